Source: an optimization exercise on an open RTL-to-GDS flow (aim: a short achievable clock period and few clock cycles per item). Production flows keep margins and buffers that such runs may drop. In this exercise RTL edits were held to simulation tests only and were not proved equivalent to the original. Runs are listed by start time; runs that overlapped did not see each other's results, and the first one shown may already differ from the original design. Not every run is shown, and edits may drop behaviour that the tests do not exercise.

### flow/constraint.sdc
create_clock -name core_clock -period 10.0 [get_ports {Clk}]
set_input_delay 2.0000 -clock core_clock [delete_from_list [all_inputs] [get_ports {Clk}]]
set_output_delay 2.0000 -clock core_clock [all_outputs]
set_load 0.01 [all_outputs]
### flow/run.sh
#!/bin/bash
# synth_recipe.tcl (not shown) runs the flow's synth.tcl, then flattens the netlist and writes it again
# the make line also repeats each setting of config.mk as NAME=value (left out here)
make -C /OpenROAD-flow-scripts/flow DESIGN_CONFIG=/design/flow/config.mk WORK_HOME=/design/flow/orfs CLKGATE_MAP_FILE= SYNTH_SCRIPT=/design/flow/synth_recipe.tcl finish
### flow/design.v
`timescale 1ns / 1ps
module MUX2X32(A0,A1,S,Y);
    input[31:0]A0,A1;
    input S;
    output[31:0]Y;
    function[31:0]select;
        input[31:0]A0,A1;
        input S;
        case(S)
        1'b0:select=A0;
        1'b1:select=A1;
        endcase
    endfunction
    assign Y=select(A0,A1,S);
endmodule
`timescale 1ns / 1ps
module MUX2X5(A0,A1,S,Y);
input[4:0]A0,A1;
input S;
output[4:0]Y;
function[4:0]select;
    input[4:0]A0,A1;
    input S;
    case(S)
    1'b0:select=A0;
    1'b1:select=A1;
    endcase
endfunction
assign Y=select(A0,A1,S);
endmodule
`timescale 1ns / 1ps
module MUX4X32(A0,A1,A2,A3,S,Y);
    input [31:0]A0,A1,A2,A3;
    input [1:0]S;
    output [31:0]Y;
    function [31:0]select;
        input [31:0]A0,A1,A2,A3;
        input [1:0]S;
        case(S)
            2'b00:select=A0;
            2'b01:select=A1;
            2'b10:select=A2;
            2'b11:select=A3;
        endcase
    endfunction
    assign Y=select(A0,A1,A2,A3,S);
endmodule
`timescale 1ns / 1ps
module CLA_32(X,Y,Cin,S);
    input[31:0]X,Y;
    input Cin;
    output[31:0]S;
    assign S = X + Y + Cin;
endmodule
`timescale 1ns / 1ps
module ADDSUB_32(X,Y,Sub,S);
    input[31:0]X,Y;
    input Sub;
    output[31:0]S;
    CLA_32 adder0(X,Y^{32{Sub}},Sub,S);
endmodule
`timescale 1ns / 1ps
module ALU(X,Y,Aluc,R,Z);
    input[31:0]X,Y;
    input[1:0]Aluc;
    output[31:0]R;
    output Z;
    wire [31:0]d_as,d_and,d_or,d_and_or;
    ADDSUB_32 as32(X,Y,Aluc[0],d_as);
    assign d_and = X&Y;
    assign d_or = X|Y;
    MUX2X32 select1(d_and,d_or,Aluc[0],d_and_or);
    MUX2X32 select2(d_as,d_and_or,Aluc[1],R);
    assign Z=~|R;
endmodule
`timescale 1ns / 1ps
module dffe32(d,Clk,Clrn,e,q);
    input [31:0]d;
    input Clk,Clrn,e;
    output reg [31:0]q;
    always @(posedge Clk or negedge Clrn)    
        if(Clrn == 0)begin
            q <= 0 ;
        end else begin
        if(e)
             q<=d;
        end
endmodule
`timescale 1ns / 1ps
module REGFILE_1(rna,rnb,d,wn,we,clk,Clrn,qa,qb);
    input [4:0]rna,rnb,wn;
    input [31:0]d;
    input we,clk,Clrn;
    output [31:0]qa,qb;
    reg [31:0]register [1:31];
    integer i;
    assign qa=(rna==0)?0:((we&&(wn==rna))?d:register[rna]);
    assign qb=(rnb==0)?0:((we&&(wn==rnb))?d:register[rnb]);
    always @(posedge clk or negedge Clrn) begin        
        if(Clrn == 0) begin
            for(i=1;i<32;i=i+1)
                register[i]<=32'h0;
        end else if ((wn!=0)&&we)
            register[wn]<=d;
        end
endmodule
`timescale 1ns / 1ps
module pipe_CONUNIT(Op,M_Op,Func,M_Z,Regrt,Se,Wreg,Aluqb,Aluc,Wmem,Pcsrc,Reg2reg,E_Rd,M_Rd,E_Wreg,M_Wreg,Rs,Rt,FwdA,FwdB,E_Reg2reg,stall,br_taken);
    input [5:0]Op,Func,M_Op;
    input M_Z;
    input E_Wreg,M_Wreg,E_Reg2reg;
    input [4:0]E_Rd,M_Rd,Rs,Rt;
    output Regrt,Se,Wreg,Aluqb,Wmem,Reg2reg,stall,br_taken;
    output [1:0]Pcsrc,Aluc;
    output reg [1:0]FwdA,FwdB;
    wire R_type=~|Op;
    wire I_add=R_type&Func[5]&~Func[4]&~Func[3]&~Func[2]&~Func[1]&~Func[0];
    wire I_sub=R_type&Func[5]&~Func[4]&~Func[3]&~Func[2]&Func[1]&~Func[0];
    wire I_and=R_type&Func[5]&~Func[4]&~Func[3]&Func[2]&~Func[1]&~Func[0];
    wire I_or=R_type&Func[5]&~Func[4]&~Func[3]&Func[2]&~Func[1]&Func[0];
    wire I_addi=~Op[5]&~Op[4]&Op[3]&~Op[2]&~Op[1]&~Op[0];
    wire I_andi=~Op[5]&~Op[4]&Op[3]&Op[2]&~Op[1]&~Op[0];
    wire I_ori=~Op[5]&~Op[4]&Op[3]&Op[2]&~Op[1]&Op[0];
    wire I_lw=Op[5]&~Op[4]&~Op[3]&~Op[2]&Op[1]&Op[0];
    wire I_sw=Op[5]&~Op[4]&Op[3]&~Op[2]&Op[1]&Op[0];
    wire I_beq=~Op[5]&~Op[4]&~Op[3]&Op[2]&~Op[1]&~Op[0];
    wire I_bne=~Op[5]&~Op[4]&~Op[3]&Op[2]&~Op[1]&Op[0];
    wire M_beq=~M_Op[5]&~M_Op[4]&~M_Op[3]&M_Op[2]&~M_Op[1]&~M_Op[0];
    wire M_bne=~M_Op[5]&~M_Op[4]&~M_Op[3]&M_Op[2]&~M_Op[1]&M_Op[0];
    wire I_J=~Op[5]&~Op[4]&~Op[3]&~Op[2]&Op[1]&~Op[0];
    wire E_Inst = I_add|I_sub|I_and|I_or|I_sw|I_beq|I_bne;
    assign Regrt = I_addi|I_andi|I_ori|I_lw|I_sw|I_beq|I_bne|I_J;
    assign Se = I_addi|I_lw|I_sw|I_beq|I_bne;
    assign Wreg = I_add|I_sub|I_and|I_or|I_addi|I_andi|I_ori|I_lw;
    assign Aluqb = I_add|I_sub|I_and|I_or|I_beq|I_bne|I_J;
    assign Aluc[1] = I_and|I_or|I_andi|I_ori;
    assign Aluc[0] = I_sub|I_or|I_ori|I_beq|I_bne;
    assign Wmem = I_sw;
    assign br_taken = (M_beq&M_Z)|(M_bne&~M_Z);
    assign Pcsrc[1] = br_taken|I_J;
    assign Pcsrc[0] = I_J&~br_taken;
    assign Reg2reg = I_add|I_sub|I_and|I_or|I_addi|I_andi|I_ori|I_sw|I_beq|I_bne|I_J;
    always@(E_Rd,M_Rd,E_Wreg,M_Wreg,Rs,Rt)begin
        FwdA=2'b00; 
        if((Rs==E_Rd)&(E_Rd!=0)&(E_Wreg==1))begin
            FwdA=2'b10; 
        end else begin
            if((Rs==M_Rd)&(M_Rd!=0)&(M_Wreg==1))begin
                FwdA=2'b01; 
            end
        end
        end
    always@(E_Rd,M_Rd,E_Wreg,M_Wreg,Rs,Rt)begin
        FwdB=2'b00; 
        if((Rt==E_Rd)&(E_Rd!=0)&(E_Wreg==1))begin
                   FwdB=2'b10; 
        end else begin
            if((Rt==M_Rd)&(M_Rd!=0)&(M_Wreg==1))begin
                FwdB=2'b01; 
            end
        end
    end
    assign stall=((Rs==E_Rd)|(Rt==E_Rd))&(E_Reg2reg==0)&(E_Rd!=0)&(E_Wreg==1);
endmodule
`timescale 1ns / 1ps
module pipepc(d,e,Clk,Clrn,q);
    input [31:0]d;
    input Clk,Clrn,e;
    output reg [31:0]q;
    always @(posedge Clk or negedge Clrn)    
        if(Clrn == 0)begin
              q <= 0 ;
        end else begin
        if(e)
             q<=d;
        end
endmodule
`timescale 1ns / 1ps
module pipeif(Pcsrc,Addr,M_bpc,jpc,npc,pc4);
    input [1:0]Pcsrc;
    input [31:0]Addr,M_bpc,jpc;
    output [31:0]npc,pc4;
    MUX4X32 nextpc(pc4,32'h0,M_bpc,jpc,Pcsrc,npc);    
    assign pc4=Addr+4;       
endmodule
`timescale 1ns / 1ps
module pipe_irid_reg(pc4,Inst,we_irid,flush,Clk,Clrn,D_pc4,D_Inst);
    input [31:0]pc4,Inst;
    input we_irid,flush,Clk,Clrn;
    output [31:0]D_pc4,D_Inst;
    dffe32 ifid_pc4(pc4,Clk,Clrn,we_irid,D_pc4);
    dffe32 ifid_Inst(flush ? 32'h0 : Inst,Clk,Clrn,we_irid | flush,D_Inst);
endmodule
`timescale 1ns / 1ps
module pipeid(Clk,Clrn,D_pc4,D_Inst,E_Rd,M_Rd,M_Op,M_Z,E_Wreg,M_Wreg,E_Reg2reg,W_Wreg,Wreg,Aluqb,Wmem,Reg2reg,we_irid,we_pc,flush_irid,bubble_e,bubble_m,Aluc,Pcsrc,FwdA,FwdB,jpc,immediate,W_Din,W_Rd,I_Rd,Op,qa,qb);
    input Clk,Clrn;
    input [31:0]D_pc4,D_Inst,W_Din;
    input [4:0]E_Rd,M_Rd,W_Rd;
    input [5:0]M_Op;
    input M_Z,E_Wreg,M_Wreg,E_Reg2reg,W_Wreg;
    output Wreg,Aluqb,Wmem,Reg2reg;
    output we_irid,we_pc,flush_irid,bubble_e,bubble_m;
    output [1:0]Aluc,Pcsrc;
    output [4:0]I_Rd;
    output [1:0]FwdA,FwdB;
    output [31:0]jpc,immediate;
    output [5:0]Op;
    output [31:0]qa,qb;
    wire [5:0]Func;
    wire [4:0]rs,rt,rd;
    wire Regrt,stall,Se,br_taken;
    wire e =Se&D_Inst[15];                          
    assign immediate ={{16{e}},D_Inst[15:0]};
    assign Op=D_Inst[31:26];
    assign Func=D_Inst[5:0];
    assign rs=D_Inst[25:21];
    assign rt=D_Inst[20:16];
    assign rd=D_Inst[15:11];
    assign we_irid=~stall;
    assign we_pc=~stall|br_taken;
    assign flush_irid=br_taken|(Pcsrc[0]&~stall);
    assign bubble_e=stall|br_taken;
    assign bubble_m=br_taken;
    pipe_CONUNIT CONUNIT(Op,M_Op,Func,M_Z,Regrt,Se,Wreg,Aluqb,Aluc,Wmem,Pcsrc,Reg2reg,E_Rd,M_Rd,E_Wreg,M_Wreg,rs,rt,FwdA,FwdB,E_Reg2reg,stall,br_taken);
    REGFILE_1 i0(rs,rt,W_Din,W_Rd,W_Wreg,Clk,Clrn,qa,qb);
    MUX2X5 reg_wr(rd,rt,Regrt,I_Rd);
    assign jpc={D_pc4[31:28],D_Inst[25:0],2'b00};
endmodule
`timescale 1ns / 1ps
module pipe_idexe_reg(Clk,Clrn,bubble,Wreg,Reg2reg,Wmem,Aluqb,Aluc,FwdA,FwdB,Op,I_Rd,D_pc4,qa,qb,immediate,E_Wreg,E_Reg2reg,E_Wmem,E_Aluqb,E_Op,E_Aluc,E_Rd,E_pc4,E_qa,E_qb,E_immediate,E_FwdA,E_FwdB);
    input Clk,Clrn,bubble;
    input Wreg,Reg2reg,Wmem,Aluqb;
    input [1:0]Aluc,FwdA,FwdB;
    input [5:0]Op;
    input [4:0]I_Rd;
    input [31:0]D_pc4,qa,qb,immediate;
    output reg E_Wreg,E_Reg2reg,E_Wmem,E_Aluqb;
    output reg [5:0]E_Op;
    output reg [1:0]E_Aluc;
    output reg [4:0]E_Rd;
    output reg [31:0]E_pc4,E_qa,E_qb,E_immediate;
    output reg [1:0]E_FwdA,E_FwdB;
    always@ (posedge Clk or negedge Clrn)
        if(Clrn==0)begin
            E_Wreg<=0;     E_Reg2reg<=0;
            E_Wmem<=0;     E_Aluqb  <=0;
            E_Op  <=0;     E_Aluc   <=0;
            E_Rd  <=0;     E_pc4    <=0;
            E_qa  <=0;     E_qb     <=0;
            E_FwdA<=0;     E_FwdB   <=0;
            E_immediate<=0;
        end else begin
            E_Wreg<=Wreg&~bubble;  E_Reg2reg<=Reg2reg;
            E_Wmem<=Wmem&~bubble;  E_Aluqb<=Aluqb;
            E_Op<=bubble?6'b0:Op;  E_Aluc<=Aluc;
            E_Rd<=I_Rd;         E_pc4<=D_pc4;
            E_qa<=qa;           E_qb<=qb;
            E_FwdA<=FwdA;       E_FwdB<=FwdB;
            E_immediate<=immediate;
        end
endmodule
`timescale 1ns / 1ps
module pipeexe(E_Aluqb,E_Aluc,E_pc4,E_qa,E_qb,E_immediate,W_Din,M_ALUR,E_FwdA,E_FwdB,E_bpc,E_ALUR,E_FwdB_out,E_Z);
    input E_Aluqb;
    input [1:0]E_Aluc;
    input [31:0]E_pc4,E_qa,E_qb,E_immediate,W_Din,M_ALUR;
    input [1:0]E_FwdA,E_FwdB;
    output [31:0]E_bpc,E_ALUR,E_FwdB_out;
    output E_Z;
    wire [31:0]E_beqbne_imm;
    wire [31:0]ALU_X1,ALU_Y1;
    wire [31:0]A3=32'h0;
    assign E_beqbne_imm=E_immediate<<2; 
    CLA_32 pc4_imm(E_pc4,E_beqbne_imm,1'b0,E_bpc); 
    MUX4X32 ALU_X(E_qa,W_Din,M_ALUR,A3,E_FwdA,ALU_X1);
    MUX4X32 ALU_Y(E_qb,W_Din,M_ALUR,A3,E_FwdB,E_FwdB_out);
    MUX2X32 alu_b(E_immediate,E_FwdB_out,E_Aluqb,ALU_Y1);
    ALU ii0(ALU_X1,ALU_Y1,E_Aluc,E_ALUR,E_Z);
endmodule
`timescale 1ns / 1ps
module pipe_exemem_reg(Clk,Clrn,bubble,E_Wreg,E_Reg2reg,E_Wmem,E_Z,E_Op,E_bpc,E_ALUR,E_FwdB_out,E_Rd,M_Wreg,M_Reg2reg,M_Wmem,M_Z,M_Op,M_bpc,M_ALUR,M_FwdB_out,M_Rd);
    input Clk,Clrn,bubble;
    input E_Wreg,E_Reg2reg,E_Wmem,E_Z;
    input [5:0]E_Op;
    input [31:0]E_bpc,E_ALUR,E_FwdB_out;
    input [4:0]E_Rd;
    output reg M_Wreg,M_Reg2reg,M_Wmem,M_Z;
    output reg [5:0]M_Op;
    output reg [31:0]M_bpc,M_ALUR,M_FwdB_out;
    output reg [4:0]M_Rd;
    always@ (posedge Clk or negedge Clrn)
        if(Clrn==0)begin
            M_Wreg<=0;          M_Reg2reg<=0;
            M_Wmem<=0;          M_Z<=0;
            M_Op<=0;            M_bpc<=0;
            M_ALUR<=0;          M_FwdB_out<=0;
            M_Rd<=0;
        end else begin
            M_Wreg<=E_Wreg&~bubble;  M_Reg2reg<=E_Reg2reg;
            M_Wmem<=E_Wmem&~bubble;  M_Z<=E_Z;
            M_Op<=bubble?6'b0:E_Op;  M_bpc<=E_bpc;
            M_ALUR<=E_ALUR;          M_FwdB_out<=E_FwdB_out;
            M_Rd<=E_Rd;
        end
endmodule
`timescale 1ns / 1ps
module pipe_memwb_reg(Clk,Clrn,M_Wreg,M_Reg2reg,M_ALUR,M_Dout,M_Rd,W_Wreg,W_Reg2reg,W_ALUR,W_Dout,W_Rd);
    input Clk,Clrn;
    input M_Wreg,M_Reg2reg;
    input [31:0]M_ALUR,M_Dout;
    input [4:0]M_Rd;
    output reg W_Wreg,W_Reg2reg;
    output reg [31:0]W_ALUR,W_Dout;
    output reg [4:0]W_Rd;
    always@ (posedge Clk or negedge Clrn)
        if(Clrn==0)begin
            W_Wreg<=0;          W_Reg2reg<=0;
            W_ALUR<=0;          W_Dout<=0;
            W_Rd<=0;
        end else begin
            W_Wreg<=M_Wreg;     W_Reg2reg<=M_Reg2reg;
            W_ALUR<=M_ALUR;     W_Dout<=M_Dout;
            W_Rd<=M_Rd;
        end
endmodule
`timescale 1ns / 1ps
module pipewb(W_Reg2reg,W_ALUR,W_Dout,W_Din);
    input W_Reg2reg;
    input [31:0]W_ALUR,W_Dout;
    output [31:0]W_Din;
    MUX2X32 i0(W_Dout,W_ALUR,W_Reg2reg,W_Din);      
endmodule
`timescale 1ns / 1ps
module pipelinedcpu(Clk,Clrn,Addr,Inst,D_Addr,D_Wdata,D_We,D_Rdata);
    input Clk,Clrn;
    output [31:0]Addr;
    input [31:0]Inst;
    output [31:0]D_Addr,D_Wdata;
    output D_We;
    input [31:0]D_Rdata;
    wire [31:0]M_FwdB_out,M_Dout,W_Din;
    wire [31:0]E_ALUR,M_ALUR,W_ALUR;
    wire [1:0]FwdA,FwdB,E_FwdA,E_FwdB;
    wire [31:0]npc,M_bpc,jpc,pc4,D_pc4,D_Inst,immediate,qa,qb,E_pc4,E_qa,E_qb,E_immediate,E_bpc,E_FwdB_out,W_Dout;
    wire we_irid,we_pc,flush_irid,bubble_e,bubble_m,M_Z,E_Wreg,M_Wreg,E_Reg2reg,W_Wreg,Wreg,Aluqb,Wmem,Reg2reg,E_Wmem,E_Aluqb,E_Z,M_Reg2reg,M_Wmem,W_Reg2reg;
    wire [1:0]Pcsrc,Aluc,E_Aluc;
    wire [4:0]E_Rd,M_Rd,W_Rd,I_Rd;
    wire [5:0]M_Op,Op,E_Op;
    pipepc i0(npc,we_pc,Clk,Clrn,Addr);
    pipeif i1(Pcsrc,Addr,M_bpc,jpc,npc,pc4);
    pipe_irid_reg i2(pc4,Inst,we_irid,flush_irid,Clk,Clrn,D_pc4,D_Inst);
    pipeid i3(Clk,Clrn,D_pc4,D_Inst,E_Rd,M_Rd,M_Op,M_Z,E_Wreg,M_Wreg,E_Reg2reg,W_Wreg,Wreg,Aluqb,Wmem,Reg2reg,we_irid,we_pc,flush_irid,bubble_e,bubble_m,Aluc,Pcsrc,FwdA,FwdB,jpc,immediate,W_Din,W_Rd,I_Rd,Op,qa,qb);
    pipe_idexe_reg i4(Clk,Clrn,bubble_e,Wreg,Reg2reg,Wmem,Aluqb,Aluc,FwdA,FwdB,Op,I_Rd,D_pc4,qa,qb,immediate,E_Wreg,E_Reg2reg,E_Wmem,E_Aluqb,E_Op,E_Aluc,E_Rd,E_pc4,E_qa,E_qb,E_immediate,E_FwdA,E_FwdB);
    pipeexe i5(E_Aluqb,E_Aluc,E_pc4,E_qa,E_qb,E_immediate,W_Din,M_ALUR,E_FwdA,E_FwdB,E_bpc,E_ALUR,E_FwdB_out,E_Z);
    pipe_exemem_reg i6(Clk,Clrn,bubble_m,E_Wreg,E_Reg2reg,E_Wmem,E_Z,E_Op,E_bpc,E_ALUR,E_FwdB_out,E_Rd,M_Wreg,M_Reg2reg,M_Wmem,M_Z,M_Op,M_bpc,M_ALUR,M_FwdB_out,M_Rd);
    assign D_Addr  = M_ALUR;
    assign D_Wdata = M_FwdB_out;
    assign D_We    = M_Wmem;
    assign M_Dout  = D_Rdata;
    pipe_memwb_reg i8(Clk,Clrn,M_Wreg,M_Reg2reg,M_ALUR,M_Dout,M_Rd,W_Wreg,W_Reg2reg,W_ALUR,W_Dout,W_Rd);
    pipewb i9(W_Reg2reg,W_ALUR,W_Dout,W_Din);
endmodule
### flow/config.mk
export PLATFORM = sky130hd
export DESIGN_NAME = pipelinedcpu
export DESIGN_NICKNAME = pipelinedcpu
export VERILOG_FILES = /design/flow/design.v
export SDC_FILE = /design/flow/constraint.sdc
export NUM_CORES = 4
export LEC_CHECK = 0
export CAP_MARGIN = 20
export CORE_MARGIN = 2
export CORE_UTILIZATION = 40
export SLEW_MARGIN = 20
==> run_results.csv, run 1 <==
group,metric,value,unit
grt,antenna_found_initial,16,
cells_and_area,fin_nets,6948,
hold_path,hold_start,"i4.E_pc4[0]",
cells_and_area,layout.cells.non_filler,9142,
grt,grt_first_pass_wirelength,442,mm
setup_path,cp-start-kind,"register",
floorplan,dieArea,169000,um^2
detailed_routing,drt_iter0_drc,11547,
setup_path,crit_path_cell_trace,"mux2i_4, a211oi_1, or2_2, ha_1, nor2b_1, o211ai_1, a21oi_1, or4b_1, o211a_2, nand4b_1, or4_1, or4b_1, or4_1, or4_1, nor4_2",
logic_synthesis,yosys.area.top_type_share,0.530,
place,dpl.cell_count,8841,
sta,final.min_clock_period,6.99,ns
logic_synthesis,synth_edf_count,0,
status,outcome,"finished clean",
setup_path,cp-end-kind,"register",
logic_synthesis,synth_fa_ha_area_frac,0.0160,
floorplan,start_util,0.402,
grt,grtUsageTotal,0.364,
setup_path,crit_buf_inv,0,
setup_path,reg2reg_to,"i6.M_Z",
setup_path,required,10.70,ns
setup_path,critical_path.top_delay_family,"simple AND/OR/NAND/NOR gates",
sta,max_freq,143,MHz
clocking,numCtsBuffers,150,
hold_path,hold_class,"register to register",
hold_path,holdPathEnd,"i6.M_bpc[0]",
floorplan,chipWidth,411,um
job,cap_violations,0,
setup_path,worstPathArrival,7.70,ns
detailed_routing,ant_nets,0,
logic_synthesis,synth_xor_area_frac,0.0172,
grt,grt_overflow,0,
logic_synthesis,synth_compound_area_frac,0.257,
detailed_routing,vias,62898,
logic_synthesis,synth_cells,6968,
clocking,clk_pin_slew,0.06,ns
logic_synthesis,synth.distinct_cells,80,
clocking,cts_tree,"built",
place,place_area,70700,um^2
clocking,cts_repair_resize_count,0,
grt,grt_pass1_vias,58805,
hold_path,hold_depth,0,
logic_synthesis,synth.most_common_cell,"dfrtp_1",
logic_synthesis,ys_seq_elements,1404,
floorplan,num_io_pins,163,
cells_and_area,fin_area,76500,um^2
detailed_routing,wl_per_cell,34.4,um
logic_synthesis,yosys_warnings,11,
setup_path,cpMostUsedCell,"or4_1",
clocking,cts.sinks,1404,
cells_and_area,synthToLayoutAreaGrowth,15.3,%
cells_and_area,fillers,15446,
logic_synthesis,synth_top_family_by_area,"compound AO/OA/AOI/OAI gates",
sta,slew_headroom,0.133,
logic_synthesis,synth_flop_cell,"dfrtp_1",
sta,tightestPinTransition,1.30,ns
place,gp_congestion,0.948,
clocking,htreeDepth,4,
cells_and_area,drive_gt1_frac,0.0879,
clocking,cts_setup_buffers,0,
logic_synthesis,synth_top_cell_by_area,"dfrtp_1",
logic_synthesis,synth_common_cells,"dfrtp_1, nor2_1, a21oi_1",
place,place.port_buffers,162,
floorplan,die_h,411,um
floorplan,core_area,165000,um^2
sta,clock_skew,0.0340,ns
detailed_routing,route.detailed.drc,0,
clocking,clk_path_buf_depth,3,
detailed_routing,wl,314,mm
logic_synthesis,synthMuxAreaShare,0.00777,
logic_synthesis,netlist_area,66300,um^2
setup_path,reg2reg_slack,3.01,ns
setup_path,crit_slowest_cell,"mux2i_4",
setup_path,path_max_fanout,36,
detailed_routing,viasPerCell,6.88,
sta,finalSetupTns,0,ns
clocking,hold_buffers,0,
logic_synthesis,syn_area_per_cell,9.52,um^2
sta,finalHoldViolations,0,
detailed_routing,drtPass1Iterations,14,
sta,report.final.slew_viol_count,0,
logic_synthesis,yosys.area_share.simple,0.132,
setup_path,path_class,"register to register",
cells_and_area,multi_input_area,29600,um^2
sta,rsz0062_at_grt,"no",
logic_synthesis,synth-seq-area-share,0.530,
sta,setup_viol,0,
setup_path,r2r-start,"i8.W_Reg2reg",
setup_path,critPathMaxStageDelay,0.96,ns
cells_and_area,seq_area,35100,um^2
sta,finalCritPeriodShare,0.699,
place,dpl.hpwl,177,mm
clocking,clkLatencyLatePin,0.81,ns
clocking,cts_root_buf,"clkbuf_16",
setup_path,r2r_cells,15,
grt,grt_max_degree,160,
floorplan,rows,149,
logic_synthesis,synth_area_leaders,"dfrtp_1, a21oi_1, nor2_1",
logic_synthesis,synth-async-reset-ratio,1.00,
-- cells by family after synthesis --
group                      Yosys count
AOI/OAI and AO/OA                 2628
and+or+nand+nor                   1974
DFF                               1404
buffers and inverters              698
xor gates and xnor gates           130
adders and majority gates           89
muxes                               45
-- per-stage QoR --
step	utilization	setup WS, ns	hold WS [ns]
after floorplan	-	4.14	0.331
after detailed placement	0.429	2.76	0.342
after global routing	0.464	2.65	0.368
after CTS	0.461	2.72	0.356
final	0.464	3.01	0.354
after global placement	0.429	2.82	0.333
-- area by class of cell --
| class | count | share of cell area |
|---|---|---|
| timing repair buffer | 343 | 0.0450 |
| inverter | 55 | 0.00270 |
| sequential | 1404 | 0.460 |
| antenna | 14 | 0.000458 |
| multi-input combinational | 4866 | 0.387 |
| clock inverter | 62 | 0.0119 |
| clock buffer | 209 | 0.0575 |
| tap | 2189 | 0.0358 |
-- state kept, by name, indices dropped and copies added (netlist names), 5 cells and up --
register and flops:
i3.i0.register 992, i0.q 32, i2.ifid_Inst.q 32, i2.ifid_pc4.q 32
i4.E_pc4 32, i4.E_qa 32, i4.E_qb 32, i6.M_ALUR 32
i6.M_FwdB_out 32, i6.M_bpc 32, i8.W_ALUR 32, i8.W_Dout 32
i4.E_immediate 17, i4.E_Op 6, i6.M_Op 6, i4.E_Rd 5
i6.M_Rd 5, i8.W_Rd 5
-- layer usage --
metal / track usage / part of all wire
met1: 0.484 / 0.37
met3: 0.155 / 0.16
met5: 0.00509 / 0.00062
met4: 0.203 / 0.075
met2: 0.493 / 0.39
-- how the worst max path moves through the flow --
stage | startpoint | endpoint | slack, ns | cells past startpoint
2_1_floorplan | i4.E_FwdB[0] | i6.M_Z | 4.14 | 21
3_3_place_gp | i8.W_Reg2reg | i6.M_Z | 2.82 | 17
3_5_place_dp | i8.W_Reg2reg | i6.M_Z | 2.76 | 17
4_1_cts | i8.W_Reg2reg | i6.M_Z | 2.72 | 17
5_1_grt | i8.W_Reg2reg | i6.M_Z | 2.65 | 18
6_report | i8.W_Reg2reg | i6.M_Z | 3.01 | 15
-- worst reg2reg max path, stage by stage, from the launching register on --
cell	delay [ns]
dfrtp_4	0.79
mux2i_4	1.00
a211oi_1	0.25
or2_2	0.34
ha_1	0.34
nor2b_1	0.18
o211ai_1	0.48
a21oi_1	0.27
or4b_1	0.52
o211a_2	0.17
nand4b_1	0.23
or4_1	0.56
or4b_1	0.50
or4_1	0.48
or4_1	0.56
nor4_2	0.23
-- layout by cell type, fill, tap and decap left out, types with 64 or more instances in the layout --
cell type,Yosys,routed
a222oi_1,64,64
a21oi_1,836,836
nand4_1,142,142
dfrtp_1,1404,1399
nor2_4,0,73
clkdlybuf4s50_1,0,161
xnor2_1,83,83
o21ai_0,567,567
a22o_1,242,242
a22oi_1,425,425
buf_4,3,152
clkbuf_16,0,156
nand2_1,566,555
nand3_1,87,86
nor2_1,885,810
a221oi_1,272,272
Testbench counts, summed over its fixed seeds: cycles 39,346, instrs 28,142.
Power of run 1 is not shown: the default activity estimate is doubtful for this run.
==> run 2, diff against run 1 <==
==> flow/design.v (replaced) <==
`timescale 1ns / 1ps
module pipelinedcpu(Clk,Clrn,Addr,Inst,D_Addr,D_Wdata,D_We,D_Rdata);
    input Clk,Clrn;
    output [31:0]Addr;
    input [31:0]Inst;
    output [31:0]D_Addr,D_Wdata;
    output D_We;
    input [31:0]D_Rdata;
    reg  [9:0] pc;                       
    assign Addr = {20'b0, pc, 2'b00};
    reg  [15:0] btb_v;
    reg  [5:0]  btb_tag [0:15];
    reg  [9:0]  btb_tgt [0:15];
    wire [3:0]  bidx    = pc[3:0];
    wire        btb_hit = btb_v[bidx] & (btb_tag[bidx] == pc[9:4]);
    wire [9:0]  pc1     = pc + 10'd1;
    wire [9:0]  f_next  = btb_hit ? btb_tgt[bidx] : pc1;
    reg  [31:0] ir;
    reg         d_valid, d_bp;
    reg  [9:0]  d_pc;
    wire [5:0]  op = ir[31:26];
    wire [5:0]  fn = ir[5:0];
    wire [4:0]  rs = ir[25:21];
    wire [4:0]  rt = ir[20:16];
    wire [4:0]  rd = ir[15:11];
    wire r_type = (op == 6'b000000);
    wire i_add  = r_type & (fn == 6'b100000);
    wire i_sub  = r_type & (fn == 6'b100010);
    wire i_and  = r_type & (fn == 6'b100100);
    wire i_or   = r_type & (fn == 6'b100101);
    wire i_addi = (op == 6'b001000);
    wire i_andi = (op == 6'b001100);
    wire i_ori  = (op == 6'b001101);
    wire i_lw   = (op == 6'b100011);
    wire i_sw   = (op == 6'b101011);
    wire i_beq  = (op == 6'b000100);
    wire i_bne  = (op == 6'b000101);
    wire i_j    = (op == 6'b000010);
    wire i_alur = i_add | i_sub | i_and | i_or;
    wire i_br   = i_beq | i_bne;
    wire use_rs = i_alur | i_addi | i_andi | i_ori | i_lw | i_sw | i_br;
    wire use_rt = i_alur | i_sw | i_br;
    wire use_imm = i_addi | i_andi | i_ori | i_lw | i_sw;
    wire [4:0] dst = i_alur ? rd : rt;
    wire d_wr  = (i_alur | i_addi | i_andi | i_ori | i_lw) & (dst != 5'd0);
    wire se    = i_addi | i_lw | i_sw;
    wire [31:0] imm = {{16{se & ir[15]}}, ir[15:0]};
    reg         e_wr, e_load;
    reg  [4:0]  e_dst;
    reg         m_wr, m_load;
    reg  [4:0]  m_dst;
    reg  [31:0] m_res;
    wire stall = e_load & ((use_rs & (rs == e_dst)) | (use_rt & (rt == e_dst)));
    reg  [31:0] rf [1:31];
    wire [31:0] m_val = m_load ? D_Rdata : m_res;
    wire [31:0] rf_a  = (rs == 5'd0) ? 32'd0 : rf[rs];
    wire [31:0] rf_b  = (rt == 5'd0) ? 32'd0 : rf[rt];
    wire [31:0] qa    = (m_wr & (m_dst == rs)) ? m_val : rf_a;
    wire [31:0] qb    = (m_wr & (m_dst == rt)) ? m_val : rf_b;
    wire fa  = e_wr & (e_dst == rs);
    wire frt = e_wr & (e_dst == rt);
    wire [9:0] d_pc1  = d_pc + 10'd1;
    wire [9:0] d_btgt = d_pc1 + ir[9:0];
    wire       d_zoff = (ir[15:0] == 16'd0);
    wire       d_pt   = i_br & ~d_zoff & (d_bp | ir[15]);
    wire [9:0] d_expect = i_j ? ir[9:0] : (d_pt ? d_btgt : d_pc1);
    wire       id_redirect = d_valid & (d_expect != pc);
    reg         e_bp, e_store, e_beq, e_bne, e_pt, e_sub, e_logic, e_or, e_fa, e_fb, e_frt;
    reg  [31:0] e_a, e_b, e_rt;
    reg  [9:0]  e_pc, e_pc1, e_btgt;
    wire [31:0] alu_a = e_fa  ? m_res : e_a;
    wire [31:0] alu_b = e_fb  ? m_res : e_b;
    wire [31:0] sd    = e_frt ? m_res : e_rt;
    wire [31:0] sum   = alu_a + (alu_b ^ {32{e_sub}}) + {31'd0, e_sub};
    wire [31:0] lgc   = e_or ? (alu_a | alu_b) : (alu_a & alu_b);
    wire [31:0] res   = e_logic ? lgc : sum;
    wire eq_rr = (e_a == e_rt);
    wire eq_ma = (m_res == e_rt);
    wire eq_mb = (e_a == m_res);
    wire eq    = e_fa ? (e_frt ? 1'b1 : eq_ma) : (e_frt ? eq_mb : eq_rr);
    wire taken = (e_beq & eq) | (e_bne & ~eq);
    wire e_br  = e_beq | e_bne;              
    wire ex_mis = e_br & (taken ^ e_pt);
    wire [9:0] e_fix = taken ? e_btgt : e_pc1;
    reg         m_store;
    reg  [31:0] m_sd;
    assign D_Addr  = m_res;
    assign D_Wdata = m_sd;
    assign D_We    = m_store;
    integer i;
    always @(posedge Clk or negedge Clrn) begin
        if (Clrn == 0) begin
            pc <= 0;
            btb_v <= 0;
            ir <= 0; d_valid <= 0; d_bp <= 0; d_pc <= 0;
            e_wr <= 0; e_load <= 0; e_dst <= 0; e_store <= 0; e_beq <= 0; e_bne <= 0;
            e_pt <= 0; e_bp <= 0; e_sub <= 0; e_logic <= 0; e_or <= 0; e_fa <= 0; e_fb <= 0; e_frt <= 0;
            e_a <= 0; e_b <= 0; e_rt <= 0; e_pc <= 0; e_pc1 <= 0; e_btgt <= 0;
            m_wr <= 0; m_load <= 0; m_dst <= 0; m_res <= 0; m_store <= 0; m_sd <= 0;
            for (i = 1; i < 32; i = i + 1) rf[i] <= 32'd0;
        end else begin
            if (ex_mis)           pc <= e_fix;
            else if (id_redirect) pc <= d_expect;
            else if (!stall)      pc <= f_next;
            if (ex_mis | (id_redirect & ~stall)) begin
                ir <= 0; d_valid <= 0; d_bp <= 0;
            end else if (!stall) begin
                ir <= Inst; d_valid <= 1; d_bp <= btb_hit; d_pc <= pc;
            end
            if (ex_mis | stall) begin
                e_wr <= 0; e_load <= 0; e_store <= 0; e_beq <= 0; e_bne <= 0; e_pt <= 0; e_bp <= 0;
            end else begin
                e_wr <= d_wr; e_load <= i_lw; e_store <= i_sw;
                e_beq <= i_beq & ~d_zoff; e_bne <= i_bne & ~d_zoff; e_pt <= d_pt;
                e_bp <= d_bp;
            end
            e_dst <= dst;
            e_sub <= i_sub; e_logic <= i_and | i_or | i_andi | i_ori; e_or <= i_or | i_ori;
            e_fa <= fa; e_fb <= frt & ~use_imm; e_frt <= frt;
            e_a <= qa; e_b <= use_imm ? imm : qb; e_rt <= qb;
            e_pc <= d_pc; e_pc1 <= d_pc1; e_btgt <= d_btgt;
            m_wr <= e_wr; m_load <= e_load; m_store <= e_store; m_dst <= e_dst;
            m_res <= res; m_sd <= sd;
            if (m_wr) rf[m_dst] <= m_val;
            if (btb_wr) btb_v[btb_widx] <= 1'b1;
            else if (e_br & ~taken & e_bp) btb_v[e_pc[3:0]] <= 1'b0;
        end
    end
    wire       btb_wr_br = e_br & taken;
    wire       btb_wr    = btb_wr_br | (d_valid & i_j & ~d_bp);
    wire [3:0] btb_widx  = btb_wr_br ? e_pc[3:0] : d_pc[3:0];
    always @(posedge Clk) begin
        if (btb_wr) begin
            btb_tag[btb_widx] <= btb_wr_br ? e_pc[9:4] : d_pc[9:4];
            btb_tgt[btb_widx] <= btb_wr_br ? e_btgt : ir[9:0];
        end
    end
endmodule
==> run 2 against run 1 <==
Net effect:
- cell area grew 8.8%
- still clean on timing, DRC and antenna
- core utilization decreased by 0.43 points
- largest cell class unchanged
- clock-buffer cell count grew 15
- highest routed layer unchanged
==> run_results.csv, run 2 <==
group,metric,value,unit
logic_synthesis,synth_edf_count,256,
clocking,cts_tree,"built",
floorplan,dieArea,186000,um^2
clocking,htreeDepth,4,
clocking,cts_setup_buffers,0,
clocking,numCtsBuffers,160,
setup_path,cp-end-kind,"register",
setup_path,worstPathArrival,6.91,ns
sta,slew_headroom,0.0870,
logic_synthesis,synth-async-reset-ratio,0.833,
floorplan,start_util,0.403,
logic_synthesis,yosys.area.top_type_share,0.439,
sta,report.final.slew_viol_count,0,
sta,final.min_clock_period,6.49,ns
logic_synthesis,synth_area_leaders,"dfrtp_1, edfxtp_1, a21oi_1",
cells_and_area,largest_register,"rf",
clocking,cts_repair_resize_count,0,
setup_path,required,10.42,ns
cells_and_area,drive_gt1_frac,0.120,
grt,grt_max_degree,150,
logic_synthesis,ys_seq_elements,1534,
cells_and_area,fin_nets,7076,
clocking,cts.sinks,1534,
setup_path,reg2reg_slack,3.51,ns
grt,grt_pass1_vias,60900,
hold_path,hold_class,"register to register",
logic_synthesis,synth_top_cell_by_area,"dfrtp_1",
clocking,clk_path_buf_depth,3,
grt,grtUsageTotal,0.343,
floorplan,die_h,431,um
sta,finalSetupTns,0,ns
grt,antenna_found_initial,15,
clocking,cts_root_buf,"clkbuf_16",
sta,max_freq,154,MHz
detailed_routing,wl_per_cell,34.5,um
clocking,hold_buffers,0,
sta,finalHoldViolations,0,
logic_synthesis,synth-seq-area-share,0.544,
detailed_routing,drtPass1Iterations,14,
place,gp_congestion,0.963,
detailed_routing,ant_nets,0,
logic_synthesis,yosys_warnings,2,
place,place.port_buffers,140,
clocking,clkLatencyLatePin,0.84,ns
logic_synthesis,synth_cells,7080,
logic_synthesis,synth_common_cells,"dfrtp_1, nor2_1, a21oi_1",
job,cap_violations,0,
cells_and_area,fin_area,83200,um^2
cells_and_area,largest_reg_flops,992,
setup_path,path_class,"register to register",
logic_synthesis,synth.distinct_cells,89,
place,dpl.hpwl,187,mm
floorplan,rows,156,
clocking,clk_pin_slew,0.06,ns
detailed_routing,viasPerCell,6.78,
setup_path,path_max_fanout,48,
cells_and_area,synthToLayoutAreaGrowth,14.1,%
place,place_area,77400,um^2
logic_synthesis,syn_area_per_cell,10.3,um^2
sta,clock_skew,0.0519,ns
status,outcome,"finished clean",
logic_synthesis,netlist_area,72900,um^2
floorplan,core_area,181000,um^2
cells_and_area,final_common_cell,"dfrtp_1",
sta,finalCritPeriodShare,0.649,
detailed_routing,wl,327,mm
cells_and_area,top_regs,"rf (992), btb_tgt (160), btb_tag (96)",
sta,whs,0.364,ns
sta,tightestPinTransition,1.36,ns
sta,rsz0062_at_grt,"no",
setup_path,cp-start-kind,"register",
floorplan,num_io_pins,163,
cells_and_area,layout_common_cells,"dfrtp_1, a21oi_1, nor2_1",
detailed_routing,vias,64274,
sta,setup_viol,0,
grt,grt_overflow,0,
grt,grt_first_pass_wirelength,458,mm
logic_synthesis,synth.most_common_cell,"dfrtp_1",
detailed_routing,drt_iter0_drc,12457,
logic_synthesis,synth_flop_cell,"dfrtp_1",
floorplan,chipWidth,431,um
detailed_routing,route.detailed.drc,0,
==> run 2: cell count changes in the layout (fill, tap and decap cells not counted), sizes merged, moves of 44 or more <==
cell | before | now
a211oi | 55 | 11
a21oi | 836 | 756
a221oi | 272 | 168
a22o | 242 | 196
a22oi | 425 | 504
dfrtp | 1404 | 1278
edfxtp | 0 | 256
mux2 | 7 | 125
mux2i | 38 | 101
mux4 | 0 | 75
nand3 | 87 | 155
nor2 | 885 | 761
o21ai | 569 | 499
==> run 2: stage by stage <==
step | setup WS, ns | utilization | cells
after floorplan | 5.13 | - | 7101
after detailed placement | 3.74 | 0.428 | 9155
after global routing | 3.22 | 0.460 | 9463
after global placement | 3.76 | 0.427 | 9152
final | 3.51 | 0.460 | 9476
after CTS | 3.72 | 0.458 | 9449
==> run 2: cells by family (layout without fill, tap and decap cells) <==
kind of cell,count (synthesis),count (layout),share of synthesized area
flops,1534,1534,0.544
buf+inv,680,670,0.0371
xor+xnor,184,184,0.0222
fa+ha+maj,66,66,0.0110
compound gates,2373,2373,0.212
simple gates,1941,1941,0.118
other cells,1,37,0.0000514
mux,301,301,0.0563
==> run 2: worst max-delay path, stage by stage, from the launching register on <==
cell and delay (ns):
dfrtp_1 0.32, buf_4 0.46, mux2_2 0.44, xor2_1 0.15
nor4_1 0.71, nand4_1 0.22, nor3_2 0.61, nor2_1 0.22
mux2i_4 0.19, buf_4 0.51, mux2i_1 0.54, ha_1 0.52
nand2_1 0.29, nor2_2 0.78
==> run 2: area by class of cell <==
cell class	count	area [um^2]
antenna	15	37.5
clock buffer	224	4590
clock inverter	70	866
fill	16680	97800
inverter	32	120
multi-input combinational	4887	31700
sequential	1534	39700
tap	2370	2970
timing repair buffer	344	3230
==> run 2: per-layer routing <==
metal	part of all wire	vias up	track usage
met2	0.41	5175	0.476
li1	-	25958	-
met5	0.0011	-	0.00911
met4	0.083	16	0.228
met1	0.37	31559	0.442
met3	0.14	1566	0.132
==> run 2: worst paths after layout <==
kind	startpoint	to	cells after the start
setup reg to reg	e_frt	btb_tag[4][1]	13
min in group asynchronous	Clrn	rf[16][5]	1
max in group asynchronous	Clrn	e_b[26]	3
setup / recovery	e_frt	btb_tag[4][1]	13
hold reg to reg	e_store	m_store	0
hold / removal	e_store	m_store	0
Testbench counts for the RTL of run 2, summed over its fixed seeds: cycles 31,716, instrs 28,142.
Power of run 2 is not shown: the default activity estimate is doubtful for this run.
==> run 3, diff against run 2 <==
==> flow/design.v (replaced) <==
`timescale 1ns / 1ps
module pipelinedcpu(Clk,Clrn,Addr,Inst,D_Addr,D_Wdata,D_We,D_Rdata);
    input Clk,Clrn;
    output [31:0]Addr;
    input [31:0]Inst;
    output [31:0]D_Addr,D_Wdata;
    output D_We;
    input [31:0]D_Rdata;
    reg  [9:0] pc;                       
    assign Addr = {20'b0, pc, 2'b00};
    wire [9:0] pc1 = pc + 10'd1;
    reg  [63:0] bh_v, bh_t;
    wire [5:0]  f_op   = Inst[31:26];
    wire        f_j    = (f_op == 6'b000010);
    wire        f_br   = (f_op[5:1] == 5'b00010);
    wire        f_zoff = (Inst[15:0] == 16'd0);
    wire [9:0]  f_btgt = pc1 + Inst[9:0];
    wire        f_pt   = f_br & ~f_zoff & (bh_v[pc[5:0]] ? bh_t[pc[5:0]] : Inst[15]);
    wire [9:0]  f_next = f_j ? Inst[9:0] : (f_pt ? f_btgt : pc1);
    reg         m_wr, m_load;
    reg  [4:0]  m_dst;
    reg  [31:0] m_res;
    wire [31:0] m_val = m_load ? D_Rdata : m_res;
    reg  [31:0] rf [1:31];
    reg  [31:0] ir;
    reg         d_valid, d_pt;
    reg  [9:0]  d_pc1, d_btgt;
    reg  [9:0]  d_alt;                       
    reg  [5:0]  d_pc;
    reg  [31:1] d_sa, d_sb;                  
    wire [5:0]  op = ir[31:26];
    wire [5:0]  fn = ir[5:0];
    wire [4:0]  rs = ir[25:21];
    wire [4:0]  rt = ir[20:16];
    wire [4:0]  rd = ir[15:11];
    wire r_type = (op == 6'b000000);
    wire i_add  = r_type & (fn == 6'b100000);
    wire i_sub  = r_type & (fn == 6'b100010);
    wire i_and  = r_type & (fn == 6'b100100);
    wire i_or   = r_type & (fn == 6'b100101);
    wire i_addi = (op == 6'b001000);
    wire i_andi = (op == 6'b001100);
    wire i_ori  = (op == 6'b001101);
    wire i_lw   = (op == 6'b100011);
    wire i_sw   = (op == 6'b101011);
    wire i_beq  = (op == 6'b000100);
    wire i_bne  = (op == 6'b000101);
    wire i_alur = i_add | i_sub | i_and | i_or;
    wire i_lgc  = i_and | i_or | i_andi | i_ori;
    wire use_rs = i_alur | i_addi | i_andi | i_ori | i_lw | i_sw | i_beq | i_bne;
    wire use_rt = i_alur | i_sw | i_beq | i_bne;
    wire use_imm = i_addi | i_andi | i_ori | i_lw | i_sw;
    wire [4:0] dst = i_alur ? rd : rt;
    wire d_wr  = (i_alur | i_addi | i_andi | i_ori | i_lw) & (dst != 5'd0);
    wire se    = i_addi | i_lw | i_sw;
    wire [31:0] imm = {{16{se & ir[15]}}, ir[15:0]};
    wire d_zoff = (ir[15:0] == 16'd0);
    wire d_beq  = d_valid & i_beq & ~d_zoff;    
    wire d_bne  = d_valid & i_bne & ~d_zoff;
    reg         e_wr, e_load, e_lgc, e_zok;     
    reg  [4:0]  e_dst;
    wire        e_zero;                      
    wire stall = d_valid & e_load & ((use_rs & (rs == e_dst)) | (use_rt & (rt == e_dst)));
    reg  [31:0] rf_a, rf_b;
    integer k;
    always @(*) begin
        rf_a = 32'd0; rf_b = 32'd0;
        for (k = 1; k < 32; k = k + 1) begin
            rf_a = rf_a | ({32{d_sa[k]}} & rf[k]);
            rf_b = rf_b | ({32{d_sb[k]}} & rf[k]);
        end
    end
    wire m_a = m_wr & (m_dst == rs);
    wire m_b = m_wr & (m_dst == rt);
    wire [31:0] qa = m_a ? m_val : rf_a;
    wire [31:0] qb = m_b ? m_val : rf_b;
    wire fa  = e_wr & (e_dst == rs);
    wire frt = e_wr & (e_dst == rt);
    wire fb  = frt & ~use_imm;
    wire id_eq  = (rs == rt) | e_zero;
    wire id_ok  = (rs == rt) | (e_zok & ((fa & (rt == 5'd0)) | (frt & (rs == 5'd0))));
    wire id_mis = (d_beq | d_bne) & id_ok & ~stall & (id_eq ^ d_pt ^ i_bne);
    reg         e_store, e_beq, e_bne, e_pt, e_inv, e_sub, e_or, e_fa, e_fb, e_frt;
    reg  [9:0]  e_alt;
    reg         s_rr, s_mr, s_rma, s_rms, s_mm, s_0;        
    reg  [31:0] e_a, e_b, e_bx, e_rt;
    reg  [5:0]  e_pc;
    wire [31:0] sum_rr  = e_a + e_bx + {31'd0, e_sub};
    wire [31:0] sum_mr  = m_res + e_bx + {31'd0, e_sub};
    wire [31:0] sum_rma = e_a + m_res;
    wire [31:0] sum_rms = e_a - m_res;
    wire [31:0] alu_a = e_fa ? m_res : e_a;
    wire [31:0] lgc_b = e_fb ? m_res : e_b;
    wire [31:0] lgc   = e_or ? (alu_a | lgc_b) : (alu_a & lgc_b);
    wire [31:0] res   = ({32{s_rr}}  & sum_rr)  | ({32{s_mr}}  & sum_mr)
                      | ({32{s_rma}} & sum_rma) | ({32{s_rms}} & sum_rms)
                      | ({32{s_mm}}  & {m_res[30:0], 1'b0}) | ({32{e_lgc}} & lgc);
    wire [31:0] addr  = e_fa ? sum_mr : sum_rr;   
    wire [31:0] sd    = e_frt ? m_res : e_rt;
    function zsum;
        input [31:0] a, b;
        input c;
        zsum = ((a ^ b) == {a[30:0] | b[30:0], c});
    endfunction
    assign e_zero = e_fa ? zsum(m_res, e_bx, e_sub) : zsum(e_a, e_bx, e_sub);
    wire eq_rr = (e_a == e_rt);
    wire eq_ma = (m_res == e_rt);
    wire eq_mb = (e_a == m_res);
    wire eq    = e_fa ? (e_frt ? 1'b1 : eq_ma) : (e_frt ? eq_mb : eq_rr);
    wire taken = (e_beq & eq) | (e_bne & ~eq);
    wire e_br  = e_beq | e_bne;
    wire ex_mis = e_br & (eq ^ e_inv);         
    reg         m_store;
    reg  [31:0] m_addr, m_sd;
    assign D_Addr  = m_addr;
    assign D_Wdata = m_sd;
    assign D_We    = m_store;
    reg        u_we, u_t;
    reg  [5:0] u_idx;
    integer i;
    always @(posedge Clk or negedge Clrn) begin
        if (Clrn == 0) begin
            pc <= 0;
            bh_v <= 0; bh_t <= 0; u_we <= 0; u_t <= 0; u_idx <= 0;
            d_valid <= 0; d_pt <= 0;
            e_wr <= 0; e_load <= 0; e_lgc <= 0; e_dst <= 0; e_store <= 0; e_beq <= 0; e_bne <= 0;
            e_pt <= 0; e_inv <= 0; e_zok <= 0; e_sub <= 0; e_or <= 0; e_fa <= 0; e_fb <= 0; e_frt <= 0;
            s_rr <= 0; s_mr <= 0; s_rma <= 0; s_rms <= 0; s_mm <= 0; s_0 <= 0;
            m_wr <= 0; m_load <= 0; m_dst <= 0; m_store <= 0;
            for (i = 1; i < 32; i = i + 1) rf[i] <= 32'd0;
        end else begin
            if (ex_mis)      pc <= e_alt;
            else if (id_mis) pc <= d_alt;
            else if (!stall) pc <= f_next;
            if (ex_mis | id_mis) d_valid <= 0;
            else if (!stall) d_valid <= 1;
            if (!stall) d_pt <= f_pt;
            if (ex_mis | stall) begin
                e_wr <= 0; e_load <= 0; e_store <= 0; e_beq <= 0; e_bne <= 0; e_pt <= 0; e_inv <= 0;
            end else begin
                e_wr <= d_valid & d_wr; e_load <= d_valid & i_lw; e_store <= d_valid & i_sw;
                e_beq <= d_beq; e_bne <= d_bne;
                e_pt <= d_pt ^ id_mis;
                e_inv <= d_pt ^ id_mis ^ i_bne;
            end
            e_dst <= dst;
            e_sub <= i_sub; e_or <= i_or | i_ori;
            e_fa <= fa; e_fb <= fb; e_frt <= frt;
            e_lgc <= i_lgc;
            e_zok <= d_wr & ~i_lw & ~i_lgc & ~fb;
            s_rr  <= ~i_lgc & ~fa & ~fb;
            s_mr  <= ~i_lgc &  fa & ~fb;
            s_rma <= ~i_lgc & ~fa &  fb & ~i_sub;
            s_rms <= ~i_lgc & ~fa &  fb &  i_sub;
            s_mm  <= ~i_lgc &  fa &  fb & ~i_sub;
            s_0   <= ~i_lgc &  fa &  fb &  i_sub;    
            m_wr <= e_wr; m_load <= e_load; m_store <= e_store; m_dst <= e_dst;
            if (m_wr) rf[m_dst] <= m_val;
            u_we <= e_br; u_t <= taken; u_idx <= e_pc;
            if (u_we) begin
                bh_v[u_idx] <= 1'b1;
                bh_t[u_idx] <= u_t;
            end
        end
    end
    always @(posedge Clk) begin
        if (!stall) begin
            ir <= Inst; d_pc <= pc[5:0]; d_pc1 <= pc1; d_btgt <= f_btgt;
            d_alt <= f_pt ? pc1 : f_btgt;
        end
        if (!stall) begin
            for (k = 1; k < 32; k = k + 1) begin
                d_sa[k] <= (Inst[25:21] == k);
                d_sb[k] <= (Inst[20:16] == k);
            end
        end
        e_a <= qa; e_b <= use_imm ? imm : qb; e_bx <= (use_imm ? imm : qb) ^ {32{i_sub}}; e_rt <= qb;
        e_pc <= d_pc;
        e_alt <= (d_pt ^ id_mis) ? d_pc1 : d_btgt;
        m_res <= res; m_addr <= addr; m_sd <= sd;
    end
endmodule
==> flow/flow/run.sh (new file) <==
#!/bin/bash
set -euo pipefail
MARGIN=$(cat flow/margin.txt)
bash standard.sh SETUP_SLACK_MARGIN=$MARGIN finish > flow_make.log 2>&1
==> flow/flow/margin.txt (new file) <==
7
==> flow/standard.sh (new file) <==
#!/bin/bash
# synth_recipe.tcl (not shown) runs the flow's synth.tcl, then flattens the netlist and writes it again
# the make line also repeats each setting of config.mk as NAME=value (left out here)
make -C /OpenROAD-flow-scripts/flow DESIGN_CONFIG=/design/flow/config.mk WORK_HOME=/design/flow/orfs CLKGATE_MAP_FILE= SYNTH_SCRIPT=/design/flow/synth_recipe.tcl "${@:-finish}"
--- a/flow/config.mk
+++ b/flow/config.mk
@@ -7,2 +7,3 @@
 export LEC_CHECK = 0
+export ABC_CLOCK_PERIOD_IN_PS = 2500
 export CAP_MARGIN = 20
removed: flow/run.sh
==> run 3 against run 2 <==
Net effect:
- synthesized cell count is 13% higher
- cell area rose by 12%
- clock-buffer cell count up 7
- via count rose by 16%
- sequential cell count up 7
- first-iteration DRC count rose by 3.8%
- still clean
- routed wire length increased by 18%
- cell count grew 14%
==> run_results.csv, run 3 <==
group,metric,value,unit
status,outcome,"finished clean",
logic_synthesis,synth_area_leaders,"dfrtp_1, dfxtp_1, edfxtp_1",
setup_path,path_max_fanout,5,
grt,grt_first_pass_wirelength,528,mm
place,dpl.hpwl,217,mm
detailed_routing,drt_iter0_drc,12929,
floorplan,rows,161,
setup_path,crit_path_cell_trace,"buf_6, buf_6, buf_6, fa_2, buf_6, buf_6, a211oi_4, o211ai_1, a21bo_2, a31oi_2, buf_4, o21ai_4, nand2_4, o31ai_2, a21oi_2, xnor2_1, mux2i_2",
detailed_routing,wl_per_cell,35.7,um
cells_and_area,seq_area,38300,um^2
cells_and_area,top_regs,"rf (992), bh_t (64), bh_v (64)",
cells_and_area,fillers,17627,
sta,setup_viol,0,
grt,grt_overflow,0,
setup_path,path_class,"register to register",
logic_synthesis,synth_top_cell_by_area,"dfrtp_1",
cells_and_area,drive_gt1_frac,0.190,
clocking,htreeDepth,4,
setup_path,critPathMaxStageDelay,0.42,ns
clocking,clk_pin_slew,0.06,ns
floorplan,die_h,443,um
logic_synthesis,synth_edf_count,130,
detailed_routing,drtPass1Iterations,12,
setup_path,cpMostUsedCell,"buf_6",
sta,slew_headroom,0.127,
grt,grt_pass1_vias,70052,
setup_path,critical_path.top_delay_family,"compound AO/OA/AOI/OAI gates",
sta,finalHoldViolations,0,
cells_and_area,final_common_cell,"dfrtp_1",
logic_synthesis,synth_common_cells,"dfrtp_1, nor2_1, a21oi_1",
sta,final.min_clock_period,3.57,ns
sta,tightestPinTransition,1.31,ns
grt,grt_max_degree,138,
detailed_routing,viasPerCell,6.93,
place,gp_congestion,1.03,
setup_path,cp-end-kind,"register",
clocking,clkLatencyLatePin,0.83,ns
logic_synthesis,synth_cells,8002,
place,dpl.cell_count,10210,
sta,report.final.slew_viol_count,0,
cells_and_area,layout.cells.non_filler,10777,
sta,clock_skew,0.0382,ns
grt,antenna_found_initial,13,
setup_path,crit_slowest_cell,"dfrtp_1",
cells_and_area,largest_register,"rf",
sta,max_freq,280,MHz
logic_synthesis,yosys_warnings,2,
clocking,hold_buffers,0,
clocking,numCtsBuffers,166,
logic_synthesis,synth-seq-area-share,0.492,
clocking,cts.sinks,1541,
floorplan,chipWidth,443,um
logic_synthesis,netlist_area,77200,um^2
clocking,cts_root_buf,"clkbuf_16",
job,cap_violations,0,
setup_path,worstPathArrival,4.25,ns
floorplan,num_io_pins,163,
detailed_routing,wl,385,mm
grt,grtUsageTotal,0.375,
logic_synthesis,synth.distinct_cells,94,
cells_and_area,fin_area,93600,um^2
logic_synthesis,synth-async-reset-ratio,0.760,
cells_and_area,synthToLayoutAreaGrowth,21.1,%
detailed_routing,ant_nets,0,
clocking,cts_tree,"built",
setup_path,crit_buf_inv,6,
floorplan,start_util,0.402,
logic_synthesis,synth.most_common_cell,"dfrtp_1",
logic_synthesis,yosys.area.top_type_share,0.379,
logic_synthesis,synth_flop_cell,"dfrtp_1",
cells_and_area,layout_common_cells,"dfrtp_1, nor2_1, a21oi_1",
place,place.port_buffers,140,
cells_and_area,multi_input_area,40000,um^2
cells_and_area,largest_reg_flops,992,
place,place_area,81700,um^2
logic_synthesis,syn_area_per_cell,9.65,um^2
detailed_routing,vias,74713,
detailed_routing,route.detailed.drc,0,
logic_synthesis,ys_seq_elements,1541,
setup_path,cp-start-kind,"register",
cells_and_area,finalCoreUtilization,0.487,
hold_path,hold_class,"register to register",
floorplan,core_area,192000,um^2
setup_path,required,10.68,ns
sta,finalCritPeriodShare,0.357,
sta,finalSetupTns,0,ns
cells_and_area,fin_nets,8374,
clocking,clk_path_buf_depth,3,
floorplan,dieArea,197000,um^2
sta,rsz0062_at_grt,"yes",
-- run 3: cell count changes after synthesis, moves of 107 or more --
| cell | previous run | this run |
|---|---|---|
| ha_1 | 49 | 198 |
| edfxtp_1 | 256 | 130 |
| o21ai_0 | 497 | 618 |
| a221oi_1 | 168 | 286 |
| xnor2_1 | 98 | 222 |
| inv_1 | 31 | 178 |
| dfrtp_1 | 1278 | 1171 |
| dfxtp_1 | 0 | 240 |
-- run 3: final timing paths --
kind	from	to	slack, ns	depth (start not counted)
worst max-delay path	e_sub	m_addr[31]	6.43	17
worst min-delay path	e_pc[5]	u_idx[5]	0.33	0
worst max register to register	e_sub	m_addr[31]	6.43	17
worst min register to register	e_pc[5]	u_idx[5]	0.33	0
max in group asynchronous	Clrn	rf[4][19]	7.18	3
min in group asynchronous	Clrn	rf[12][14]	1.18	1
-- run 3: what timing repair did --
item	4_1_cts	5_1_grt
setup buffers	138	76
pin swaps	129	123
gates cloned	23	8
gates resized for setup	947	310
endpoints found under the setup margin	1480	1312
-- run 3: cell type report --
cell class                      instances  share of cell area
Multi-Input combinational cell       5627               0.427
Antenna cell                           16            0.000428
Timing Repair Buffer                  586              0.0632
Clock buffer                          231              0.0500
Tap cell                             2526              0.0338
Clock inverter                         69             0.00889
Sequential cell                      1541               0.409
Inverter                              181             0.00752
-- run 3: logic make-up after synthesis --
logic type,synth area share
mux,0.0413
compound gates,0.241
buf+inv,0.0441
flops,0.492
other cells,0.0000485
xor+xnor,0.0317
simple gates,0.116
fa+ha+maj,0.0340
-- run 3: per-layer routing --
metal	GRT usage	vias to the layer above	wire, um
li1	-	29680	-
met1	0.483	36406	140000
met2	0.506	6672	151000
met3	0.157	1937	59600
met4	0.253	18	34500
met5	0.00488	-	211
-- run 3: stage by stage --
stage	hold slack, ns	setup slack [ns]
4_1_cts	0.329	6.46
5_1_grt	0.334	6.37
3_3_place_gp	0.320	5.11
3_5_place_dp	0.321	5.16
2_1_floorplan	0.316	5.57
6_report	0.328	6.43
Testbench counts for the RTL of run 3, summed over its fixed seeds: cycles 30,408, instrs 28,142.
Power of run 3 is not shown: the default activity estimate is doubtful for this run.
==> run 4, diff against run 3 <==
--- a/flow/design.v
+++ b/flow/design.v
@@ -9,2 +9,3 @@
     reg  [9:0] pc;                       
+    reg        run;
     assign Addr = {20'b0, pc, 2'b00};
@@ -62,3 +63,4 @@
     wire        e_zero;                      
-    wire stall = d_valid & e_load & ((use_rs & (rs == e_dst)) | (use_rt & (rt == e_dst)));
+    wire stall = d_valid & ((e_load & ((use_rs & (rs == e_dst)) | (use_rt & (rt == e_dst))))
+                          | (e_wr & i_add & (rs == e_dst) & (rt == e_dst)));
     reg  [31:0] rf_a, rf_b;
@@ -84,3 +86,3 @@
     reg  [9:0]  e_alt;
-    reg         s_rr, s_mr, s_rma, s_rms, s_mm, s_0;        
+    reg         s_rr, s_mr, s_rma, s_rms;    
     reg  [31:0] e_a, e_b, e_bx, e_rt;
@@ -96,3 +98,3 @@
                       | ({32{s_rma}} & sum_rma) | ({32{s_rms}} & sum_rms)
-                      | ({32{s_mm}}  & {m_res[30:0], 1'b0}) | ({32{e_lgc}} & lgc);
+                      | ({32{e_lgc}} & lgc);
     wire [31:0] addr  = e_fa ? sum_mr : sum_rr;   
@@ -122,3 +124,3 @@
         if (Clrn == 0) begin
-            pc <= 0;
+            run <= 0;
             bh_v <= 0; bh_t <= 0; u_we <= 0; u_t <= 0; u_idx <= 0;
@@ -127,3 +129,3 @@
             e_pt <= 0; e_inv <= 0; e_zok <= 0; e_sub <= 0; e_or <= 0; e_fa <= 0; e_fb <= 0; e_frt <= 0;
-            s_rr <= 0; s_mr <= 0; s_rma <= 0; s_rms <= 0; s_mm <= 0; s_0 <= 0;
+            s_rr <= 0; s_mr <= 0; s_rma <= 0; s_rms <= 0;
             m_wr <= 0; m_load <= 0; m_dst <= 0; m_store <= 0;
@@ -131,6 +133,4 @@
         end else begin
-            if (ex_mis)      pc <= e_alt;
-            else if (id_mis) pc <= d_alt;
-            else if (!stall) pc <= f_next;
-            if (ex_mis | id_mis) d_valid <= 0;
+            run <= 1;
+            if (ex_mis | id_mis | ~run) d_valid <= 0;
             else if (!stall) d_valid <= 1;
@@ -154,4 +154,2 @@
             s_rms <= ~i_lgc & ~fa &  fb &  i_sub;
-            s_mm  <= ~i_lgc &  fa &  fb & ~i_sub;
-            s_0   <= ~i_lgc &  fa &  fb &  i_sub;    
             m_wr <= e_wr; m_load <= e_load; m_store <= e_store; m_dst <= e_dst;
@@ -166,2 +164,6 @@
     always @(posedge Clk) begin
+        if (!run)        pc <= 10'd0;
+        else if (ex_mis) pc <= e_alt;
+        else if (id_mis) pc <= d_alt;
+        else if (!stall) pc <= f_next;
         if (!stall) begin
==> run 4 against run 3 <==
Net effect:
- global-route usage up 0.21 points
- synthesized cell count down 0.47%
- non-clock buffer count down 6
- sequential share of layout area up 0.084 points
- worst hold slack about the same
- cell count down 0.40%
- clock skew down 0.0041 ns
- clock-buffer cell count up 7
- largest cell class unchanged
- register-to-register slack better by 0.02 ns
- highest routed layer unchanged
- first-iteration DRC count up 3.7%
==> run_results.csv, run 4 <==
group,metric,value,unit
status,outcome,"finished clean",
setup_path,path_class,"register to register",
logic_synthesis,yosys.area.top_type_share,0.378,
clocking,cts_root_buf,"clkbuf_16",
cells_and_area,drive_gt1_frac,0.191,
cells_and_area,final_common_cell,"dfrtp_1",
place,place.port_buffers,140,
cells_and_area,synthToLayoutAreaGrowth,21.3,%
sta,finalSetupTns,0,ns
cells_and_area,fillers,17366,
setup_path,cp-end-kind,"register",
detailed_routing,ant_nets,0,
grt,grt_overflow,0,
place,dpl.hpwl,224,mm
logic_synthesis,synth_area_leaders,"dfrtp_1, dfxtp_1, a21oi_1",
logic_synthesis,synth-async-reset-ratio,0.753,
detailed_routing,wl,382,mm
floorplan,num_io_pins,163,
logic_synthesis,synth.most_common_cell,"dfrtp_1",
detailed_routing,drt_iter0_drc,13405,
detailed_routing,viasPerCell,6.83,
cells_and_area,layout_common_cells,"dfrtp_1, nor2_1, a21oi_1",
logic_synthesis,ys_seq_elements,1541,
grt,antenna_found_initial,24,
setup_path,r2r_cells,13,
detailed_routing,route.detailed.drc,0,
place,place_area,81300,um^2
logic_synthesis,synth_common_cells,"dfrtp_1, nor2_1, a21oi_1",
hold_path,hold_class,"register to register",
floorplan,die_h,442,um
setup_path,cpMostUsedCell,"nand4_1",
clocking,hold_buffers,0,
setup_path,r2r-start,"m_res[9]",
detailed_routing,drtPass1Iterations,13,
cells_and_area,largest_register,"rf",
sta,clock_skew,0.0341,ns
clocking,cts.sinks,1541,
logic_synthesis,synth_flop_cell,"dfrtp_1",
detailed_routing,wl_per_cell,35.6,um
grt,grt_pass1_vias,69617,
cells_and_area,top_regs,"rf (992), bh_t (64), bh_v (64)",
grt,grt_first_pass_wirelength,530,mm
logic_synthesis,synth-seq-area-share,0.494,
setup_path,critPathLaunch,"m_res[9]",
sta,tightestPinTransition,1.29,ns
logic_synthesis,synth_edf_count,130,
setup_path,cp-start-kind,"register",
clocking,cts_tree,"built",
setup_path,worstPathArrival,4.29,ns
clocking,clk_path_buf_depth,3,
sta,rsz0062_at_grt,"yes",
logic_synthesis,yosys_warnings,2,
clocking,clkLatencyLatePin,0.85,ns
floorplan,start_util,0.403,
sta,finalCritPeriodShare,0.355,
sta,max_freq,282,MHz
setup_path,required,10.74,ns
setup_path,critPathMaxStageDelay,0.39,ns
setup_path,crit_path_cell_trace,"inv_4, ha_4, xor2_4, nand4_1, nor4_4, nand4_1, buf_6, and4_4, o21ai_4, nor2_4, xnor2_4, clkbuf_16, mux2_2",
grt,grt_max_degree,166,
sta,report.final.slew_viol_count,0,
sta,finalHoldViolations,0,
sta,slew_headroom,0.137,
place,gp_congestion,1.01,
setup_path,reg2reg_to,"e_alt[8]",
cells_and_area,fin_nets,8332,
clocking,numCtsBuffers,167,
sta,fin_ws,6.45,ns
floorplan,chipWidth,442,um
grt,grtUsageTotal,0.377,
setup_path,cp-endpoint,"e_alt[8]",
cells_and_area,fin_area,93200,um^2
sta,setup_viol,0,
logic_synthesis,synth_cells,7964,
logic_synthesis,synth.distinct_cells,88,
logic_synthesis,netlist_area,76900,um^2
job,cap_violations,0,
clocking,htreeDepth,4,
setup_path,path_max_fanout,6,
floorplan,dieArea,196000,um^2
setup_path,reg2reg_slack,6.45,ns
logic_synthesis,syn_area_per_cell,9.65,um^2
sta,final.min_clock_period,3.55,ns
place,place_ws,4.71,ns
cells_and_area,largest_reg_flops,992,
logic_synthesis,synth_top_cell_by_area,"dfrtp_1",
detailed_routing,vias,73359,
floorplan,rows,160,
clocking,clk_pin_slew,0.06,ns
floorplan,core_area,191000,um^2
setup_path,crit_slowest_cell,"dfxtp_4",
[run 4: cell count changes after synthesis, sizes merged, moves of 48 or more]
| cell | delta |
|---|---|
| nand2b | +54 |
| a22o | +63 |
| o21bai | -54 |
| a21oi | +48 |
| o21ai | -95 |
| xor2 | +53 |
| xnor2 | -58 |
[run 4: layer usage]
layer	routed length, um	vias up	GRT usage
li1	-	29468	-
met1	141000	35732	0.482
met2	154000	6366	0.525
met3	55400	1761	0.148
met4	31800	32	0.249
met5	352	-	0.00342
[run 4: layout make-up]
class | instances | area, um^2 | share of cell area
Clock buffer | 238 | 4850 | 0.0521
Sequential cell | 1541 | 38200 | 0.410
Antenna cell | 22 | 55.1 | 0.000591
Clock inverter | 71 | 971 | 0.0104
Multi-Input combinational cell | 5598 | 39500 | 0.424
Tap cell | 2511 | 3140 | 0.0337
Inverter | 173 | 692 | 0.00742
Timing Repair Buffer | 580 | 5750 | 0.0617
[run 4: critical path: cells and delay by family (launching register included)]
family	cells	cell delay [ns]
and+or+nand+nor	5	1.15
xor gates and xnor gates	2	0.58
buffers and inverters	3	0.48
DFF	1	0.39
muxes	1	0.32
adders and majority gates	1	0.29
AOI/OAI and AO/OA	1	0.22
[run 4: stage by stage]
stage / cells / util / hold WS, ns
6_report: 10734 / 0.489 / 0.328
5_1_grt: 10718 / 0.489 / 0.333
4_1_cts: 10616 / 0.474 / 0.328
3_5_place_dp: 10172 / 0.427 / 0.320
3_3_place_gp: 10171 / 0.427 / 0.317
2_1_floorplan: 7985 / - / 0.316
[run 4: worst min path at each step]
stage          slack, ns       end  cells after the start     from
2_1_floorplan       0.32  u_idx[0]                      0  e_pc[0]
3_3_place_gp        0.32  u_idx[2]                      0  e_pc[2]
3_5_place_dp        0.32  u_idx[2]                      0  e_pc[2]
4_1_cts             0.33  u_idx[2]                      0  e_pc[2]
5_1_grt             0.33  u_idx[4]                      0  e_pc[4]
6_report            0.33  u_idx[4]                      0  e_pc[4]
[run 4: repair_timing]
item                                    4_1_cts  5_1_grt
gates resized for setup                     845      385
buffers inserted                            124       77
endpoints found under the setup margin     1023      558
cloned                                       11        5
pin swaps                                   110      140
[run 4: logic make-up (layout without fill, tap and decap cells)]
| logic type | Yosys count | after routing | share of synthesized area |
|---|---|---|---|
| buf+inv | 850 | 1062 | 0.0437 |
| flops | 1541 | 1541 | 0.494 |
| xor+xnor | 272 | 272 | 0.0312 |
| other cells | 2 | 45 | 0.0000977 |
| fa+ha+maj | 205 | 205 | 0.0341 |
| mux | 248 | 252 | 0.0391 |
| compound gates | 2707 | 2707 | 0.235 |
| simple gates | 2139 | 2139 | 0.123 |
Testbench counts for the RTL of run 4, summed over its fixed seeds: cycles 30,454, instrs 28,142.
Power of run 4 is not shown: the default activity estimate is doubtful for this run.
==> run 5, diff against run 4 <==
--- a/flow/design.v
+++ b/flow/design.v
@@ -180,3 +180,3 @@
         e_pc <= d_pc;
-        e_alt <= (d_pt ^ id_mis) ? d_pc1 : d_btgt;
+        e_alt <= d_alt;
         m_res <= res; m_addr <= addr; m_sd <= sd;
--- a/flow/config.mk
+++ b/flow/config.mk
@@ -10,3 +10,3 @@
 export CORE_MARGIN = 2
-export CORE_UTILIZATION = 40
+export CORE_UTILIZATION = 55
 export SLEW_MARGIN = 20
==> run 5 against run 4 <==
Net effect:
- core utilization is 18 points higher
- sequential share of layout area is 0.12 points higher
- still clean on timing, DRC and antenna
- clock skew rose by 0.016 ns
- setup slack lost 0.16 ns
- cell count down 6.7%
- worst hold slack hardly changed
==> run_results.csv, run 5 <==
group,metric,value,unit
status,outcome,"finished clean",
logic_synthesis,synth_common_cells,"dfrtp_1, nor2_1, a21oi_1",
logic_synthesis,synth_top_cell_by_area,"dfrtp_1",
setup_path,path_class,"register to register",
logic_synthesis,yosys_warnings,2,
detailed_routing,vias,74767,
logic_synthesis,yosys.area.top_type_share,0.381,
grt,grt_first_pass_wirelength,525,mm
logic_synthesis,synth-async-reset-ratio,0.763,
sta,setup_viol,0,
setup_path,r2r-start,"e_sub",
setup_path,critPathLaunch,"e_sub",
clocking,cts_root_buf,"clkbuf_16",
cells_and_area,fin_nets,8335,
detailed_routing,drt_iter0_drc,14934,
floorplan,die_h,376,um
floorplan,rows,136,
setup_path,path_max_fanout,3,
setup_path,reg2reg_slack,6.29,ns
clocking,clkLatencyLatePin,0.83,ns
sta,rsz0062_at_grt,"yes",
cells_and_area,fillers,10846,
logic_synthesis,synth.most_common_cell,"dfrtp_1",
grt,grtUsageTotal,0.523,
grt,grt_max_degree,177,
sta,final.min_clock_period,3.71,ns
clocking,numCtsBuffers,160,
grt,grt_overflow,0,
grt,grt_use_met1,0.649,
sta,whs,0.328,ns
floorplan,dieArea,142000,um^2
clocking,htreeDepth,4,
sta,clock_skew,0.0500,ns
sta,report.final.slew_viol_count,0,
detailed_routing,route.detailed.drc,0,
cells_and_area,synthToLayoutAreaGrowth,20.2,%
logic_synthesis,synth-seq-area-share,0.490,
logic_synthesis,synth.distinct_cells,87,
logic_synthesis,synth_edf_count,110,
grt,top_usage_layer,"met2",
detailed_routing,viasPerCell,7.46,
cells_and_area,drive_gt1_frac,0.192,
setup_path,cp-endpoint,"m_res[28]",
cells_and_area,layout_common_cells,"dfrtp_1, nor2_1, a21oi_1",
floorplan,num_io_pins,163,
place,place.port_buffers,140,
sta,slew_headroom,0.149,
sta,max_freq,270,MHz
cells_and_area,final_common_cell,"dfrtp_1",
detailed_routing,ant_nets,0,
logic_synthesis,syn_area_per_cell,9.59,um^2
setup_path,worstPathArrival,4.37,ns
clocking,clk_pin_slew,0.06,ns
logic_synthesis,synth_flop_cell,"dfrtp_1",
cells_and_area,largest_reg_flops,992,
floorplan,chipWidth,376,um
place,gp_congestion,1.02,
cells_and_area,top_regs,"rf (992), bh_t (64), bh_v (64)",
setup_path,required,10.66,ns
sta,finalCritPeriodShare,0.371,
floorplan,core_area,137000,um^2
place,dpl.hpwl,210,mm
detailed_routing,drtPass1Iterations,13,
cells_and_area,layout.cells.non_filler,10017,
sta,finalSetupTns,0,ns
setup_path,reg2reg_to,"m_res[28]",
setup_path,cp-start-kind,"register",
logic_synthesis,netlist_area,76300,um^2
detailed_routing,wl_per_cell,37.7,um
detailed_routing,wl,378,mm
job,cap_violations,0,
grt,grt.met3_usage,0.242,
grt,met2_usage,0.704,
cells_and_area,largest_register,"rf",
floorplan,start_util,0.555,
setup_path,r2r_cells,14,
logic_synthesis,synth_cells,7954,
clocking,cts_tree,"built",
place,dpl.cell_count,9402,
logic_synthesis,ys_seq_elements,1521,
clocking,clk_path_buf_depth,3,
cells_and_area,finalCoreUtilization,0.667,
grt,grt_pass1_vias,70265,
sta,tightestPinTransition,1.28,ns
sta,finalHoldViolations,0,
clocking,cts.sinks,1521,
setup_path,cp-end-kind,"register",
hold_path,hold_class,"register to register",
grt,antenna_found_initial,27,
logic_synthesis,synth_area_leaders,"dfrtp_1, dfxtp_1, a21oi_1",
-- run 5: cell count changes in the layout (fill, tap and decap cells not counted), moves of 23 or more --
cell,delta
o21ai_0,+93
a22o_1,-67
o21bai_1,+59
nand2_1,-44
nand2b_1,-41
dfxtp_4,+29
xnor2_1,+27
a21o_1,+26
a21oi_1,-26
xor2_1,-23
-- run 5: cell type report --
cell class	instances	area, um^2	area share
clock inverters	62	865	0.00943
inverters	168	643	0.00701
flip-flops and latches	1521	37700	0.411
well taps	1794	2240	0.0245
diodes	31	77.6	0.000846
clock buffers	228	4590	0.0501
multi-input cells	5624	40000	0.436
repair buffers	589	5600	0.0611
-- run 5: metrics by stage --
| step | area, um^2 | setup WS, ns |
|---|---|---|
| 2_1_floorplan | 76600 | 5.93 |
| 3_3_place_gp | 79400 | 5.10 |
| 3_5_place_dp | 79500 | 5.06 |
| 4_1_cts | 89700 | 6.32 |
| 5_1_grt | 91600 | 6.26 |
| 6_report | 91700 | 6.29 |
-- run 5: what timing repair did --
action / CTS / global route
setup endpoints to repair: 828 / 1055
hold buffers: 0 / 0
gates resized for setup: 1049 / 253
setup buffers: 183 / 78
pin swaps: 153 / 89
cloned: 29 / 3
-- run 5: critical path, cell delays in order (launching register included) --
cell and delay (ns):
dfrtp_2 0.43, fa_2 0.40, inv_2 0.08, fa_2 0.22, nor2b_2 0.06, o31a_1 0.27
or4_4 0.44, a31o_4 0.26, o311a_4 0.37, a22oi_2 0.18, buf_6 0.16, a31oi_2 0.12
nor2_1 0.16, xor2_1 0.23, o221ai_1 0.14
-- run 5: logic make-up (layout without fill, tap and decap cells) --
kind of cell	after synthesis	in the layout	synth area share
buffers and inverters	854	1047	0.0441
muxes	229	246	0.0361
adders and majority gates	206	206	0.0345
xor gates and xnor gates	277	277	0.0318
AOI/OAI and AO/OA	2815	2818	0.245
other	2	54	0.0000985
and+or+nand+nor	2050	2054	0.118
DFF	1521	1521	0.490
-- run 5: how the worst min path moves through the flow --
stage	cells past startpoint	from	slack (ns)	to
after floorplan	0	e_pc[0]	0.32	u_idx[0]
final	0	e_pc[0]	0.33	u_idx[0]
after global placement	0	e_pc[3]	0.32	u_idx[3]
after CTS	0	e_pc[0]	0.32	u_idx[0]
after detailed placement	0	e_pc[3]	0.32	u_idx[3]
after global routing	0	e_pc[0]	0.33	u_idx[0]
-- run 5: per-layer routing --
layer  share of wire  wire length, um  vias up
met2            0.39           148000     7144
met1            0.34           129000    35890
li1                -                -    29491
met4            0.10            38400       22
met3            0.16            61200     2220
met5         0.00093              351        -
Testbench counts for the RTL of run 5, summed over its fixed seeds: cycles 30,454, instrs 28,142.
Power of run 5 is not shown: the default activity estimate is doubtful for this run.
==> run 6, diff against run 5 <==
--- a/flow/design.v
+++ b/flow/design.v
@@ -180,3 +180,3 @@
         e_pc <= d_pc;
-        e_alt <= d_alt;
+        e_alt <= (d_pt ^ id_mis) ? d_pc1 : d_btgt;
         m_res <= res; m_addr <= addr; m_sd <= sd;
==> flow/flow/margin.txt (replaced) <==
8
--- a/flow/config.mk
+++ b/flow/config.mk
@@ -10,3 +10,3 @@
 export CORE_MARGIN = 2
-export CORE_UTILIZATION = 55
+export CORE_UTILIZATION = 40
 export SLEW_MARGIN = 20
==> run 6 against run 5 <==
Net effect:
- the flow now stops in 5_1_grt
- area after synthesis grew 0.80%
- synthesized cell count is 0.13% higher
==> run_results.csv, run 6 <==
group,metric,value,unit
clocking,cts.sinks,1541,
floorplan,num_io_pins,163,
place,gp_congestion,1.04,
floorplan,die_h,442,um
clocking,clk_path_buf_depth,3,
logic_synthesis,synth_flop_cell,"dfrtp_1",
clocking,htreeDepth,4,
logic_synthesis,synth_cells,7964,
grt,grt_max_degree,85,
logic_synthesis,synth-seq-area-share,0.494,
clocking,numCtsBuffers,170,
place,place.port_buffers,140,
logic_synthesis,yosys_warnings,2,
logic_synthesis,synth-async-reset-ratio,0.753,
logic_synthesis,synth_top_cell_by_area,"dfrtp_1",
logic_synthesis,yosys.area.top_type_share,0.378,
logic_synthesis,ys_seq_elements,1541,
status,outcome,"did not finish",
status,haltStage,"5_1_grt",
floorplan,start_util,0.403,
floorplan,chipWidth,442,um
status,error,"[ERROR RSZ-0074] Failed to build tree from global routes for pin 'place553/X' and net 'net552' at grid (182850, 217350): found route to 51 pins, expected 52",
logic_synthesis,synth_edf_count,130,
logic_synthesis,syn_area_per_cell,9.65,um^2
logic_synthesis,synth.most_common_cell,"dfrtp_1",
place,dpl.hpwl,223,mm
logic_synthesis,synth.distinct_cells,88,
floorplan,rows,160,
logic_synthesis,synth_area_leaders,"dfrtp_1, dfxtp_1, a21oi_1",
clocking,cts_root_buf,"clkbuf_16",
logic_synthesis,synth_common_cells,"dfrtp_1, nor2_1, a21oi_1",
logic_synthesis,netlist_area,76900,um^2
==> run 6: cell count changes after synthesis, sizes merged, moves of 30 or more <==
| cell | change |
|---|---|
| a22o | +67 |
| a21o | -30 |
| o21bai | -58 |
| a21oi | +52 |
| xnor2 | -34 |
| nand2b | +41 |
| o21ai | -91 |
| nand2 | +47 |
==> run 6: through the flow <==
step / setup WS [ns] / hold slack, ns / area, um^2 / cells / util
floorplan: 6.05 / 0.314 / 82700 / 7985 / -
global placement: 5.13 / 0.317 / 85300 / 10192 / 0.447
detailed placement: 5.20 / 0.322 / 85300 / 10193 / 0.447
CTS: 6.53 / 0.327 / 112000 / 11414 / 0.589
==> run 6: worst min-delay path by stage <==
stage,depth (start not counted),slack [ns],end,start
after detailed placement,0,0.32,u_idx[5],e_pc[5]
after global placement,0,0.32,u_idx[0],e_pc[0]
after CTS,0,0.33,u_idx[2],e_pc[2]
after floorplan,0,0.31,u_idx[0],e_pc[0]
==> run 6: what timing repair did <==
| item | 4_1_cts |
|---|---|
| gates resized for setup | 2788 |
| hold buffers | 0 |
| cloned | 182 |
| endpoints found under the setup margin | 2738 |
| pin swaps | 467 |
| buffers inserted | 725 |
==> run 6: cells by family after synthesis <==
logic type	after synthesis	synth area share
muxes	248	0.0391
AOI/OAI and AO/OA	2707	0.235
DFF	1541	0.494
buffers and inverters	850	0.0437
adders and majority gates	205	0.0341
xor gates and xnor gates	272	0.0312
other	2	0.0000977
and+or+nand+nor	2139	0.123
Testbench counts for the RTL of run 6, summed over its fixed seeds: cycles 30,454, instrs 28,142.
==> run 7, diff against run 6 <==
==> flow/flow/margin.txt (replaced) <==
7
--- a/flow/config.mk
+++ b/flow/config.mk
@@ -10,3 +10,3 @@
 export CORE_MARGIN = 2
-export CORE_UTILIZATION = 40
+export CORE_UTILIZATION = 50
 export SLEW_MARGIN = 20
==> run 7 against run 6 <==
Net effect:
- now clean on timing, DRC and antenna
- area after synthesis unchanged
- synthesized cell count unchanged
==> run_results.csv, run 7 <==
group,metric,value,unit
status,outcome,"finished clean",
grt,grt_pass1_vias,69401,
cells_and_area,final_common_cell,"dfrtp_1",
logic_synthesis,synth_edf_count,130,
logic_synthesis,synth.distinct_cells,88,
clocking,htreeDepth,4,
sta,clock_skew,0.0495,ns
detailed_routing,vias,74399,
floorplan,chipWidth,396,um
logic_synthesis,synthMuxAreaShare,0.0391,
sta,max_freq,285,MHz
detailed_routing,drtPass1Iterations,13,
logic_synthesis,synth_common_cells,"dfrtp_1, nor2_1, a21oi_1",
floorplan,die_h,396,um
logic_synthesis,synth_flop_cell,"dfrtp_1",
logic_synthesis,synth-async-reset-ratio,0.753,
floorplan,start_util,0.505,
logic_synthesis,synth_area_leaders,"dfrtp_1, dfxtp_1, a21oi_1",
sta,finalHoldViolations,0,
clocking,cts_tree,"built",
detailed_routing,wl_met1,137,mm
detailed_routing,wl_met3,57.3,mm
cells_and_area,fin_nets,8366,
logic_synthesis,ys_seq_elements,1541,
detailed_routing,wl,384,mm
floorplan,rows,143,
sta,rsz0062_at_grt,"yes",
cells_and_area,synthToLayoutAreaGrowth,20.4,%
logic_synthesis,synth_top_cell_by_area,"dfrtp_1",
logic_synthesis,synth.most_common_cell,"dfrtp_1",
setup_path,worstPathArrival,4.18,ns
detailed_routing,wl_per_cell,37.3,um
sta,final.min_clock_period,3.51,ns
grt,antenna_found_initial,22,
detailed_routing,dr_wl_met2,154,mm
cells_and_area,layout_common_cells,"dfrtp_1, nor2_1, a21oi_1",
setup_path,required,10.67,ns
cells_and_area,fillers,12767,
place,place.port_buffers,140,
logic_synthesis,synth-seq-area-share,0.494,
sta,tightestPinTransition,1.30,ns
detailed_routing,highest_layer,"met5",
sta,finalCritPeriodShare,0.351,
floorplan,num_io_pins,163,
detailed_routing,ant_nets,0,
logic_synthesis,synth_cells,7964,
detailed_routing,viasPerCell,7.23,
logic_synthesis,yosys.area_share.simple,0.123,
logic_synthesis,synth_fa_ha_area_frac,0.0341,
sta,report.final.slew_viol_count,0,
clocking,clkLatencyLatePin,0.83,ns
sta,slew_headroom,0.131,
floorplan,core_area,152000,um^2
grt,grt_max_degree,155,
cells_and_area,seq_area,38200,um^2
cells_and_area,largest_register,"rf",
cells_and_area,top_regs,"rf (992), bh_t (64), bh_v (64)",
grt,grt_first_pass_wirelength,530,mm
logic_synthesis,yosys_warnings,2,
setup_path,cp-end-kind,"register",
cells_and_area,finalCoreUtilization,0.608,
logic_synthesis,yosys.area.top_type_share,0.378,
setup_path,path_max_fanout,4,
logic_synthesis,synth_compound_area_frac,0.235,
grt,grtUsageTotal,0.476,
logic_synthesis,synth_xor_area_frac,0.0312,
place,gp_congestion,1.03,
logic_synthesis,syn_area_per_cell,9.65,um^2
clocking,cts.sinks,1541,
place,place_area,80700,um^2
setup_path,cp-start-kind,"register",
cells_and_area,drive_gt1_frac,0.192,
sta,finalSetupTns,0,ns
grt,grt_overflow,0,
sta,setup_viol,0,
detailed_routing,drt_iter0_drc,13768,
cells_and_area,fin_area,92600,um^2
logic_synthesis,netlist_area,76900,um^2
place,dpl.hpwl,219,mm
clocking,cts_root_buf,"clkbuf_16",
detailed_routing,route.detailed.drc,0,
clocking,clk_pin_slew,0.07,ns
clocking,numCtsBuffers,166,
cells_and_area,multi_input_area,39500,um^2
setup_path,path_class,"register to register",
logic_synthesis,synth_top_family_by_area,"compound AO/OA/AOI/OAI gates",
job,cap_violations,0,
floorplan,dieArea,157000,um^2
cells_and_area,largest_reg_flops,992,
clocking,clk_path_buf_depth,3,
hold_path,hold_class,"register to register",
-- run 7: cell counts after synthesis --
No cell type changed its count.
-- run 7: cell families after synthesis --
kind of cell | count (synthesis)
AO/OA/AOI/OAI | 2707
AND/OR/NAND/NOR | 2139
multiplexers | 248
other | 2
flip-flops | 1541
buffers and inverters | 850
XOR/XNOR | 272
adder cells (fa/ha/maj) | 205
-- run 7: path summary, 6_finish.rpt --
path                       cells past startpoint     start  slack [ns]    endpoint
hold / removal                                 0   e_pc[1]        0.33    u_idx[1]
hold reg to reg                                0   e_pc[1]        0.33    u_idx[1]
max in group asynchronous                      2      Clrn        7.17  rf[15][10]
min in group asynchronous                      1      Clrn        1.17  rf[14][29]
setup / recovery                              15  m_res[9]        6.49       pc[4]
setup reg to reg                              15  m_res[9]        6.49       pc[4]
-- run 7: critical path, cell delays in order, from the launching register on --
cell,delay (ns)
dfxtp_4,0.36
clkinvlp_4,0.14
ha_4,0.34
xor2_4,0.28
nand4_1,0.32
nor4_4,0.33
nand4_1,0.15
buf_6,0.19
and4_4,0.18
o21ai_4,0.23
buf_6,0.15
buf_12,0.09
o21ai_4,0.04
buf_4,0.17
a211oi_1,0.26
o32ai_1,0.11
-- run 7: timing repair --
item | in CTS | in global routing
buffers inserted | 153 | 89
endpoints found under the hold margin | 0 | 0
pin swaps | 133 | 125
resized for setup | 942 | 240
cloned | 26 | 7
setup endpoints to repair | 1051 | 779
hold buffers | 0 | 0
-- run 7: layer usage --
layer	track usage	up-vias
li1	-	29568
met1	0.602	35936
met2	0.653	6756
met3	0.202	2106
met4	0.335	33
met5	0.000924	-
-- run 7: area by class of cell --
cell class                 count  share of cell area
inverter                     173             0.00744
clock buffer                 249              0.0537
tap                         2030              0.0274
multi-input combinational   5612               0.427
antenna                       31            0.000838
clock inverter                59             0.00744
sequential                  1541               0.413
timing repair buffer         601              0.0635
-- run 7: per-stage QoR --
step	hold slack, ns	setup WS (ns)	std cells
after global routing	0.340	6.39	10268
after CTS	0.331	6.53	10165
after floorplan	0.316	6.05	7985
final	0.329	6.49	10296
after detailed placement	0.323	4.91	9678
after global placement	0.319	4.95	9672
Power of run 7 is not shown: the default activity estimate is doubtful for this run.

## re-timing with driven ports
Ports are ideal in the flow. The routed layouts listed here were re-timed in OpenROAD. Step 1 assumes that a clkbuf_16 drives the clock port and a buf_2 every other input. Step 2 adds t to the input delays and takes it off the output delays; t is the mean of the earliest and latest rising clock arrival at the registers after step 1. Input paths then give back, and output paths get back, about the clock's delay inside the block. Slacks: ideal ports / drivers / drivers and shift; pairs: ideal ports / drivers.
run | shift t [ns] | setup slack, ns | worst data-port slew with drivers (ns)
run 1 | 0.887 | 3.008 / 3.008 / 3.008 | 0.10
run 2 | 0.911 | 3.506 / 3.506 / 3.506 | 0.12
run 3 | 0.893 | 6.427 / 6.392 / 5.747 | 0.13
run 4 | 0.930 | 6.451 / 6.451 / 5.779 | 0.22
run 5 | 0.891 | 6.294 / 6.294 / 5.621 | 0.20
run 7 | 0.897 | 6.493 / 6.493 / 5.734 | 0.15
After both steps setup and hold are still met in every run listed. For run 7, which loses most, drivers alone change the setup slack by 0.000 ns; drivers and shift together by -0.759 ns.
